Background: an optimization exercise with open tools, aiming at small area. Do not read the settings as production practice. In this exercise RTL edits were held to simulation tests only and were not proved equivalent to the original. Runs are listed by start time; runs that overlapped did not see each other's results, and the first one shown may already differ from the original design. Not every run is shown, and edits may drop behaviour that the tests do not exercise. No driver is modelled on the clock port, so clocking that relies on it looks cheaper here than on a real chip. No activity file was given, so power comes from the tool's default toggle rates.

<file path="flow/config.mk">
export PLATFORM = sky130hd
export DESIGN_NAME = cpu
export DESIGN_NICKNAME = cpu
export VERILOG_FILES = /design/flow/design.v
export SDC_FILE = /design/flow/constraint.sdc
export NUM_CORES = 4
export LEC_CHECK = 0
export ABC_AREA = 1
export CAP_MARGIN = 20
export CORE_MARGIN = 2
export CORE_UTILIZATION = 40
export SLEW_MARGIN = 20
</file>
<file path="flow/constraint.sdc">
create_clock -name core_clock -period 8.0 [get_ports {clk}]
set_input_delay 1.6000 -clock core_clock [delete_from_list [all_inputs] [get_ports {clk}]]
set_output_delay 1.6000 -clock core_clock [all_outputs]
set_load 0.01 [all_outputs]
</file>
<file path="flow/design.v">
module cpu
	(output reg [7:0] address,
	 output wire [7:0] to_memory,
	 output wire write,
	 input wire [7:0] from_memory,
	 input wire clk, reset);
	reg [7:0] A, B, PC;
	reg [3:0] CCR;       
	reg [3:0] ph;        
	reg [2:0] cls;       
	reg       rsel;      
	localparam C_HALT = 3'd0, C_ALU = 3'd1, C_BRN = 3'd2, C_BRT = 3'd3,
	           C_IMM = 3'd4, C_DIR = 3'd5, C_ST = 3'd6;
	wire [7:0] m = from_memory;
	wire [3:0] n = m[3:0];
	wire p0 = (ph == 4'd0), p1 = (ph == 4'd1), p2 = (ph == 4'd2);
	wire p4 = (ph == 4'd4), p5 = (ph == 4'd5), p6 = (ph == 4'd6), p7 = (ph == 4'd7);
	wire p8 = (ph == 4'd8);
	wire pr = (ph == 4'd9);    
	wire hi4 = (m[7:4] == 4'h4);
	wire hi2 = (m[7:4] == 4'h2);
	wire is_alu = hi4 && (n >= 4'h2) && (n <= 4'hD);
	wire is_br  = hi2 && (n <= 4'h8);
	wire is_ld  = (m == 8'h86) || (m == 8'h87) || (m == 8'h88) || (m == 8'h89);
	wire is_st  = (m == 8'h96) || (m == 8'h97);
	reg  cond;
	always @(*) begin
		case (n)
			4'h0: cond = 1'b1;
			4'h1: cond = CCR[3];
			4'h2: cond = ~CCR[3];
			4'h3: cond = CCR[2];
			4'h4: cond = ~CCR[2];
			4'h5: cond = CCR[1];
			4'h6: cond = ~CCR[1];
			4'h7: cond = CCR[0];
			default: cond = ~CCR[0];
		endcase
	end
	reg [2:0] dcls;
	always @(*) begin
		if (is_alu) dcls = C_ALU;
		else if (is_br) dcls = cond ? C_BRT : C_BRN;
		else if (is_ld) dcls = m[0] ? C_DIR : C_IMM;
		else if (is_st) dcls = C_ST;
		else dcls = C_HALT;
	end
	wire drsel = m[4] ? m[0] : m[3];    
	reg       xA, xM, xP, yB, yM, inv, k, chain, cout_sel;
	always @(*) begin
		xA = 1'b0; xM = 1'b0; xP = 1'b0; yB = 1'b0; yM = 1'b0; inv = 1'b0;
		k = 1'b0; chain = 1'b1; cout_sel = 1'b0;
		if (pr) ;                                         
		else if (p0 | p4) xP = 1'b1;                      
		else if (p1 | p5) begin xM = 1'b1; k = 1'b1; end  
		else if (p7) begin xA = ~rsel; yB = rsel; end     
		else if (p6 | p8) yM = 1'b1;                      
		else begin                                        
			xA = 1'b1;
			case (n)
				4'h2, 4'hD: yB = 1'b1;                                    
				4'h3: begin yB = 1'b1; inv = 1'b1; k = 1'b1; end          
				4'h4: begin yB = 1'b1; chain = 1'b0; cout_sel = 1'b1; end  
				4'h5: begin yB = 1'b1; chain = 1'b0; k = 1'b1; cout_sel = 1'b1; end  
				4'h6, 4'h7: k = 1'b1;                                     
				4'h8, 4'h9: inv = 1'b1;                                   
				4'hA: begin yB = 1'b1; chain = 1'b0; end                  
				default: begin inv = 1'b1; chain = 1'b0; end              
			endcase
		end
	end
	wire [7:0] X = ({8{xA}} & A) | ({8{xM}} & address) | ({8{xP}} & PC);
	wire [7:0] Y = (({8{yB}} & B) | ({8{yM}} & m)) ^ {8{inv}};
	wire [8:0] c;        
	wire [7:0] ci;       
	wire [7:0] s;
	genvar i;
	generate for (i = 0; i < 8; i = i + 1) begin : rc
		if (i == 0) assign ci[i] = k;
		else assign ci[i] = chain ? c[i] : k;
		assign s[i] = X[i] ^ Y[i] ^ ci[i];
		assign c[i+1] = (X[i] & Y[i]) | (X[i] & ci[i]) | (Y[i] & ci[i]);
	end endgenerate
	wire [7:0] res = cout_sel ? c[8:1] : s;
	wire fN = res[7];
	wire fZ = ~|res;
	wire fV = chain & (c[8] ^ c[7]);
	wire fC = chain & (c[8] ^ inv);
	wire dst_b = (n == 4'h7) || (n == 4'h9) || (n == 4'hC) || (n == 4'hD);
	wire alu_go = p2 & is_alu;
	wire ld_go  = (p6 & (cls == C_IMM)) | p8;
	wire mar_en = p0 | pr | (p4 & (cls != C_ALU)) | (p6 & ((cls == C_DIR) | (cls == C_ST)));
	wire pc_en  = pr | p1 | p5 | (p6 & (cls == C_BRT));
	wire a_en   = pr | (alu_go & ~dst_b) | (ld_go & ~rsel);
	wire b_en   = pr | (alu_go & dst_b) | (ld_go & rsel);
	assign write = p7 & (cls == C_ST);
	assign to_memory = res;
	reg [3:0] nph;
	always @(*) begin
		case (ph)
			4'd0, 4'd9: nph = 4'd1;
			4'd1: nph = 4'd2;
			4'd2: nph = 4'd3;
			4'd3: nph = (cls == C_HALT) ? 4'd3 : 4'd4;
			4'd4: nph = (cls == C_ALU) ? 4'd0 : 4'd5;
			4'd5: nph = (cls == C_BRN) ? 4'd0 : 4'd6;
			4'd6: nph = ((cls == C_IMM) | (cls == C_BRT)) ? 4'd0 : 4'd7;
			4'd7: nph = (cls == C_ST) ? 4'd0 : 4'd8;
			default: nph = 4'd0;
		endcase
	end
	always @(posedge clk or negedge reset)
		if (!reset) ph <= 4'd9;
		else ph <= nph;
	always @(posedge clk)
		if (p2) begin
			cls  <= dcls;
			rsel <= drsel;
		end
	always @(posedge clk or negedge reset)
		if (!reset) begin
			address <= 8'h00; CCR <= 4'h0;
		end else begin
			if (mar_en) address <= res;
			if (alu_go) CCR <= {fN, fZ, fV, fC};
		end
	always @(posedge clk) begin
		if (pc_en) PC <= res;
		if (a_en) A <= res;
		if (b_en) B <= res;
	end
endmodule
</file>
<file path="flow/run.sh">
#!/bin/bash
# synth_recipe.tcl (not shown) runs the flow's synth.tcl, then flattens the netlist and writes it again
# the make line also repeats each setting of config.mk as NAME=value (left out here)
make -C /OpenROAD-flow-scripts/flow DESIGN_CONFIG=/design/flow/config.mk WORK_HOME=/design/flow/orfs CLKGATE_MAP_FILE= SYNTH_SCRIPT=/design/flow/synth_recipe.tcl finish
</file>
==> flow_metrics.tcl, run 1 <==
set metrics [dict create \
    yosysTopAreaCellShare_pct 29.3 \
    yosys.area.top_type "edfxtp_1" \
    period_share_pct 102 \
    crit_family "adder cells" \
    so_faults "negative setup slack" \
    final_nets 454 \
    track_usage_pct 21.9 \
    seq_area_frac_synth_pct 43.4 \
    clock_latency_ns 0.31 \
    area_growth_pct 32.3 \
    ant_nets 0 \
    grt_max_degree 17 \
    portBuffers 26 \
    cpMostUsedCell "fa_2" \
    critPathMaxFanout 4 \
    htreeDepth 2 \
    synth_area_leaders "edfxtp_1 29%, nand2_1 12%, dfrtp_1 12%, nand3_1 6.8%, inv_1 6.0%" \
    drv_slew 0 \
    clock.fmax_ghz 0.122 \
    synth-edff-count 28 \
    end_kind "output pin" \
    hpwl_microns 6050 \
    critical-path-max-stage-delay_ns 0.42 \
    yosysMostFrequentCell "nand2_1" \
    worst_pin_slew_ns 1.01 \
    n_antenna_cell 0 \
    clock_skew_ns 0.00469 \
    syn_nets 378 \
    drtIter0Drc 178 \
    async_flop_share_pct 36.4 \
    syn_inst 358 \
    ys_ff_latch 44 \
    dieArea_sq_um 7860 \
    min-delay-start "cls[1]" \
    clock-sinks 44 \
    cts_tree "done" \
    setup_violations 1 \
    fin_crit_ns 8.17 \
    critPathSlowestCell "fa_1" \
    design.core.area_sq_um 6870 \
    hold_path.class "register to register" \
    gr-total-overflow 0 \
    io_pins 27 \
    timing.critical_path.buf_inv 6 \
    grt_pass1_wl_microns 12900 \
    status "complete, but fails checks" \
    path_clk_slew_ns 0.09 \
    die_x_microns 88.7 \
    design_area_sq_um 3790 \
    root_buffer "clkbuf_8" \
    cts_max_path_buffers 2 \
    avgSynthCellArea_sq_um 8.01 \
    wire_per_inst_microns 14.8 \
    synth_top_flop_cell "edfxtp_1" \
    worstReg2RegStart "ph[0]" \
    synth_top_cells_by_count "95 x nand2_1, 46 x inv_1, 39 x nand3_1" \
    num_vias 2677 \
    die_y_microns 88.7 \
    slew-limit-headroom_pct 32.4 \
    numCtsBuffers 5 \
    cp-startpoint "from_memory[1]" \
    yosysWarningCount 1 \
    synth_cell_type_count 36 \
    hold_viol_final 0 \
    fillCellCount 643 \
    drive_above_1_share_pct 25.1 \
    vias_per_cell 5.04 \
    totalWireLength_microns 7850 \
    first_pass_iters 5 \
    place_area_sq_um 3560 \
    gp_congestion 0.908 \
    antenna_found_initial 0 \
    start_kind "input port" \
    drc 0 \
    rsz0062_at_grt "true" \
    drv_cap 0 \
    synth_area_sq_um 2870 \
    worstSetupPathType "input port to output pin" \
    timing.final.ws_setup_ns -0.172 \
    start_util_pct 41.7 \
    required_ns 6.40 \
    worstPathArrival_ns 6.57 \
    rows 30 \
    grt_pass1_vias 2653 \
]
## cell families (layout without fill, tap and decap cells)
family	count (synthesis)	count (layout)	share of synthesized area, %
AND/OR/NAND/NOR	180	180	27.8
AO/OA/AOI/OAI	63	63	13.2
buffers and inverters	59	136	8.47
flip-flops	44	44	43.4
adder cells (fa/ha/maj)	10	10	6.46
XOR/XNOR	2	2	0.611
## through the flow
stage                     worst slack [ns]  utilization [%]  TNS (ns)  cells  hold slack (ns)
after detailed placement             -1.23             51.8     -2.35    510            0.481
after floorplan                     -0.254                -    -0.254    358            0.451
final                               -0.172             55.2    -0.172    531            0.497
after global routing                -0.456             55.2    -0.505    531            0.515
after global placement               -1.11             51.8     -2.00    510            0.462
after CTS                           -0.249             55.3    -0.768    534            0.492
## per-layer routing
| metal | track usage (%) | up-vias | share of wire [%] |
|---|---|---|---|
| met5 | 0 | - | 0 |
| met4 | 5.23 | 0 | 1.0 |
| met3 | 3.73 | 9 | 4.7 |
| met2 | 36.3 | 70 | 48 |
| met1 | 29.9 | 1254 | 46 |
| li1 | - | 1344 | - |
## flip-flops by register name (all words and copies together), names as in the netlist
signal   flops
rsel         1
CCR          4
PC           8
B            8
A            8
ph           4
cls          3
address      8
## worst reg2reg max path: cells and delay by family (launching register included)
| family | cells | cell delay [ns] |
|---|---|---|
| fa+ha+maj | 8 | 2.76 |
| buf+inv | 15 | 1.54 |
| simple gates | 13 | 1.31 |
| flops | 1 | 0.60 |
| compound gates | 6 | 0.58 |
## path summary, 6_finish.rpt
kind / endpoint / slack, ns / depth (start not counted)
min reg2reg: ph[3] / 0.50 / 1
min in group asynchronous: ph[2] / 1.78 / 1
min: ph[3] / 0.50 / 1
max: to_memory[7] / -0.17 / 34
max reg2reg: B[7] / 0.99 / 42
max in group asynchronous: address[5] / 5.68 / 1
## timing repair
| action | 4_1_cts | 5_1_grt |
|---|---|---|
| setup endpoints to repair | 3 | 6 |
| setup buffers | 16 | 4 |
| hold buffers | 0 | 0 |
| pin swaps | 25 | 4 |
| gates resized for setup | 22 | 20 |
## cell usage in the layout (no fill, tap or decap), types with 3 or more instances in the layout
cell type / Yosys / routed
o21ai_1: 3 / 4
nor2_2: 3 / 4
o21ai_0: 23 / 18
o211ai_1: 15 / 15
nand3_1: 39 / 38
nand2_2: 2 / 7
nor3_1: 6 / 6
clkbuf_8: 0 / 5
fa_2: 0 / 7
buf_4: 1 / 49
nand2_1: 95 / 90
buf_6: 2 / 3
nor2_1: 27 / 26
inv_2: 5 / 8
dfrtp_1: 14 / 14
a21oi_1: 12 / 10
edfxtp_1: 28 / 28
inv_1: 46 / 42
clkdlybuf4s50_1: 0 / 20
o21ai_2: 3 / 6
## final cells by class
cell class                      instances  area (sq um)  share of cell area, %
Clock buffer                            5          68.8                   1.81
Clock inverter                          3          46.3                   1.22
Inverter                               52           210                   5.54
Multi-Input combinational cell        255          1470                   38.7
Sequential cell                        44          1240                   32.8
Tap cell                               96           120                   3.17
Timing Repair Buffer                   76           637                   16.8
Power of run 1 is not shown: default switching activity piles up to over one toggle a cycle in this logic, so the estimate is an artifact.
==> inputs of run 2 (changes only) <==
==> flow/design.v (replaced) <==
module ALUb
	(output wire [7:0] res,
	 output wire [3:0] NZVC,
	 input wire [7:0] X, Y,
	 input wire k, chain, cout_sel, sub);
	wire [8:0] c;        
	wire [7:0] ci;       
	wire [7:0] s;
	genvar i;
	generate for (i = 0; i < 8; i = i + 1) begin : rc
		if (i == 0) assign ci[i] = k;
		else assign ci[i] = chain ? c[i] : k;
		assign s[i] = X[i] ^ Y[i] ^ ci[i];
		assign c[i+1] = (X[i] & Y[i]) | (X[i] & ci[i]) | (Y[i] & ci[i]);
	end endgenerate
	assign res = cout_sel ? c[8:1] : s;
	assign NZVC = {res[7], ~|res, chain & (c[8] ^ c[7]), chain & (c[8] ^ sub)};
endmodule
module cpu
	(output reg [7:0] address,
	 output wire [7:0] to_memory,
	 output wire write,
	 input wire [7:0] from_memory,
	 input wire clk, reset);
	reg [7:0] A, B, PC;
	reg [3:0] CCR;       
	reg [3:0] ph;
	reg [2:0] cls;       
	reg       rsel;      
	localparam R  = 4'd0,    
	           F0 = 4'd1,    
	           F1 = 4'd2,    
	           F2 = 4'd3,    
	           DA = 4'd4,    
	           XA = 4'd5,    
	           DN = 4'd6,    
	           H  = 4'd7,    
	           S4 = 4'd8,    
	           S5 = 4'd9,    
	           S6 = 4'd10,   
	           S7 = 4'd11,   
	           S8 = 4'd12;   
	wire [7:0] m = from_memory;
	wire [3:0] n = m[3:0];
	wire pR = (ph == R), pF0 = (ph == F0), pF1 = (ph == F1), pF2 = (ph == F2);
	wire pS4 = (ph == S4), pS5 = (ph == S5), pS6 = (ph == S6), pS7 = (ph == S7);
	wire pS8 = (ph == S8);
	wire is_alu = (m[7:4] == 4'h4) && (n >= 4'h2) && (n <= 4'hD);
	wire is_br  = (m[7:4] == 4'h2) && (n <= 4'h8);
	wire is_ld  = (m[7:4] == 4'h8) && (n >= 4'h6) && (n <= 4'h9);
	wire is_st  = (m[7:1] == 7'b1001011);
	reg  taken;
	always @(*) begin
		case (n)
			4'h0: taken = 1'b1;
			4'h1: taken = CCR[3];
			4'h2: taken = ~CCR[3];
			4'h3: taken = CCR[2];
			4'h4: taken = ~CCR[2];
			4'h5: taken = CCR[1];
			4'h6: taken = ~CCR[1];
			4'h7: taken = CCR[0];
			default: taken = ~CCR[0];
		endcase
	end
	wire c_imm = cls[2] & ~cls[1] & ~cls[0];
	wire c_dir = cls[2] & ~cls[1] & cls[0];
	wire c_st  = cls[2] & cls[1];
	wire c_brt = ~cls[2] & cls[1];
	wire c_brn = ~cls[2] & ~cls[1];
	reg f_yB, f_inv, f_k, f_chain, f_cs, f_dstb;
	always @(*) begin
		f_yB = 1'b1; f_inv = 1'b0; f_k = 1'b0; f_chain = 1'b1; f_cs = 1'b0; f_dstb = 1'b0;
		case (n)
			4'h3: begin f_inv = 1'b1; f_k = 1'b1; end
			4'h4: begin f_chain = 1'b0; f_cs = 1'b1; end
			4'h5: begin f_chain = 1'b0; f_cs = 1'b1; f_k = 1'b1; end
			4'h6: begin f_yB = 1'b0; f_k = 1'b1; end
			4'h7: begin f_yB = 1'b0; f_k = 1'b1; f_dstb = 1'b1; end
			4'h8: begin f_yB = 1'b0; f_inv = 1'b1; end
			4'h9: begin f_yB = 1'b0; f_inv = 1'b1; f_dstb = 1'b1; end
			4'hA: f_chain = 1'b0;
			4'hB: begin f_yB = 1'b0; f_inv = 1'b1; f_chain = 1'b0; end
			4'hC: begin f_yB = 1'b0; f_inv = 1'b1; f_chain = 1'b0; f_dstb = 1'b1; end
			4'hD: f_dstb = 1'b1;
			default: ;
		endcase
	end
	wire xA = pF2 | (pS7 & ~rsel);
	wire xM = pF1 | pS5;
	wire xP = pF0 | pS4;
	wire yB = (pF2 & f_yB) | (pS7 & rsel);
	wire yM = pS6 | pS8;
	wire inv = pF2 & f_inv;
	wire k = xM | (pF2 & f_k);
	wire chain = ~pF2 | f_chain;
	wire cout_sel = pF2 & f_cs;
	wire [7:0] X = ({8{xA}} & A) | ({8{xM}} & address) | ({8{xP}} & PC);
	wire [7:0] Y = (({8{yB}} & B) | ({8{yM}} & m)) ^ {8{inv}};
	wire [7:0] res;
	wire [3:0] NZVC;
	ALUb alu (.res(res), .NZVC(NZVC), .X(X), .Y(Y), .k(k), .chain(chain), .cout_sel(cout_sel), .sub(inv));
	wire alu_go = pF2 & is_alu;
	wire ld_go  = (pS6 & c_imm) | pS8;
	wire mar_en = pR | pF0 | pS4 | (pS6 & cls[2] & (cls[1] | cls[0]));
	wire pc_en  = pR | xM | (pS6 & c_brt);
	wire a_en   = pR | (alu_go & ~f_dstb) | (ld_go & ~rsel);
	wire b_en   = pR | (alu_go & f_dstb) | (ld_go & rsel);
	assign write = pS7 & cls[1];
	assign to_memory = X | Y;    
	reg [3:0] nph;
	always @(*) begin
		case (ph)
			R, F0: nph = F1;
			F1: nph = F2;
			F2: nph = is_alu ? DA : (is_br | is_ld | is_st) ? DN : H;
			DA: nph = XA;
			DN: nph = S4;
			H:  nph = H;
			S4: nph = S5;
			S5: nph = c_brn ? F0 : S6;
			S6: nph = (c_imm | c_brt) ? F0 : S7;
			S7: nph = c_st ? F0 : S8;
			default: nph = F0;    
		endcase
	end
	always @(posedge clk or negedge reset)
		if (!reset) ph <= R;
		else ph <= nph;
	always @(posedge clk)
		if (pF2) begin
			cls  <= {m[7], m[7] ? m[4] : taken, m[0]};
			rsel <= m[3] | (m[4] & m[0]);
		end
	always @(posedge clk or negedge reset)
		if (!reset) begin
			address <= 8'h00; CCR <= 4'h0;
		end else begin
			if (mar_en) address <= res;
			if (alu_go) CCR <= NZVC;
		end
	always @(posedge clk) begin
		if (pc_en) PC <= res;
		if (a_en) A <= res;
		if (b_en) B <= res;
	end
endmodule
==> run 2 against run 1 <==
Effect of this change: the run now finishes clean; final cell count is 3.8% lower; largest cell class unchanged; critical path type is now input port to register; design area is 6.0% lower; first-iteration DRC count is 13% lower; critical endpoint is now address[7]; die area is 5.8% higher; sequential share of layout area is 2.0 points higher; maximum frequency is 11% higher.
==> flow_metrics.tcl, run 2 <==
set metrics [dict create \
    yosys.area.top_type "edfxtp_1" \
    drv_slew 0 \
    drtIter0Drc 155 \
    yosysWarningCount 1 \
    syn_inst 374 \
    worst_pin_slew_ns 1.01 \
    cpMostUsedCell "nand2_1" \
    synth-edff-count 28 \
    status "no timing/DRC/antenna violations" \
    timing.critical_path.buf_inv 3 \
    root_buffer "clkbuf_8" \
    synth_area_sq_um 3040 \
    synth_area_leaders "edfxtp_1 28%, nand2_1 14%, dfrtp_1 13%, inv_1 7.7%, fa_1 5.3%" \
    holdPathEnd "CCR[1]" \
    wire_per_inst_microns 14.8 \
    clock.fmax_ghz 0.135 \
    setup_violations 0 \
    portBuffers 26 \
    reg2reg_to "address[7]" \
    min-delay-start "CCR[1]" \
    final_cell_mix "113 x nand2_1, 62 x inv_1, 28 x edfxtp_1" \
    yosys.area_share.xor_xnor_pct 0.576 \
    required_ns 8.24 \
    worstSetupPathType "input port to register" \
    ys_ff_latch 44 \
    fillCellCount 740 \
    n_antenna_cell 0 \
    synth_top_cells_by_count "113 x nand2_1, 62 x inv_1, 28 x edfxtp_1" \
    first_pass_iters 5 \
    synth_top_family_by_area "simple AND/OR/NAND/NOR gates" \
    cts_tree "done" \
    gp_congestion 0.932 \
    slew-limit-headroom_pct 32.3 \
    num_vias 2545 \
    final_common_cell "nand2_1" \
    reg2reg_depth 25 \
    seq_area_frac_synth_pct 40.8 \
    rsz0062_at_grt "false" \
    area_growth_pct 17.2 \
    fin_setup_tns_ns 0 \
    hpwl_microns 5760 \
    synth_top_flop_cell "edfxtp_1" \
    final_nets 437 \
    yosysTopAreaCellShare_pct 27.6 \
    avgSynthCellArea_sq_um 8.13 \
    async_flop_share_pct 36.4 \
    cts_max_path_buffers 2 \
    io_pins 27 \
    clock-sinks 44 \
    numCtsBuffers 5 \
    design.core.area_sq_um 7290 \
    worstPathArrival_ns 7.62 \
    drv_cap 0 \
    antenna_found_initial 0 \
    die_y_microns 91.2 \
    cts_resized 0 \
    grt_pass1_wl_microns 12500 \
    die_x_microns 91.2 \
    cts_setup_buffers 0 \
    hold_viol_final 0 \
    track_usage_pct 19.4 \
    yosysMostFrequentCell "nand2_1" \
    gr-total-overflow 0 \
    muxShareOfSynthArea_pct 0.329 \
    end_kind "register" \
    syn_nets 400 \
    htreeDepth 2 \
    fin_crit_ns 7.39 \
    synthAdderAreaFrac_pct 8.56 \
    grt_max_degree 17 \
    critPathSlowestCell "clkdlybuf4s50_1" \
    hold_buffers 0 \
    period_share_pct 92.3 \
    drive_above_1_share_pct 10.7 \
    vias_per_cell 4.98 \
    min_path_cells 2 \
    totalWireLength_microns 7550 \
    start_kind "input port" \
    clock_latency_ns 0.31 \
    synth_cell_type_count 38 \
    synth_compound_area_share_pct 11.6 \
    grt_pass1_vias 2471 \
    hold_path.class "register to register" \
    dieArea_sq_um 8320 \
    drc 0 \
    yosys.area_share.simple_pct 27.9 \
    critPathMaxFanout 7 \
    rows 31 \
    ant_nets 0 \
    start_util_pct 41.7 \
    path_clk_slew_ns 0.08 \
    worstReg2RegStart "ph[1]" \
    crit_family "adder cells" \
    clock_skew_ns 0.00568 \
    rrSetupSlack_ns 1.47 \
    critical-path-max-stage-delay_ns 0.51 \
]
run 2: cell families (layout without fill, tap and decap cells):
group / Yosys count / count (layout)
DFF: 44 / 44
buffers and inverters: 73 / 111
xor gates and xnor gates: 2 / 2
adders and majority gates: 16 / 16
muxes: 1 / 1
AOI/OAI and AO/OA: 55 / 55
and+or+nand+nor: 183 / 183
run 2: worst min-delay path: cells and delay by family, from the launching register on:
| kind | cells | cell delay (ns) |
|---|---|---|
| compound gates | 1 | 0.06 |
| flops | 1 | 0.38 |
| simple gates | 1 | 0.06 |
run 2: area by class of cell:
type	instances	area (sq um)	area share, %
Clock buffer	6	82.6	2.32
Clock inverter	2	38.8	1.09
Inverter	68	260	7.30
Multi-Input combinational cell	257	1490	41.8
Sequential cell	44	1240	34.8
Tap cell	99	124	3.47
Timing Repair Buffer	35	328	9.20
run 2: worst max-delay path by stage:
stage	start	to	slack, ns	cells after the start
6_report	from_memory[1]	address[7]	0.61	31
3_3_place_gp	from_memory[3]	address[7]	0.44	26
5_1_grt	from_memory[1]	address[7]	0.19	31
3_5_place_dp	from_memory[1]	address[7]	0.31	31
4_1_cts	from_memory[1]	address[7]	0.59	31
2_1_floorplan	from_memory[0]	CCR[2]	0.89	32
run 2: metal layers:
layer / wire, microns / vias to the layer above / share of wire (%) / global-route usage [%]
met5: 0 / - / 0 / 0
met4: 133 / 0 / 1.8 / 5.93
met3: 303 / 11 / 4.0 / 2.82
met2: 3480 / 55 / 46 / 30.6
met1: 3630 / 1197 / 48 / 27.6
li1: - / 1282 / - / -
run 2: through the flow:
stage	instance area [sq um]	hold slack [ns]	setup WS [ns]	utilization, %	cells
finish	3560	0.530	0.614	48.9	511
global route	3560	0.548	0.185	48.9	511
CTS	3560	0.538	0.594	48.9	511
detailed placement	3440	0.511	0.307	47.2	503
global placement	3440	0.507	0.441	47.2	503
floorplan	3040	0.469	0.891	-	374
Power of run 2 is not shown: the default activity estimate is doubtful for this run.
==> inputs of run 3 (changes only) <==
==> flow/flow/run.sh (new file) <==
#!/bin/bash
# Own layout flow:
#  1. the standard synthesis (standard.sh), unchanged;
#  2. its combinational cells re-mapped by ABC with an area script; the
#     registers stay as the standard synthesis made them (same cells, names);
#  3. the standard layout of that netlist, with the smallest buffer on
#     the ports.
# Each tool's output goes to a log of its own in the work folder.
set -euo pipefail
W=$(pwd)
R=$W/orfs/results/$FLOW_PLATFORM/cpu/base
PDIR=$FLOW_HOME/platforms/$FLOW_PLATFORM
export RS_LIB=$PDIR/lib/sky130_fd_sc_hd__tt_025C_1v80.lib
export RS_DONT_USE=$(sed -n '/^export DONT_USE_CELLS/,/^$/p' $PDIR/config.mk | grep -o 'sky130_fd_sc_hd__[a-z0-9_]*' | tr '\n' ' ')
export RS_IN=$W/synth_standard.v
export RS_OUT=$W/synth_resynth.v
export RS_ABC=$W/flow/resynth.abc

bash standard.sh "$R/1_2_yosys.v" > log_synth_standard.log 2>&1
cp "$R/1_2_yosys.v" "$RS_IN"
yosys -c flow/resynth.tcl > log_resynth.log 2>&1
cp "$RS_OUT" "$R/1_2_yosys.v"
bash standard.sh BUFFER_PORTS_ARGS="-buffer_cell sky130_fd_sc_hd__buf_1" finish > log_layout.log 2>&1
==> flow/flow/resynth.abc (new file) <==
strash
&get -n
&deepsyn -T 20
&put
dch -f
map -a
==> flow/flow/resynth.tcl (new file) <==
# Re-map the combinational part of the standard synthesis netlist with ABC.
# Cells are read with their functions; the flip-flop cells are kept as black
# boxes, so the registers keep their cells and instance names.
yosys read_liberty -ignore_miss_func $::env(RS_LIB)
yosys read_verilog $::env(RS_IN)
yosys hierarchy -top cpu
yosys blackbox sky130_fd_sc_hd__df* sky130_fd_sc_hd__edf*
yosys flatten
yosys rename -hide w:*.*
yosys opt -purge
set du {}
foreach c $::env(RS_DONT_USE) { lappend du -dont_use $c }
yosys abc -liberty $::env(RS_LIB) {*}$du -script $::env(RS_ABC)
yosys opt_clean -purge
yosys splitnets
yosys opt_clean -purge
yosys hilomap -singleton -hicell sky130_fd_sc_hd__conb_1 HI -locell sky130_fd_sc_hd__conb_1 LO
yosys insbuf -buf sky130_fd_sc_hd__buf_4 A X
yosys stat -liberty $::env(RS_LIB)
yosys write_verilog -noattr -noexpr -nohex -nodec -selected $::env(RS_OUT)
==> flow/standard.sh (new file) <==
#!/bin/bash
# synth_recipe.tcl (not shown) runs the flow's synth.tcl, then flattens the netlist and writes it again
# the make line also repeats each setting of config.mk as NAME=value (left out here)
make -C /OpenROAD-flow-scripts/flow DESIGN_CONFIG=/design/flow/config.mk WORK_HOME=/design/flow/orfs CLKGATE_MAP_FILE= SYNTH_SCRIPT=/design/flow/synth_recipe.tcl "${@:-finish}"
removed: flow/run.sh
==> run 3 against run 2 <==
Effect of this change: register-to-register slack gained 0.38 ns; routed wire length shrank 6.6%; sequential share of layout area grew 8.6 points; non-clock buffer count shrank 6; count of clock-buffer cells in the layout is the same; final cell count shrank 16%; first-iteration DRC count shrank 14%; die area shrank 16%; flip-flop and latch count is the same; global-route usage grew 1.3 points; synthesized cell count shrank 15%; worst setup slack gained 1.1 ns; critical path type unchanged.
==> flow_metrics.tcl, run 3 <==
set metrics [dict create \
    syn_inst 317 \
    path_clk_slew_ns 0.08 \
    cts_setup_buffers 0 \
    totalWireLength_microns 7050 \
    period_share_pct 78.4 \
    critical-path-max-stage-delay_ns 0.37 \
    worst-path-stages 27 \
    grt_pass1_vias 2224 \
    rsz0062_at_grt "false" \
    num_vias 2393 \
    setup_violations 0 \
    timing.final.ws_setup_ns 1.73 \
    area_growth_pct 13.3 \
    avgSynthCellArea_sq_um 7.97 \
    numCtsBuffers 5 \
    fillCellCount 613 \
    clock_latency_ns 0.30 \
    final_cell_mix "53 x clkinv_1, 50 x nand2_1, 46 x nor2_1" \
    hold_buffers 0 \
    cts_tree "done" \
    grt_pass1_wl_microns 11400 \
    slew-limit-headroom_pct 28.5 \
    design.core.area_sq_um 6030 \
    hpwl_microns 5530 \
    wire_per_inst_microns 16.4 \
    die_x_microns 83.5 \
    worst_pin_slew_ns 1.06 \
    ant_nets 0 \
    grt_max_degree 17 \
    clock_skew_ns 0.00918 \
    status "no timing/DRC/antenna violations" \
    worstSetupPathType "input port to register" \
    clock.fmax_ghz 0.159 \
    first_pass_iters 5 \
    critPathMaxFanout 16 \
    drtIter0Drc 134 \
    hold_path.class "register to register" \
    portBuffers 26 \
    drc 0 \
    io_pins 27 \
    n_antenna_cell 0 \
    start_kind "input port" \
    gp_congestion 0.950 \
    die_y_microns 83.5 \
    critPathSlowestCell "o21ai_0" \
    gr-total-overflow 0 \
    worstPathArrival_ns 6.51 \
    fin_setup_tns_ns 0 \
    syn_nets 327 \
    min_path_cells 2 \
    crit_family "compound AO/OA/AOI/OAI gates" \
    final_common_cell "clkinv_1" \
    fin_crit_ns 6.27 \
    fin_util_pct 47.5 \
    drive_above_1_share_pct 3.95 \
    end_kind "register" \
    clock-sinks 44 \
    vias_per_cell 5.58 \
    final_nets 363 \
    drv_slew 0 \
    timing.critical_path.buf_inv 6 \
    antenna_found_initial 0 \
    root_buffer "clkbuf_8" \
    dp_slack_ns 1.58 \
    start_util_pct 41.9 \
    cts_max_path_buffers 2 \
    cts_resized 0 \
    hold_viol_final 0 \
    reg2reg_depth 28 \
    drv_cap 0 \
    track_usage_pct 20.7 \
    synth_area_sq_um 2520 \
    required_ns 8.24 \
    htreeDepth 2 \
    yosysWarningCount 1 \
    dieArea_sq_um 6960 \
    rows 28 \
]
run 3: per-stage QoR:
step | hold slack [ns] | instances | instance area [sq um]
floorplan | 0.486 | 317 | 2520
global placement | 0.540 | 421 | 2740
detailed placement | 0.540 | 421 | 2740
CTS | 0.562 | 429 | 2860
global route | 0.582 | 429 | 2860
finish | 0.559 | 429 | 2860
run 3: path summary, 6_finish.rpt:
kind                                 from         end  slack, ns
max                        from_memory[2]      CCR[2]       1.73
min                            address[5]  address[5]       0.56
max reg2reg                         ph[3]      CCR[2]       1.85
min reg2reg                    address[5]  address[5]       0.56
max in group asynchronous           reset  address[0]       5.95
min in group asynchronous           reset      CCR[2]       1.44
run 3: cell type report:
type	instances	area [sq um]	share of cell area [%]
multi-input cells	220	1080	37.9
well taps	75	93.8	3.28
flip-flops and latches	44	1240	43.4
repair buffers	29	120	4.20
clock buffers	6	82.6	2.89
clock inverters	2	38.8	1.36
inverters	53	199	6.96
run 3: per-layer routing:
layer | GRT usage [%] | vias up | share of wire, %
met5 | 0 | - | 0
li1 | - | 1182 | -
met2 | 30.9 | 104 | 42
met4 | 5.87 | 0 | 1.7
met1 | 31.2 | 1094 | 49
met3 | 3.46 | 13 | 6.4
run 3: worst register-to-register path, delay by kind of cell, from the launching register on:
kind,cells,cell delay [ns]
XOR/XNOR,1,0.27
AO/OA/AOI/OAI,15,3.15
buffers and inverters,4,0.80
AND/OR/NAND/NOR,8,1.41
flip-flops,1,0.46
Power of run 3 is not shown: the default activity estimate is doubtful for this run.
==> inputs of run 4 (changes only) <==
--- a/flow/flow/run.sh
+++ b/flow/flow/run.sh
@@ -22,2 +22,4 @@
 cp "$RS_OUT" "$R/1_2_yosys.v"
-bash standard.sh BUFFER_PORTS_ARGS="-buffer_cell sky130_fd_sc_hd__buf_1" finish > log_layout.log 2>&1
+bash standard.sh BUFFER_PORTS_ARGS="-buffer_cell sky130_fd_sc_hd__buf_1" \
+  CTS_ARGS="-sink_clustering_enable -repair_clock_nets -dont_use_dummy_load -buf_list sky130_fd_sc_hd__clkbuf_8 -sink_clustering_size 24" \
+  finish > log_layout.log 2>&1
==> run 4 against run 3 <==
Effect of this change: worst setup slack improved by 0.022 ns; routed wire length is 0.18% lower; highest routed layer unchanged; die area is the same; maximum frequency increased by 0.36%; design area fell by 1.8%; via count about the same; utilization fell by 0.87 points; flip-flop and latch count unchanged.
==> flow_metrics.tcl, run 4 <==
set metrics [dict create \
    min-delay-start "address[5]" \
    hpwl_microns 5530 \
    fin_crit_ns 6.25 \
    cts_setup_buffers 0 \
    htreeDepth 2 \
    avgSynthCellArea_sq_um 7.97 \
    clock_skew_ns 0.0181 \
    portBuffers 26 \
    worstReg2RegStart "ph[3]" \
    die_y_microns 83.5 \
    required_ns 8.24 \
    period_share_pct 78.1 \
    cts_tree "done" \
    hold_viol_final 0 \
    clock-sinks 44 \
    drc 0 \
    end_kind "register" \
    totalWireLength_microns 7040 \
    reg2reg_to "CCR[2]" \
    design.core.area_sq_um 6030 \
    synth_area_sq_um 2520 \
    critPathMaxFanout 16 \
    final_common_cell "clkinv_1" \
    holdPathEnd "address[5]" \
    numCtsBuffers 5 \
    hold_buffers 0 \
    ant_nets 0 \
    drive_above_1_share_pct 3.13 \
    slew-limit-headroom_pct 25.5 \
    root_buffer "clkbuf_8" \
    clock_latency_ns 0.29 \
    cts_max_path_buffers 2 \
    status "no timing/DRC/antenna violations" \
    io_pins 27 \
    fillCellCount 612 \
    rrSetupSlack_ns 1.89 \
    area_growth_pct 11.2 \
    min_path_cells 2 \
    n_antenna_cell 0 \
    cts_resized 0 \
    grt_max_degree 17 \
    syn_nets 327 \
    gp_congestion 0.950 \
    reg2reg_depth 28 \
    hold_path.class "register to register" \
    drv_slew 0 \
    setup_violations 0 \
    final_cell_mix "53 x clkinv_1, 50 x nand2_1, 46 x nor2_1" \
    worst_pin_slew_ns 1.11 \
    timing.final.ws_setup_ns 1.75 \
    syn_inst 317 \
    clock.fmax_ghz 0.160 \
    start_kind "input port" \
    antenna_found_initial 0 \
    dp_slack_ns 1.58 \
    worstSetupPathType "input port to register" \
    gr-total-overflow 0 \
    fin_setup_tns_ns 0 \
    grt_pass1_vias 2215 \
    rows 28 \
    grt_pass1_wl_microns 11400 \
    rsz0062_at_grt "false" \
    num_vias 2394 \
    dieArea_sq_um 6960 \
    track_usage_pct 20.6 \
    drtIter0Drc 141 \
    die_x_microns 83.5 \
    yosysWarningCount 1 \
    first_pass_iters 5 \
    worstPathArrival_ns 6.48 \
    vias_per_cell 5.62 \
    drv_cap 0 \
    wire_per_inst_microns 16.5 \
    path_clk_slew_ns 0.08 \
    start_util_pct 41.9 \
    final_nets 363 \
]
run 4: cell count changes in the layout (fill, tap and decap cells not counted):
cell	delta
clkbuf_8	-1
clkinv_4	-1
bufinv_16	-1
run 4: worst max path at each step:
stage,startpoint,to,slack [ns],cells after the start
2_1_floorplan,from_memory[2],CCR[2],1.85,25
3_3_place_gp,from_memory[2],CCR[2],1.73,27
3_5_place_dp,from_memory[2],CCR[2],1.58,27
4_1_cts,from_memory[2],CCR[2],1.85,27
5_1_grt,from_memory[2],CCR[2],1.03,27
6_report,from_memory[2],CCR[2],1.75,27
run 4: layout make-up:
cell class | instances | area, sq um | area share, %
Timing Repair Buffer | 29 | 120 | 4.28
Tap cell | 75 | 93.8 | 3.34
Multi-Input combinational cell | 220 | 1080 | 38.6
Clock buffer | 5 | 68.8 | 2.45
Sequential cell | 44 | 1240 | 44.2
Inverter | 53 | 199 | 7.09
run 4: critical path, stage by stage:
cell,delay (ns)
buf_1,0.17
clkinv_1,0.15
nor2_1,0.13
clkinv_1,0.11
nor3_1,0.17
buf_4,0.24
o221ai_1,0.33
a21oi_1,0.29
nor2_1,0.08
a21oi_1,0.19
clkinv_1,0.10
o21ai_0,0.22
a21oi_1,0.11
nor2_1,0.17
a311oi_1,0.10
o21ai_0,0.28
o21ai_0,0.19
nand2_1,0.11
o21ai_0,0.14
a22oi_1,0.20
a31oi_1,0.09
o21ai_0,0.36
nor2_1,0.10
xnor2_1,0.27
clkinv_1,0.20
nor2_1,0.18
a32o_1,0.17
run 4: metal layers:
metal  wire, microns  vias up  global-route usage, %
met1            3460     1098                   31.2
li1                -     1176                      -
met5               0        -                      0
met2            3000      108                   30.7
met4             114        0                   5.43
met3             461       12                   3.46
run 4: metrics by stage:
stage          hold WS, ns  utilization, %  instances  area, sq um
2_1_floorplan        0.486               -        317         2520
5_1_grt              0.582            46.6        426         2810
3_3_place_gp         0.540            45.5        421         2740
3_5_place_dp         0.540            45.5        421         2740
6_report             0.559            46.6        426         2810
4_1_cts              0.560            46.6        426         2810
Power of run 4 is not shown: the default activity estimate is doubtful for this run.
==> inputs of run 5 (changes only) <==
==> flow/flow/run.sh (replaced) <==
#!/bin/bash
# Own layout flow:
#  1. the standard synthesis (standard.sh), unchanged;
#  2. its combinational cells re-mapped by ABC with an area script
#     (deepsyn with a few seeds; the smallest result is kept); the registers
#     stay as the standard synthesis made them (same cells, same names);
#  3. the standard layout of that netlist, with the smallest buffer on
#     the ports and a clock tree of small buffers without dummy loads.
# Each tool's output goes to a log of its own in the work folder.
set -euo pipefail
W=$(pwd)
R=$W/orfs/results/$FLOW_PLATFORM/cpu/base
PDIR=$FLOW_HOME/platforms/$FLOW_PLATFORM
export RS_LIB=$PDIR/lib/sky130_fd_sc_hd__tt_025C_1v80.lib
export RS_DONT_USE=$(sed -n '/^export DONT_USE_CELLS/,/^$/p' $PDIR/config.mk | grep -o 'sky130_fd_sc_hd__[a-z0-9_]*' | tr '\n' ' ')
export RS_IN=$W/synth_standard.v
SEEDS="1 2 3 4 5 6 7 8"
source flow/settings.sh

bash standard.sh "$R/1_2_yosys.v" > log_synth_standard.log 2>&1
cp "$R/1_2_yosys.v" "$RS_IN"

run_seed() {
  local s=$1
  sed "s/@SEED@/$s/" flow/resynth.abc > $W/resynth_$s.abc
  RS_ABC=$W/resynth_$s.abc RS_OUT=$W/synth_resynth_$s.v yosys -c flow/resynth.tcl > log_resynth_$s.log 2>&1 || true
}
n=0
for s in $SEEDS; do
  run_seed $s &
  n=$((n + 1))
  if (( n % ${NUM_CORES:-4} == 0 )); then wait; fi
done
wait
best=""; best_area=""
for s in $SEEDS; do
  a=$(grep "Chip area for module" log_resynth_$s.log | tail -1 | awk '{print $NF}') || true
  [[ -n "$a" && -s synth_resynth_$s.v ]] || continue
  if [[ -z "$best" ]] || awk -v a=$a -v b=$best_area 'BEGIN{exit !(a<b)}'; then best=$s; best_area=$a; fi
done
echo "resynthesis: seed $best, area $best_area" > log_resynth_choice.log
cp "synth_resynth_$best.v" "$R/1_2_yosys.v"

bash standard.sh BUFFER_PORTS_ARGS="-buffer_cell sky130_fd_sc_hd__buf_1" \
  CTS_ARGS="$CTS_ARGS" finish > log_layout.log 2>&1
==> flow/flow/resynth.abc (replaced) <==
strash
&get -n
&deepsyn -S @SEED@ -T 20
&put
dch -f
map -a
==> flow/flow/settings.sh (new file) <==
CTS_ARGS="-sink_clustering_enable -repair_clock_nets -dont_use_dummy_load -buf_list sky130_fd_sc_hd__clkbuf_8 -sink_clustering_size 24"
--- a/flow/config.mk
+++ b/flow/config.mk
@@ -10,3 +10,3 @@
 export CORE_MARGIN = 2
-export CORE_UTILIZATION = 40
+export CORE_UTILIZATION = 70
 export SLEW_MARGIN = 20
==> run 5 against run 4 <==
Effect of this change: design area fell by 0.94%; worst hold slack got worse by 0.034 ns; still clean on timing, DRC and antenna; critical endpoint unchanged; critical path type unchanged; die area fell by 41%; maximum frequency fell by 7.9%; first-iteration DRC count rose to 2.8 times the previous value; sequential share of layout area rose by 0.42 points.
==> flow_metrics.tcl, run 5 <==
set metrics [dict create \
    clock_skew_ns 0.0223 \
    hold_path.class "register to register" \
    timing.critical_path.buf_inv 7 \
    portBuffers 26 \
    rows 21 \
    synth_area_sq_um 2530 \
    fin_hold_ws_ns 0.524 \
    drv_cap 0 \
    vias_per_cell 6.27 \
    cts_max_path_buffers 2 \
    clock.fmax_ghz 0.147 \
    hpwl_microns 5380 \
    gp_congestion 0.953 \
    final_cell_mix "58 x nand2_1, 54 x nor2_1, 49 x clkinv_1" \
    design_area_sq_um 2780 \
    yosysWarningCount 1 \
    design.core.area_sq_um 3420 \
    gr-total-overflow 0 \
    numCtsBuffers 5 \
    use_met3_pct 7.04 \
    required_ns 8.20 \
    cts_resized 0 \
    reg2reg_depth 30 \
    worstPathArrival_ns 6.99 \
    grt_busiest_layer "met2" \
    min_path_cells 2 \
    worst_pin_slew_ns 1.02 \
    clock-sinks 44 \
    die_y_microns 64.2 \
    critical-path-max-stage-delay_ns 0.62 \
    grt_pass1_vias 2398 \
    use_met2_pct 63.0 \
    crit_family "compound AO/OA/AOI/OAI gates" \
    fin_setup_tns_ns 0 \
    wire_per_inst_microns 17.6 \
    period_share_pct 84.8 \
    n_antenna_cell 0 \
    die_x_microns 64.2 \
    start_kind "input port" \
    path_clk_slew_ns 0.06 \
    grt_max_degree 17 \
    rsz0062_at_grt "false" \
    critPathMaxFanout 11 \
    cpMostUsedCell "clkinv_1" \
    hold_viol_final 0 \
    track_usage_pct 37.3 \
    final_nets 369 \
    fin_crit_ns 6.78 \
    io_pins 27 \
    ant_nets 0 \
    drv_slew 0 \
    area_growth_pct 9.72 \
    worstSetupPathType "input port to register" \
    hold_buffers 0 \
    totalWireLength_microns 7090 \
    setup_violations 0 \
    cts_setup_buffers 0 \
    status "no timing/DRC/antenna violations" \
    avgSynthCellArea_sq_um 7.85 \
    stdcell_count 403 \
    dpl.cell_count 398 \
    place_area_sq_um 2710 \
    grt_use_met1_pct 46.2 \
    critPathSlowestCell "a21oi_1" \
    cts_tree "done" \
    worst-path-stages 29 \
    first_pass_iters 6 \
    num_vias 2527 \
    grt_pass1_wl_microns 11300 \
    syn_nets 333 \
    drtIter0Drc 401 \
    slew-limit-headroom_pct 32.0 \
    drive_above_1_share_pct 4.48 \
    start_util_pct 74.2 \
    final_common_cell "nand2_1" \
    root_buffer "clkbuf_8" \
    dieArea_sq_um 4120 \
    drc 0 \
    syn_inst 323 \
    htreeDepth 2 \
    clock_latency_ns 0.30 \
    end_kind "register" \
    fillCellCount 234 \
    antenna_found_initial 0 \
]
## run 5: cell count changes in the layout (fill, tap and decap cells not counted), sizes merged, moves of 4 or more
cell,delta
a221oi,-5
a31oi,-5
nand2,+8
o21ai,-5
a21oi,+8
nor2,+8
clkinv,-4
## run 5: per-layer routing
metal / vias up / routed length (microns)
li1: 1179 / -
met3: 38 / 671
met5: - / 0
met4: 0 / 315
met2: 171 / 3410
met1: 1139 / 2690
## run 5: area by class of cell
cell class,instances,area (sq um),share of cell area [%]
Clock buffer,5,68.8,2.47
Sequential cell,44,1240,44.6
Inverter,49,184,6.61
Multi-Input combinational cell,230,1110,39.9
Timing Repair Buffer,29,120,4.32
Tap cell,46,57.6,2.07
## run 5: final timing paths
path / to / startpoint / slack (ns)
max: CCR[2] / from_memory[2] / 1.22
min: CCR[3] / CCR[3] / 0.52
min in group asynchronous: address[1] / reset / 1.45
min reg2reg: CCR[3] / CCR[3] / 0.52
max in group asynchronous: address[7] / reset / 5.91
max reg2reg: CCR[2] / ph[0] / 1.52
## run 5: worst reg2reg max path: cells and delay by family, from the launching register on
kind / cells / cell delay [ns]
AND/OR/NAND/NOR: 13 / 2.36
flip-flops: 1 / 0.45
buffers and inverters: 6 / 1.22
XOR/XNOR: 1 / 0.20
AO/OA/AOI/OAI: 10 / 2.17
## run 5: per-stage QoR
step           setup slack, ns  utilization (%)
5_1_grt                  0.557             81.4
3_3_place_gp              1.50             79.4
4_1_cts                   1.41             81.4
3_5_place_dp              1.20             79.4
2_1_floorplan             2.46                -
6_report                  1.22             81.4
Power of run 5 is not shown: the default activity estimate is doubtful for this run.
==> inputs of run 6 (changes only) <==
--- a/flow/design.v
+++ b/flow/design.v
@@ -135,9 +135,6 @@
 	always @(posedge clk or negedge reset)
-		if (!reset) begin
-			address <= 8'h00; CCR <= 4'h0;
-		end else begin
-			if (mar_en) address <= res;
-			if (alu_go) CCR <= NZVC;
-		end
+		if (!reset) address <= 8'h00;
+		else if (mar_en) address <= res;
 	always @(posedge clk) begin
+		if (alu_go | pR) CCR <= {NZVC[3], NZVC[2] & ~pR, NZVC[1:0]};
 		if (pc_en) PC <= res;
--- a/flow/flow/run.sh
+++ b/flow/flow/run.sh
@@ -16,3 +16,3 @@
 export RS_IN=$W/synth_standard.v
-SEEDS="1 2 3 4 5 6 7 8"
+SEEDS="0 1 2 3 4 5 6 7"
 source flow/settings.sh
@@ -24,3 +24,3 @@
   local s=$1
-  sed "s/@SEED@/$s/" flow/resynth.abc > $W/resynth_$s.abc
+  if [[ $s == 0 ]]; then sed "s/-S @SEED@ //" flow/resynth.abc; else sed "s/@SEED@/$s/" flow/resynth.abc; fi > $W/resynth_$s.abc
   RS_ABC=$W/resynth_$s.abc RS_OUT=$W/synth_resynth_$s.v yosys -c flow/resynth.tcl > log_resynth_$s.log 2>&1 || true
--- a/flow/config.mk
+++ b/flow/config.mk
@@ -10,3 +10,3 @@
 export CORE_MARGIN = 2
-export CORE_UTILIZATION = 70
+export CORE_UTILIZATION = 40
 export SLEW_MARGIN = 20
==> run 6 against run 5 <==
Effect of this change: critical path type unchanged; final cell count grew 0.99%; critical path depth shrank 2; first-iteration DRC count shrank 45%; still clean; utilization shrank 35 points; count of clock-buffer cells in the layout is the same; design area grew 0.54%; critical endpoint is now CCR[2]; synthesized area shrank 1.0%; die area grew 68%; maximum frequency grew 18%; routed wire length shrank 9.2%.
==> flow_metrics.tcl, run 6 <==
set metrics [dict create \
    status "no timing/DRC/antenna violations" \
    critPathSlowestCell "a32oi_1" \
    path_clk_slew_ns 0.09 \
    io_pins 27 \
    critPathMaxFanout 8 \
    worstReg2RegStart "ph[1]" \
    worstSetupPathType "input port to register" \
    reg2reg_depth 26 \
    clock-sinks 44 \
    min-delay-start "address[5]" \
    portBuffers 26 \
    crit_family "compound AO/OA/AOI/OAI gates" \
    numCtsBuffers 5 \
    cp-endpoint "CCR[2]" \
    worst-path-stages 27 \
    clock_latency_ns 0.30 \
    hpwl_microns 4990 \
    antenna_found_initial 0 \
    yosysWarningCount 1 \
    grt_pass1_vias 2086 \
    wire_per_inst_microns 15.8 \
    hold_buffers 0 \
    cts_tree "done" \
    fillCellCount 595 \
    die_y_microns 83.2 \
    grt_pass1_wl_microns 10400 \
    design.core.area_sq_um 5990 \
    required_ns 8.02 \
    setup_violations 0 \
    num_vias 2261 \
    gp_congestion 0.941 \
    dieArea_sq_um 6920 \
    reg2reg_to "CCR[2]" \
    fin_setup_tns_ns 0 \
    rows 28 \
    final_cell_mix "54 x nand2_1, 43 x clkinv_1, 37 x nor2_1" \
    critical-path-max-stage-delay_ns 0.41 \
    fin_crit_ns 5.76 \
    cts_setup_buffers 0 \
    root_buffer "clkbuf_8" \
    worst_pin_slew_ns 0.994 \
    cts_resized 0 \
    worstPathArrival_ns 5.78 \
    seq_area_sq_um 1260 \
    n_antenna_cell 0 \
    hold_path.class "register to register" \
    start_util_pct 41.9 \
    grt_max_degree 16 \
    track_usage_pct 19.1 \
    timing.critical_path.buf_inv 5 \
    die_x_microns 83.2 \
    drive_above_1_share_pct 6.02 \
    end_kind "register" \
    clock_skew_ns 0.0243 \
    synth_area_sq_um 2510 \
    ant_nets 0 \
    multi_input_area_sq_um 1100 \
    cpMostUsedCell "nand2_1" \
    gr-total-overflow 0 \
    final_common_cell "nand2_1" \
    slew-limit-headroom_pct 33.4 \
    drtIter0Drc 221 \
    syn_inst 299 \
    clock.fmax_ghz 0.174 \
    syn_nets 309 \
    htreeDepth 2 \
    vias_per_cell 5.56 \
    cp-startpoint "from_memory[2]" \
    rsz0062_at_grt "false" \
    first_pass_iters 4 \
    drc 0 \
    drv_cap 0 \
    area_growth_pct 11.5 \
    final_nets 344 \
    totalWireLength_microns 6430 \
    rrSetupSlack_ns 2.51 \
    drv_slew 0 \
    hold_viol_final 0 \
    start_kind "input port" \
    avgSynthCellArea_sq_um 8.39 \
    cts_max_path_buffers 2 \
    period_share_pct 72.0 \
]
## run 6: layout make-up
class / instances / share of cell area (%)
Sequential cell: 44 / 45.1
Multi-Input combinational cell: 212 / 39.3
Inverter: 43 / 5.77
Timing Repair Buffer: 28 / 4.03
Tap cell: 75 / 3.36
Clock buffer: 5 / 2.46
## run 6: worst register-to-register path: stages (launching register included)
cell and delay (ns):
dfrtp_1 0.46, clkinv_1 0.17, nor2_1 0.14, clkinv_1 0.10
nor2_1 0.50, clkinv_1 0.22, nor3_2 0.55, xor2_1 0.32
a21oi_1 0.21, clkinv_1 0.09, o211ai_1 0.14, nand4_1 0.22
a21oi_1 0.19, a21oi_1 0.08, o22ai_1 0.21, o21ai_0 0.11
o21ai_0 0.13, clkinv_1 0.13, nand2_1 0.07, nand2_1 0.05
or2_2 0.28, nand2_1 0.09, clkinv_1 0.10, nand2_1 0.09
nand2_1 0.07, a32oi_1 0.41, nor4_1 0.08
## run 6: stage by stage
stage	util (%)	cell area, sq um	std cells	setup slack [ns]	hold WS (ns)
floorplan	-	2510	299	2.62	0.572
CTS	46.6	2790	407	2.01	0.555
global placement	45.4	2720	402	2.01	0.531
detailed placement	45.4	2720	402	1.73	0.533
global route	46.7	2800	407	1.53	0.578
finish	46.7	2800	407	2.24	0.543
## run 6: worst min path at each step
stage / to / slack [ns] / cells after the start
floorplan: address[6] / 0.57 / 1
global placement: address[5] / 0.53 / 1
detailed placement: address[5] / 0.53 / 1
CTS: address[5] / 0.56 / 1
global route: address[6] / 0.58 / 1
finish: address[5] / 0.54 / 1
## run 6: metal layers
layer  vias to the layer above  routed length (microns)  share of wire [%]  track usage [%]
li1                       1129                        -                  -                -
met2                        66                     2800                 44             28.2
met1                      1058                     3180                 49             28.4
met3                         8                      383                6.0             2.88
met5                         -                        0                  0                0
met4                         0                       75                1.2             6.86
Power of run 6 is not shown: the default activity estimate is doubtful for this run.
==> inputs of run 7 (changes only) <==
--- a/flow/design.v
+++ b/flow/design.v
@@ -29,15 +29,15 @@
 	reg       rsel;      
-	localparam R  = 4'd0,    
-	           F0 = 4'd1,    
-	           F1 = 4'd2,    
-	           F2 = 4'd3,    
-	           DA = 4'd4,    
-	           XA = 4'd5,    
+	localparam R  = 4'd4,    
+	           F0 = 4'd0,    
+	           F1 = 4'd13,    
+	           F2 = 4'd11,    
+	           DA = 4'd8,    
+	           XA = 4'd10,    
 	           DN = 4'd6,    
-	           H  = 4'd7,    
-	           S4 = 4'd8,    
-	           S5 = 4'd9,    
-	           S6 = 4'd10,   
-	           S7 = 4'd11,   
-	           S8 = 4'd12;   
+	           H  = 4'd12,    
+	           S4 = 4'd2,    
+	           S5 = 4'd15,    
+	           S6 = 4'd9,   
+	           S7 = 4'd5,   
+	           S8 = 4'd14;   
 	wire [7:0] m = from_memory;
==> flow/flow/resynth.abc (replaced) <==
strash
&get -n
&deepsyn -S @SEED@ -T 60
&put
dch -f
map -a
==> run 7 against run 6 <==
Effect of this change: still clean; routed wire length is 8.7% higher; synthesized area is 1.3% lower; design area is 1.2% lower; worst hold slack worse by 0.020 ns; count of clock-buffer cells in the layout stayed put; utilization is 0.27 points lower; critical endpoint unchanged; largest cell class unchanged.
==> flow_metrics.tcl, run 7 <==
set metrics [dict create \
    min-delay-start "address[4]" \
    synth_area_sq_um 2470 \
    power.leakage_nw 0.977 \
    wire_per_inst_microns 17.2 \
    fin_setup_tns_ns 0 \
    grt_pass1_vias 2219 \
    ir_drop_mv 0.154 \
    worstPathArrival_ns 5.75 \
    design_area_sq_um 2760 \
    avgSynthCellArea_sq_um 8.33 \
    worstReg2RegStart "ph[3]" \
    worst_pin_slew_ns 0.940 \
    clock_latency_ns 0.30 \
    final_cell_mix "47 x clkinv_1, 46 x nor2_1, 44 x nand2_1" \
    final_nets 343 \
    ant_nets 0 \
    numCtsBuffers 5 \
    period_share_pct 70.7 \
    timing.critical_path.buf_inv 5 \
    die_y_microns 82.7 \
    drtIter0Drc 189 \
    area_growth_pct 11.7 \
    num_vias 2269 \
    dpl.cell_count 401 \
    vias_per_cell 5.59 \
    totalWireLength_microns 7000 \
    cts_tree "done" \
    required_ns 8.09 \
    track_usage_pct 23.0 \
    clock.fmax_ghz 0.177 \
    clock_skew_ns 0.0206 \
    rrSetupSlack_ns 2.73 \
    cp-startpoint "from_memory[0]" \
    fin_util_pct 46.4 \
    cts_max_path_buffers 2 \
    use_met3_pct 4.67 \
    grt_use_met1_pct 30.4 \
    multi_input_area_sq_um 1040 \
    cts_resized 0 \
    cp-endpoint "CCR[2]" \
    clock-sinks 44 \
    pwr_density_cell_nw_per_um2 390 \
    root_buffer "clkbuf_8" \
    dieArea_sq_um 6830 \
    worstSetupPathType "input port to register" \
    gp_congestion 0.949 \
    drive_above_1_share_pct 4.23 \
    hold_viol_final 0 \
    final_common_cell "clkinv_1" \
    timing.final.ws_setup_ns 2.34 \
    grt_busiest_layer "met2" \
    start_util_pct 41.6 \
    path_cells "buf_1, clkinv_1, a21oi_1, clkinv_1, nor3_1, clkinv_1, nor2_1, a21oi_1, a21oi_1, nor2_1, a21oi_1, nor2_1, a211oi_1, a221oi_1, o21ai_0, o211ai_1, o31ai_1, or2_2, nand2_1, nor2_1, clkinv_1, a21boi_0, nand3_1, nor4_1" \
    worst-path-stages 24 \
    path_clk_slew_ns 0.09 \
    critPathMaxFanout 8 \
    gr-total-overflow 0 \
    antenna_found_initial 0 \
    use_met2_pct 37.7 \
    hold_buffers 0 \
    drc 0 \
    min_path_cells 2 \
    place_area_sq_um 2690 \
    syn_nets 307 \
    hpwl_microns 5170 \
    yosysWarningCount 1 \
    portBuffers 26 \
    fin_crit_ns 5.66 \
    rows 28 \
    slew-limit-headroom_pct 37.1 \
    grt_max_degree 15 \
    status "no timing/DRC/antenna violations" \
    crit_family "compound AO/OA/AOI/OAI gates" \
    rsz0062_at_grt "false" \
    critPathSlowestCell "buf_1" \
    reg2reg_to "CCR[2]" \
    first_pass_iters 5 \
    critical-path-max-stage-delay_ns 0.32 \
    cts_setup_buffers 0 \
    dp_slack_ns 2.13 \
    reg2reg_depth 23 \
    die_x_microns 82.7 \
    stdcell_count 406 \
    seq_area_sq_um 1260 \
    hold_path.class "register to register" \
    end_kind "register" \
    drv_cap 0 \
    design.core.area_sq_um 5960 \
    fillCellCount 619 \
    grt_pass1_wl_microns 11300 \
    n_antenna_cell 0 \
    start_kind "input port" \
    htreeDepth 2 \
    syn_inst 297 \
    io_pins 27 \
    setup_violations 0 \
    drv_slew 0 \
]
run 7: worst min path at each step:
| stage | endpoint | slack (ns) |
|---|---|---|
| finish | address[4] | 0.52 |
| global route | address[4] | 0.55 |
| CTS | address[7] | 0.52 |
| detailed placement | address[7] | 0.50 |
| global placement | address[0] | 0.50 |
| floorplan | address[4] | 0.53 |
run 7: power by group:
group / switching [mW] / internal (mW)
Sequential: 0.0479 / 0.385
Combinational: 0.371 / 0.149
Clock: 0.0685 / 0.0563
Total: 0.488 / 0.590
run 7: metal layers:
layer	up-vias	share of wire [%]
met5	-	0
met4	0	1.9
met3	14	7.2
met2	94	47
met1	1047	44
li1	1114	-
run 7: worst min-delay path: stages (launching register included):
cell and delay, ns:
dfrtp_1 0.38, nand2_1 0.06, nand2_1 0.06
run 7: layout make-up:
class                           instances  area share, %
Clock buffer                            5           2.49
Inverter                               47           6.38
Timing Repair Buffer                   29           4.35
Sequential cell                        44           45.7
Tap cell                               75           3.40
Multi-Input combinational cell        206           37.7
run 7: per-stage QoR:
| stage | hold slack [ns] | power [mW] |
|---|---|---|
| 3_3_place_gp | 0.497 | 0.952 |
| 3_5_place_dp | 0.505 | 0.956 |
| 5_1_grt | 0.548 | 1.17 |
| 2_1_floorplan | 0.534 | 0.761 |
| 6_report | 0.523 | 1.08 |
| 4_1_cts | 0.521 | 1.08 |
==> inputs of run 8 (changes only) <==
--- a/flow/design.v
+++ b/flow/design.v
@@ -29,15 +29,15 @@
 	reg       rsel;      
-	localparam R  = 4'd4,    
+	localparam R  = 4'd10,    
 	           F0 = 4'd0,    
-	           F1 = 4'd13,    
-	           F2 = 4'd11,    
-	           DA = 4'd8,    
-	           XA = 4'd10,    
-	           DN = 4'd6,    
-	           H  = 4'd12,    
-	           S4 = 4'd2,    
-	           S5 = 4'd15,    
-	           S6 = 4'd9,   
-	           S7 = 4'd5,   
-	           S8 = 4'd14;   
+	           F1 = 4'd8,    
+	           F2 = 4'd1,    
+	           DA = 4'd6,    
+	           XA = 4'd9,    
+	           DN = 4'd5,    
+	           H  = 4'd14,    
+	           S4 = 4'd4,    
+	           S5 = 4'd12,    
+	           S6 = 4'd3,   
+	           S7 = 4'd2,   
+	           S8 = 4'd11;   
 	wire [7:0] m = from_memory;
==> run 8 against run 7 <==
Effect of this change: clock skew shrank 0.0066 ns; worst hold slack gained 0.032 ns; final cell count shrank 2.0%; combinational power grew 21%; design area shrank 1.5%; routed wire length shrank 4.2%; maximum frequency grew 8.0%; first-iteration DRC count grew 39%; global-route usage shrank 0.90 points.
==> flow_metrics.tcl, run 8 <==
set metrics [dict create \
    status "no timing/DRC/antenna violations" \
    final_nets 335 \
    final_cell_mix "46 x nor2_1, 44 x nand2_1, 42 x clkinv_1" \
    synth_area_sq_um 2430 \
    track_usage_pct 22.1 \
    worstPathArrival_ns 5.27 \
    clock-sinks 44 \
    syn_nets 299 \
    final_common_cell "nor2_1" \
    worst_pin_slew_ns 1.01 \
    cts_resized 0 \
    power.leakage_nw 0.952 \
    drv_slew 0 \
    drive_above_1_share_pct 4.02 \
    timing.final.ws_setup_ns 2.76 \
    clock.fmax_ghz 0.191 \
    ir_drop_mv 0.224 \
    pwr-share-comb_pct 52.6 \
    n_antenna_cell 0 \
    grt_pass1_vias 2112 \
    start_util_pct 41.4 \
    setup_violations 0 \
    clock_skew_ns 0.0140 \
    drv_cap 0 \
    first_pass_iters 4 \
    fin_setup_tns_ns 0 \
    required_ns 8.03 \
    htreeDepth 2 \
    portBuffers 26 \
    dp_slack_ns 2.46 \
    cts_max_path_buffers 2 \
    rsz0062_at_grt "false" \
    pwr_density_cell_nw_per_um2 441 \
    hold_path.class "register to register" \
    clock_latency_ns 0.29 \
    grt_use_met1_pct 29.8 \
    drc 0 \
    use_met2_pct 35.9 \
    avgSynthCellArea_sq_um 8.43 \
    numCtsBuffers 5 \
    place_area_sq_um 2650 \
    grt_max_degree 13 \
    intPower_mw 0.640 \
    power_frac_clock_pct 10.5 \
    fin_hold_ws_ns 0.554 \
    period_share_pct 65.5 \
    ant_nets 0 \
    hold_viol_final 0 \
    totalWireLength_microns 6700 \
    design_area_sq_um 2720 \
    vias_per_cell 5.53 \
    die_y_microns 82.0 \
    root_buffer "clkbuf_8" \
    grt_busiest_layer "met2" \
    use_met3_pct 4.18 \
    cts_tree "done" \
    die_x_microns 82.0 \
    dieArea_sq_um 6730 \
    syn_inst 289 \
    worstSetupPathType "input port to register" \
    antenna_found_initial 0 \
    io_pins 27 \
    switchingPower_mw 0.562 \
    grt_pass1_wl_microns 10800 \
    wire_per_inst_microns 16.8 \
    rows 28 \
    fin_crit_ns 5.24 \
    critPathMaxFanout 10 \
    cts_setup_buffers 0 \
    pwr-share-seq_pct 36.8 \
    area_growth_pct 11.8 \
    drtIter0Drc 262 \
    design.core.area_sq_um 5890 \
    slew-limit-headroom_pct 32.4 \
    gp_congestion 0.954 \
    path_clk_slew_ns 0.08 \
    gr-total-overflow 0 \
    yosysWarningCount 1 \
    hold_buffers 0 \
    start_kind "input port" \
    swShare_pct 46.7 \
    hpwl_microns 5100 \
    end_kind "register" \
    num_vias 2202 \
]
==> run 8: final timing paths <==
check / start / slack, ns / cells past startpoint / end
max: from_memory[0] / 2.76 / 21 / CCR[2]
min: address[5] / 0.55 / 2 / address[5]
max reg2reg: ph[0] / 3.20 / 23 / CCR[2]
min reg2reg: address[5] / 0.55 / 2 / address[5]
max in group asynchronous: reset / 6.17 / 1 / ph[0]
min in group asynchronous: reset / 1.34 / 1 / address[2]
==> run 8: layout make-up <==
type | instances | area, sq um
inverters | 42 | 158
fillers | 606 | 3160
well taps | 75 | 93.8
clock buffers | 5 | 68.8
repair buffers | 29 | 120
multi-input cells | 203 | 1020
flip-flops and latches | 44 | 1260
==> run 8: metrics by stage <==
step / power (mW) / std cells / util, %
global route: 1.30 / 398 / 46.3
finish: 1.20 / 398 / 46.3
CTS: 1.20 / 398 / 46.3
detailed placement: 1.08 / 393 / 45.1
floorplan: 0.855 / 289 / -
global placement: 1.08 / 393 / 45.1
==> run 8: worst max-delay path, stage by stage <==
cell and delay [ns]:
buf_1 0.31, nand2_1 0.19, nand3_1 0.42, nor2_1 0.07, a21oi_1 0.28, o211ai_1 0.25, o21a_1 0.20, nand2_1 0.07
o311ai_0 0.14, nor2_1 0.17, clkinv_1 0.10, nand4_1 0.07, nand2_1 0.06, or2_2 0.30, nand3_1 0.10, o21a_1 0.15
a31oi_1 0.05, nor2_1 0.20, nor2_1 0.08, xnor2_1 0.37, nor4_1 0.08
==> run 8: layer usage <==
layer / wire, microns / vias up / share of wire [%]
met5: 0 / - / 0
met4: 136 / 0 / 2.0
met3: 516 / 12 / 7.7
met2: 3220 / 79 / 48
met1: 2830 / 1011 / 42
li1: - / 1100 / -
==> run 8: power groups by stage <==
| stage | sequential, mW | combinational, mW | clock (mW) |
|---|---|---|---|
| after floorplan | 0.446 | 0.409 | 0 |
| after global placement | 0.447 | 0.632 | 0 |
| after detailed placement | 0.449 | 0.629 | 0 |
| after CTS | 0.443 | 0.631 | 0.129 |
| after global routing | 0.454 | 0.709 | 0.139 |
| final | 0.443 | 0.633 | 0.127 |
==> inputs of run 9 (changes only) <==
--- a/flow/flow/run.sh
+++ b/flow/flow/run.sh
@@ -4,3 +4,3 @@
 #  2. its combinational cells re-mapped by ABC with an area script
-#     (deepsyn with a few seeds; the smallest result is kept); the registers
+#     (deepsyn and amap, a few seeds; the smallest result is kept); the registers
 #     stay as the standard synthesis made them (same cells, same names);
@@ -17,2 +17,3 @@
 SEEDS="0 1 2 3 4 5 6 7"
+POSTS="a b"
 source flow/settings.sh
@@ -22,10 +23,14 @@
 
-run_seed() {
-  local s=$1
-  if [[ $s == 0 ]]; then sed "s/-S @SEED@ //" flow/resynth.abc; else sed "s/@SEED@/$s/" flow/resynth.abc; fi > $W/resynth_$s.abc
-  RS_ABC=$W/resynth_$s.abc RS_OUT=$W/synth_resynth_$s.v yosys -c flow/resynth.tcl > log_resynth_$s.log 2>&1 || true
+run_job() {
+  local s=$1 p=$2 seedarg="" post="amap"
+  [[ $s == 0 ]] || seedarg="-S $s"
+  [[ $p == b ]] && post="dch -f; amap"
+  sed -e "s/@SEEDARG@/$seedarg/" -e "s/@POST@/$post/" flow/resynth.abc | tr ';' '\n' > $W/resynth_$s$p.abc
+  RS_ABC=$W/resynth_$s$p.abc RS_OUT=$W/synth_resynth_$s$p.v yosys -c flow/resynth.tcl > log_resynth_$s$p.log 2>&1 || true
 }
+JOBS=""
+for s in $SEEDS; do for p in $POSTS; do JOBS="$JOBS $s$p"; done; done
 n=0
-for s in $SEEDS; do
-  run_seed $s &
+for j in $JOBS; do
+  run_job ${j%?} ${j: -1} &
   n=$((n + 1))
@@ -35,8 +40,8 @@
 best=""; best_area=""
-for s in $SEEDS; do
-  a=$(grep "Chip area for module" log_resynth_$s.log | tail -1 | awk '{print $NF}') || true
-  [[ -n "$a" && -s synth_resynth_$s.v ]] || continue
-  if [[ -z "$best" ]] || awk -v a=$a -v b=$best_area 'BEGIN{exit !(a<b)}'; then best=$s; best_area=$a; fi
+for j in $JOBS; do
+  a=$(grep "Chip area for module" log_resynth_$j.log | tail -1 | awk '{print $NF}') || true
+  [[ -n "$a" && -s synth_resynth_$j.v ]] || continue
+  if [[ -z "$best" ]] || awk -v a=$a -v b=$best_area 'BEGIN{exit !(a<b)}'; then best=$j; best_area=$a; fi
 done
-echo "resynthesis: seed $best, area $best_area" > log_resynth_choice.log
+echo "resynthesis: job $best, area $best_area" > log_resynth_choice.log
 cp "synth_resynth_$best.v" "$R/1_2_yosys.v"
==> flow/flow/resynth.abc (replaced) <==
strash
&get -n
&deepsyn @SEEDARG@ -T 60
&put
@POST@
==> run 9 against run 8 <==
Effect of this change: first-iteration DRC count is 39% lower; highest routed layer unchanged; synthesized cell count is 16% lower; largest cell class unchanged; clock skew is 0.0079 ns higher; global-route usage is 1.4 points lower; sequential share of layout area is 1.2 points higher; critical path type unchanged; critical endpoint unchanged; synthesized area is 3.0% lower; still clean; critical path depth is 2 lower; count of clock-buffer cells in the layout stayed put; design area is 2.5% lower.
==> flow_metrics.tcl, run 9 <==
set metrics [dict create \
    slew-limit-headroom_pct 28.0 \
    start_kind "input port" \
    rrSetupSlack_ns 1.98 \
    drv_cap 0 \
    first_pass_iters 7 \
    track_usage_pct 20.7 \
    dieArea_sq_um 6530 \
    drive_above_1_share_pct 4.32 \
    worstReg2RegStart "ph[0]" \
    fin_crit_ns 6.56 \
    die_y_microns 80.8 \
    min-delay-start "address[5]" \
    start_util_pct 42.1 \
    design.core.area_sq_um 5610 \
    die_x_microns 80.8 \
    path_clk_slew_ns 0.08 \
    clock-sinks 44 \
    totalWireLength_microns 6360 \
    status "no timing/DRC/antenna violations" \
    fillCellCount 548 \
    final_cell_mix "36 x clkinv_1, 32 x edfxtp_1, 28 x nor2_1" \
    cts_max_path_buffers 2 \
    drtIter0Drc 161 \
    clock_skew_ns 0.0219 \
    period_share_pct 82.0 \
    critPathMaxFanout 8 \
    ant_nets 0 \
    syn_nets 252 \
    grt_max_degree 15 \
    final_nets 290 \
    yosysWarningCount 1 \
    setup_violations 0 \
    synth_area_sq_um 2360 \
    worst_pin_slew_ns 1.08 \
    rows 27 \
    reg2reg_to "CCR[2]" \
    num_vias 2062 \
    wire_per_inst_microns 18.2 \
    portBuffers 26 \
    hold_buffers 0 \
    fin_util_pct 47.3 \
    fin_setup_tns_ns 0 \
    required_ns 8.00 \
    n_antenna_cell 0 \
    area_growth_pct 12.5 \
    worstPathArrival_ns 6.56 \
    htreeDepth 2 \
    clock.fmax_ghz 0.152 \
    syn_inst 242 \
    gr-total-overflow 0 \
    drv_slew 0 \
    drc 0 \
    end_kind "register" \
    min_path_cells 1 \
    hpwl_microns 4650 \
    holdPathEnd "address[5]" \
    gp_congestion 0.990 \
    hold_viol_final 0 \
    worstSetupPathType "input port to register" \
    clock_latency_ns 0.30 \
    rsz0062_at_grt "false" \
    root_buffer "clkbuf_8" \
    hold_path.class "register to register" \
    reg2reg_depth 21 \
    cts_resized 0 \
    final_common_cell "clkinv_1" \
    cts_setup_buffers 0 \
    numCtsBuffers 5 \
    antenna_found_initial 0 \
    io_pins 27 \
    avgSynthCellArea_sq_um 9.76 \
    cts_tree "done" \
    vias_per_cell 5.89 \
    grt_pass1_vias 1858 \
    grt_pass1_wl_microns 9910 \
]
run 9: cell types whose count changed in the layout (fill, tap and decap cells not counted), moves of 5 or more:
cell      before  now
nand2_1       44   15
or2_0          0    5
nand3_1       10    4
a222oi_1       0    7
a31oi_1        7    1
a22o_1         0    5
nor2_1        46   28
clkinv_1      42   36
o22ai_1        3   12
o221ai_1       0    8
a21oi_1       30    9
run 9: how the worst max path moves through the flow:
stage / startpoint / end / slack (ns) / cells after the start
global route: from_memory[2] / CCR[2] / 0.65 / 19
CTS: from_memory[2] / CCR[2] / 1.55 / 19
detailed placement: from_memory[2] / CCR[2] / 1.26 / 19
floorplan: from_memory[2] / CCR[2] / 2.59 / 18
finish: from_memory[2] / CCR[2] / 1.44 / 19
global placement: from_memory[2] / CCR[2] / 1.27 / 19
run 9: layer usage:
metal  up-vias  global-route usage, %  routed length (microns)
met5         -                      0                        0
met4         0                   6.78                      218
met3        23                   3.89                      416
met2        87                   33.3                     2960
met1       945                   28.3                     2770
li1       1007                      -                        -
run 9: metrics by stage:
| step | instance area, sq um | std cells | setup WS, ns | hold WS [ns] |
|---|---|---|---|---|
| finish | 2660 | 350 | 1.44 | 0.537 |
| floorplan | 2360 | 242 | 2.59 | 0.550 |
| global placement | 2590 | 345 | 1.27 | 0.518 |
| detailed placement | 2590 | 345 | 1.26 | 0.518 |
| global route | 2660 | 350 | 0.650 | 0.556 |
| CTS | 2660 | 350 | 1.55 | 0.541 |
run 9: critical path, cell delays in order:
cell      delay [ns]
buf_1           0.17
clkinv_1        0.23
nor4_1          0.91
clkinv_1        0.41
o221ai_1        0.37
o22ai_1         0.17
nand3b_1        0.19
o21ai_0         0.16
o21ai_0         0.26
clkinv_1        0.11
o21ai_0         0.29
a21oi_1         0.13
o21ai_0         0.30
a21oi_1         0.14
o21ai_0         0.23
a22o_1          0.21
nor2_1          0.06
o21ai_0         0.51
nor3_1          0.09
run 9: cell type report:
class / count / area [sq um] / area share, %
timing repair buffer: 31 / 135 / 5.09
inverter: 36 / 135 / 5.09
multi-input combinational: 162 / 962 / 36.2
sequential: 44 / 1260 / 47.6
clock buffer: 5 / 68.8 / 2.59
tap: 72 / 90.1 / 3.39
Power of run 9 is not shown: the default activity estimate is doubtful for this run.
==> inputs of run 10 (changes only) <==
--- a/flow/design.v
+++ b/flow/design.v
@@ -28,3 +28,2 @@
 	reg [2:0] cls;       
-	reg       rsel;      
 	localparam R  = 4'd10,    
@@ -65,7 +64,7 @@
 	end
-	wire c_imm = cls[2] & ~cls[1] & ~cls[0];
-	wire c_dir = cls[2] & ~cls[1] & cls[0];
+	wire c_brn = ~cls[2] & ~cls[1] & ~cls[0];
+	wire c_brt = ~cls[2] & ~cls[1] & cls[0];
+	wire c_imm = ~cls[2] & cls[1];
 	wire c_st  = cls[2] & cls[1];
-	wire c_brt = ~cls[2] & cls[1];
-	wire c_brn = ~cls[2] & ~cls[1];
+	wire rsel  = cls[0];
 	reg f_yB, f_inv, f_k, f_chain, f_cs, f_dstb;
@@ -104,3 +103,3 @@
 	wire ld_go  = (pS6 & c_imm) | pS8;
-	wire mar_en = pR | pF0 | pS4 | (pS6 & cls[2] & (cls[1] | cls[0]));
+	wire mar_en = pR | pF0 | pS4 | (pS6 & cls[2]);
 	wire pc_en  = pR | xM | (pS6 & c_brt);
@@ -131,4 +130,3 @@
 		if (pF2) begin
-			cls  <= {m[7], m[7] ? m[4] : taken, m[0]};
-			rsel <= m[3] | (m[4] & m[0]);
+			cls <= m[7] ? {m[4] | m[0], m[4] | ~m[0], m[4] ? m[0] : m[3]} : {2'b00, taken};
 		end
==> run 10 against run 9 <==
Effect of this change: first-iteration DRC count is 1.2% higher; critical path type unchanged; sequential share of layout area is 0.96 points lower; worst setup slack better by 0.57 ns.
==> flow_metrics.tcl, run 10 <==
set metrics [dict create \
    status "no timing/DRC/antenna violations" \
    worstPathArrival_ns 6.18 \
    clock_latency_ns 0.30 \
    cts_resized 0 \
    htreeDepth 2 \
    crit_family "simple AND/OR/NAND/NOR gates" \
    wire_per_inst_microns 17.7 \
    start_util_pct 42.0 \
    worst-path-stages 24 \
    period_share_pct 74.9 \
    antenna_found_initial 0 \
    design.core.area_sq_um 5570 \
    min_path_cells 1 \
    required_ns 8.19 \
    fin_setup_tns_ns 0 \
    cts_max_path_buffers 2 \
    track_usage_pct 21.0 \
    critical-path-max-stage-delay_ns 0.58 \
    io_pins 27 \
    vias_per_cell 5.91 \
    rows 27 \
    numCtsBuffers 5 \
    syn_inst 245 \
    synth_area_sq_um 2340 \
    n_antenna_cell 0 \
    num_vias 2093 \
    dieArea_sq_um 6490 \
    grt_pass1_wl_microns 10000 \
    path_clk_slew_ns 0.08 \
    drtIter0Drc 163 \
    area_growth_pct 12.9 \
    slew-limit-headroom_pct 33.2 \
    end_kind "register" \
    hold_viol_final 0 \
    setup_violations 0 \
    drc 0 \
    gr-total-overflow 0 \
    gp_congestion 0.895 \
    clock.fmax_ghz 0.167 \
    design_area_sq_um 2650 \
    place_area_sq_um 2580 \
    root_buffer "clkbuf_8" \
    timing.critical_path.buf_inv 3 \
    fin_hold_ws_ns 0.541 \
    worstSetupPathType "input port to register" \
    reg2reg_depth 23 \
    final_nets 294 \
    die_y_microns 80.5 \
    drive_above_1_share_pct 4.61 \
    yosysWarningCount 1 \
    fin_crit_ns 5.99 \
    start_kind "input port" \
    grt_max_degree 16 \
    final_cell_mix "38 x nor2_1, 37 x clkinv_1, 31 x edfxtp_1" \
    first_pass_iters 4 \
    fin_util_pct 47.5 \
    drv_slew 0 \
    cts_setup_buffers 0 \
    rsz0062_at_grt "false" \
    avgSynthCellArea_sq_um 9.57 \
    critPathSlowestCell "nor2_1" \
    ant_nets 0 \
    syn_nets 255 \
    worst_pin_slew_ns 0.992 \
    cts_tree "done" \
    clock-sinks 43 \
    clock_skew_ns 0.0277 \
    die_x_microns 80.5 \
    hold_buffers 0 \
    hpwl_microns 4690 \
    final_common_cell "nor2_1" \
    grt_pass1_vias 1984 \
    cpMostUsedCell "nor2_1" \
    path_cells "buf_1, clkinv_1, nor2_1, nor2_1, nor3_1, o21ai_0, nor2_1, clkinv_1, nor2_1, a21oi_1, o21ai_0, nor2_1, or2_0, o22ai_1, o211a_1, nand2_1, o21ai_0, a22o_1, nand2_1, o21ai_0, and2_0, nor2_1, o22a_1, o22a_1" \
    totalWireLength_microns 6250 \
    drv_cap 0 \
    critPathMaxFanout 9 \
    hold_path.class "register to register" \
    portBuffers 26 \
]
## run 10: worst paths after layout
check / slack (ns) / end / startpoint
worst max-delay path: 2.01 / address[7] / from_memory[3]
worst min-delay path: 0.54 / address[1] / address[1]
worst max register to register: 2.86 / CCR[2] / ph[1]
worst min register to register: 0.54 / address[1] / address[1]
max in group asynchronous: 6.24 / ph[2] / reset
min in group asynchronous: 1.31 / address[4] / reset
## run 10: area by class of cell
class | count | area (sq um)
clock buffers | 5 | 68.8
fillers | 559 | 2930
inverters | 37 | 139
multi-input cells | 165 | 971
flip-flops and latches | 43 | 1230
well taps | 72 | 90.1
repair buffers | 32 | 143
## run 10: layer usage
| metal | vias to the layer above | track usage, % | wire [microns] |
|---|---|---|---|
| li1 | 1014 | - | - |
| met1 | 1007 | 27.1 | 2730 |
| met2 | 63 | 34.2 | 3030 |
| met3 | 9 | 5.96 | 389 |
| met4 | 0 | 6.44 | 97 |
| met5 | - | 0 | 0 |
## run 10: through the flow
step / cells / setup slack, ns
floorplan: 245 / 2.84
global placement: 349 / 1.73
detailed placement: 349 / 1.80
CTS: 354 / 2.08
global route: 354 / 1.45
finish: 354 / 2.01
## run 10: worst register-to-register path, delay by kind of cell (launching register included)
kind	cells	cell delay [ns]
AO/OA/AOI/OAI	11	2.32
AND/OR/NAND/NOR	10	1.58
flip-flops	1	0.62
buffers and inverters	2	0.37
Power of run 10 is not shown: the default activity estimate is doubtful for this run.
==> inputs of run 11 (changes only) <==
--- a/flow/design.v
+++ b/flow/design.v
@@ -28,2 +28,3 @@
 	reg [2:0] cls;       
+	reg       rsel;      
 	localparam R  = 4'd10,    
@@ -64,7 +65,7 @@
 	end
-	wire c_brn = ~cls[2] & ~cls[1] & ~cls[0];
-	wire c_brt = ~cls[2] & ~cls[1] & cls[0];
-	wire c_imm = ~cls[2] & cls[1];
+	wire c_imm = cls[2] & ~cls[1] & ~cls[0];
+	wire c_dir = cls[2] & ~cls[1] & cls[0];
 	wire c_st  = cls[2] & cls[1];
-	wire rsel  = cls[0];
+	wire c_brt = ~cls[2] & cls[1];
+	wire c_brn = ~cls[2] & ~cls[1];
 	reg f_yB, f_inv, f_k, f_chain, f_cs, f_dstb;
@@ -103,3 +104,3 @@
 	wire ld_go  = (pS6 & c_imm) | pS8;
-	wire mar_en = pR | pF0 | pS4 | (pS6 & cls[2]);
+	wire mar_en = pR | pF0 | pS4 | (pS6 & cls[2] & (cls[1] | cls[0]));
 	wire pc_en  = pR | xM | (pS6 & c_brt);
@@ -130,3 +131,4 @@
 		if (pF2) begin
-			cls <= m[7] ? {m[4] | m[0], m[4] | ~m[0], m[4] ? m[0] : m[3]} : {2'b00, taken};
+			cls  <= {m[7], m[7] ? m[4] : taken, m[0]};
+			rsel <= m[3] | (m[4] & m[0]);
 		end
--- a/flow/flow/run.sh
+++ b/flow/flow/run.sh
@@ -16,4 +16,4 @@
 export RS_IN=$W/synth_standard.v
-SEEDS="0 1 2 3 4 5 6 7"
-POSTS="a b"
+SEEDS="0"
+POSTS="a"
 source flow/settings.sh
--- a/flow/config.mk
+++ b/flow/config.mk
@@ -8,5 +8,6 @@
 export ABC_AREA = 1
-export CAP_MARGIN = 20
+export CAP_MARGIN = 0
 export CORE_MARGIN = 2
 export CORE_UTILIZATION = 40
-export SLEW_MARGIN = 20
+export GPL_TIMING_DRIVEN = 0
+export SLEW_MARGIN = 0
==> run 11 against run 10 <==
Effect of this change: final cell count decreased by 2.5%; routed wire length rose by 2.7%; clock skew down 0.014 ns; synthesized area increased by 0.75%; worst setup slack lost 1.2 ns; register-to-register slack got worse by 2.1 ns; non-clock buffer count shrank 6.
==> flow_metrics.tcl, run 11 <==
set metrics [dict create \
    setup_violations 0 \
    hold_path.class "register to register" \
    drv_cap 0 \
    dieArea_sq_um 6530 \
    grt_pass1_wl_microns 9970 \
    vias_per_cell 6.01 \
    gr-total-overflow 0 \
    cts_tree "done" \
    rsz0062_at_grt "false" \
    cts_resized 0 \
    multi_input_area_sq_um 975 \
    fillCellCount 565 \
    dp_slack_ns 0.850 \
    cp-endpoint "CCR[2]" \
    worst_pin_slew_ns 1.37 \
    portBuffers 26 \
    fin_util_pct 46.9 \
    cp-startpoint "ph[0]" \
    timing.final.ws_setup_ns 0.808 \
    root_buffer "clkbuf_8" \
    track_usage_pct 21.0 \
    slew-limit-headroom_pct 7.87 \
    final_common_cell "clkinv_1" \
    seq_area_sq_um 1260 \
    final_cell_mix "36 x clkinv_1, 32 x edfxtp_1, 28 x nor2_1" \
    start_kind "register" \
    clock_latency_ns 0.31 \
    clock-sinks 44 \
    totalWireLength_microns 6420 \
    antenna_found_initial 0 \
    rrSetupSlack_ns 0.81 \
    cts_setup_buffers 0 \
    rows 27 \
    hold_buffers 0 \
    htreeDepth 2 \
    syn_inst 242 \
    path_clk_slew_ns 0.07 \
    cts_max_path_buffers 2 \
    area_growth_pct 11.4 \
    fin_setup_tns_ns 0 \
    clock.fmax_ghz 0.139 \
    first_pass_iters 5 \
    gp_congestion 0.932 \
    stdcell_count 345 \
    worstReg2RegStart "ph[0]" \
    design.core.area_sq_um 5610 \
    hpwl_microns 4600 \
    final_nets 285 \
    start_util_pct 42.1 \
    reg2reg_to "CCR[2]" \
    hold_viol_final 0 \
    status "no timing/DRC/antenna violations" \
    dpl.cell_count 340 \
    io_pins 27 \
    grt_max_degree 15 \
    numCtsBuffers 5 \
    period_share_pct 89.9 \
    ant_nets 0 \
    syn_nets 252 \
    grt_pass1_vias 1879 \
    avgSynthCellArea_sq_um 9.76 \
    required_ns 8.03 \
    die_x_microns 80.8 \
    drc 0 \
    synth_area_sq_um 2360 \
    drtIter0Drc 231 \
    num_vias 2074 \
    drv_slew 0 \
    drive_above_1_share_pct 3.30 \
    worstPathArrival_ns 7.22 \
    worstSetupPathType "register to register" \
    wire_per_inst_microns 18.6 \
    yosysWarningCount 1 \
    critPathMaxFanout 8 \
    clock_skew_ns 0.0135 \
    end_kind "register" \
    fin_crit_ns 7.19 \
    n_antenna_cell 0 \
    reg2reg_depth 20 \
    die_y_microns 80.8 \
]
-- run 11: stage by stage --
stage | area (sq um) | hold slack [ns]
2_1_floorplan | 2360 | 0.550
3_3_place_gp | 2550 | 0.522
3_5_place_dp | 2560 | 0.521
4_1_cts | 2630 | 0.546
5_1_grt | 2630 | 0.568
6_report | 2630 | 0.549
-- run 11: per-layer routing --
metal / track usage (%) / routed length (microns) / vias up
li1: - / - / 1002
met1: 27.1 / 2930 / 994
met2: 33.3 / 2920 / 63
met3: 5.00 / 407 / 15
met4: 9.66 / 160 / 0
met5: 0 / 0 / -
-- run 11: final cells by class --
type                       count  share of cell area [%]
multi-input combinational    162                    37.1
tap                           72                    3.43
timing repair buffer          26                    3.71
clock buffer                   5                    2.62
sequential                    44                    48.0
inverter                      36                    5.14
-- run 11: how the worst min path moves through the flow --
stage | depth (start not counted) | start | slack [ns] | end
2_1_floorplan | 1 | address[5] | 0.55 | address[5]
3_3_place_gp | 1 | address[5] | 0.52 | address[5]
6_report | 1 | address[1] | 0.55 | address[1]
3_5_place_dp | 1 | address[5] | 0.52 | address[5]
4_1_cts | 1 | address[5] | 0.55 | address[5]
5_1_grt | 1 | address[2] | 0.57 | address[2]
-- run 11: worst max-delay path, cell delays in order, from the launching register on --
cell and delay (ns):
dfrtp_1 0.42, clkinv_1 0.21, nor4_1 0.97, clkinv_1 0.52, nor4_1 0.95, clkinv_1 0.42
o221ai_1 0.42, o22ai_1 0.18, nand3b_1 0.17, o21ai_0 0.15, o21ai_0 0.28, clkinv_1 0.12
o21ai_0 0.30, a21oi_1 0.15, o21ai_0 0.29, a21oi_1 0.13, o21ai_0 0.26, a22o_1 0.23
nor2_1 0.07, o21ai_0 0.55, nor3_1 0.13
Power of run 11 is not shown: the default activity estimate is doubtful for this run.
==> inputs of run 12 (changes only) <==
--- a/flow/design.v
+++ b/flow/design.v
@@ -28,3 +28,2 @@
 	reg [2:0] cls;       
-	reg       rsel;      
 	localparam R  = 4'd10,    
@@ -65,7 +64,7 @@
 	end
-	wire c_imm = cls[2] & ~cls[1] & ~cls[0];
-	wire c_dir = cls[2] & ~cls[1] & cls[0];
+	wire c_brn = ~cls[2] & ~cls[1] & ~cls[0];
+	wire c_brt = ~cls[2] & ~cls[1] & cls[0];
+	wire c_imm = ~cls[2] & cls[1];
 	wire c_st  = cls[2] & cls[1];
-	wire c_brt = ~cls[2] & cls[1];
-	wire c_brn = ~cls[2] & ~cls[1];
+	wire rsel  = cls[0];
 	reg f_yB, f_inv, f_k, f_chain, f_cs, f_dstb;
@@ -104,3 +103,3 @@
 	wire ld_go  = (pS6 & c_imm) | pS8;
-	wire mar_en = pR | pF0 | pS4 | (pS6 & cls[2] & (cls[1] | cls[0]));
+	wire mar_en = pR | pF0 | pS4 | (pS6 & cls[2]);
 	wire pc_en  = pR | xM | (pS6 & c_brt);
@@ -131,4 +130,3 @@
 		if (pF2) begin
-			cls  <= {m[7], m[7] ? m[4] : taken, m[0]};
-			rsel <= m[3] | (m[4] & m[0]);
+			cls <= m[7] ? {m[4] | m[0], m[4] | ~m[0], m[4] ? m[0] : m[3]} : {2'b00, taken};
 		end
--- a/flow/flow/run.sh
+++ b/flow/flow/run.sh
@@ -16,4 +16,4 @@
 export RS_IN=$W/synth_standard.v
-SEEDS="0"
-POSTS="a"
+SEEDS="0 1 2 3 4 5 6 7"
+POSTS="a b"
 source flow/settings.sh
==> run 12 against run 11 <==
Effect of this change: flip-flop and latch count is 1 lower; via count is 0.29% higher; maximum frequency is 15% higher; critical path depth is 1 higher; sequential share of layout area is 0.74 points lower; critical endpoint unchanged; synthesized area is 0.74% lower; design area is 0.86% lower; final cell count is 1.2% higher; worst setup slack better by 0.96 ns; first-iteration DRC count is 15% higher.
==> flow_metrics.tcl, run 12 <==
set metrics [dict create \
    rrSetupSlack_ns 1.77 \
    vias_per_cell 5.96 \
    start_util_pct 42.0 \
    cts_setup_buffers 0 \
    final_common_cell "nor2_1" \
    fillCellCount 555 \
    rsz0062_at_grt "false" \
    fin_setup_tns_ns 0 \
    die_y_microns 80.5 \
    fin_crit_ns 6.23 \
    drv_slew 0 \
    critPathMaxFanout 10 \
    rows 27 \
    antenna_found_initial 0 \
    worstPathArrival_ns 6.34 \
    clock_latency_ns 0.29 \
    clock.fmax_ghz 0.161 \
    dieArea_sq_um 6490 \
    crit_family "simple AND/OR/NAND/NOR gates" \
    drc 0 \
    io_pins 27 \
    place_area_sq_um 2530 \
    avgSynthCellArea_sq_um 9.57 \
    drtIter0Drc 265 \
    hold_viol_final 0 \
    final_cell_mix "38 x nor2_1, 37 x clkinv_1, 31 x edfxtp_1" \
    synth_area_sq_um 2340 \
    gp_congestion 0.893 \
    cts_resized 0 \
    worstSetupPathType "register to register" \
    n_antenna_cell 0 \
    end_kind "register" \
    final_nets 289 \
    root_buffer "clkbuf_8" \
    path_cells "clkinv_1, nor3_1, nor4_1, clkinv_1, nor3_1, o22ai_1, or3_1, o21ai_0, nor2_1, or2_0, o22ai_1, o211a_1, nand2_1, o21ai_0, a22o_1, nand2_1, o21ai_0, and2_0, nor2_1, o22a_1, nor3_1" \
    htreeDepth 2 \
    numCtsBuffers 5 \
    design_area_sq_um 2610 \
    grt_pass1_vias 1873 \
    portBuffers 26 \
    syn_nets 255 \
    track_usage_pct 19.5 \
    gr-total-overflow 0 \
    yosysWarningCount 1 \
    timing.critical_path.buf_inv 2 \
    cts_max_path_buffers 2 \
    num_vias 2080 \
    period_share_pct 77.8 \
    ant_nets 0 \
    status "no timing/DRC/antenna violations" \
    die_x_microns 80.5 \
    cp-startpoint "ph[1]" \
    hpwl_microns 4500 \
    wire_per_inst_microns 17.4 \
    clock_skew_ns 0.0220 \
    reg2reg_to "CCR[2]" \
    start_kind "register" \
    holdPathEnd "address[1]" \
    drive_above_1_share_pct 2.89 \
    grt_max_degree 14 \
    setup_violations 0 \
    clock-sinks 43 \
    worst_pin_slew_ns 1.39 \
    critical-path-max-stage-delay_ns 1.08 \
    min-delay-start "address[1]" \
    required_ns 8.12 \
    slew-limit-headroom_pct 6.93 \
    cts_tree "done" \
    hold_buffers 0 \
    drv_cap 0 \
    first_pass_iters 5 \
    min_path_cells 1 \
    area_growth_pct 11.3 \
    totalWireLength_microns 6080 \
    design.core.area_sq_um 5570 \
    worstReg2RegStart "ph[1]" \
    worst-path-stages 21 \
    critPathSlowestCell "nor3_1" \
    path_clk_slew_ns 0.08 \
    grt_pass1_wl_microns 9550 \
    reg2reg_depth 21 \
    syn_inst 245 \
    hold_path.class "register to register" \
]
[run 12: cell types whose count changed in the layout (fill, tap and decap cells not counted), moves of 2 or more]
cell	change
nor2_1	+10
o21a_1	+4
or3_1	+3
nor3_1	+3
nand3_1	-2
o21ai_0	-6
a22o_1	-2
o22a_1	+3
o221ai_1	-5
a22oi_1	+2
nor2b_1	-2
o32a_1	-2
nand2_1	-4
[run 12: final cells by class]
class                           count  area (sq um)  share of cell area, %
Sequential cell                    43          1230                   47.3
Multi-Input combinational cell    165           971                   37.2
Inverter                           37           139                   5.33
Timing Repair Buffer               27           105                   4.03
Tap cell                           72          90.1                   3.45
Clock buffer                        5          68.8                   2.64
[run 12: worst max-delay path by stage]
stage	endpoint	slack (ns)
2_1_floorplan	address[7]	2.84
4_1_cts	CCR[2]	1.84
3_3_place_gp	address[7]	1.68
3_5_place_dp	CCR[2]	1.65
6_report	CCR[2]	1.77
5_1_grt	CCR[2]	1.14
[run 12: stage by stage]
stage          hold WS [ns]  worst slack, ns  instances  utilization (%)
5_1_grt               0.559             1.14        349             46.8
3_3_place_gp          0.516             1.68        343             45.4
6_report              0.540             1.77        349             46.8
4_1_cts               0.541             1.84        348             46.6
3_5_place_dp          0.522             1.65        343             45.4
2_1_floorplan         0.550             2.84        245                -
[run 12: per-layer routing]
metal  GRT usage (%)  wire, microns
met3            3.60            281
met4            6.44             91
met1            26.7           2800
met5               0              0
met2            31.3           2910
Power of run 12 is not shown: the default activity estimate is doubtful for this run.
==> inputs of run 13 (changes only) <==
--- a/flow/design.v
+++ b/flow/design.v
@@ -28,2 +28,3 @@
 	reg [2:0] cls;       
+	reg       rsel;      
 	localparam R  = 4'd10,    
@@ -64,7 +65,7 @@
 	end
-	wire c_brn = ~cls[2] & ~cls[1] & ~cls[0];
-	wire c_brt = ~cls[2] & ~cls[1] & cls[0];
-	wire c_imm = ~cls[2] & cls[1];
+	wire c_imm = cls[2] & ~cls[1] & ~cls[0];
+	wire c_dir = cls[2] & ~cls[1] & cls[0];
 	wire c_st  = cls[2] & cls[1];
-	wire rsel  = cls[0];
+	wire c_brt = ~cls[2] & cls[1];
+	wire c_brn = ~cls[2] & ~cls[1];
 	reg f_yB, f_inv, f_k, f_chain, f_cs, f_dstb;
@@ -103,3 +104,3 @@
 	wire ld_go  = (pS6 & c_imm) | pS8;
-	wire mar_en = pR | pF0 | pS4 | (pS6 & cls[2]);
+	wire mar_en = pR | pF0 | pS4 | (pS6 & cls[2] & (cls[1] | cls[0]));
 	wire pc_en  = pR | xM | (pS6 & c_brt);
@@ -130,3 +131,4 @@
 		if (pF2) begin
-			cls <= m[7] ? {m[4] | m[0], m[4] | ~m[0], m[4] ? m[0] : m[3]} : {2'b00, taken};
+			cls  <= {m[7], m[7] ? m[4] : taken, m[0]};
+			rsel <= m[3] | (m[4] & m[0]);
 		end
--- a/flow/flow/run.sh
+++ b/flow/flow/run.sh
@@ -16,4 +16,4 @@
 export RS_IN=$W/synth_standard.v
-SEEDS="0 1 2 3 4 5 6 7"
-POSTS="a b"
+SEEDS="0"
+POSTS="a"
 source flow/settings.sh
@@ -46,3 +46,4 @@
 echo "resynthesis: job $best, area $best_area" > log_resynth_choice.log
-cp "synth_resynth_$best.v" "$R/1_2_yosys.v"
+# one clock buffer drives every register's clock pin
+python3 flow/clkbuf.py "synth_resynth_$best.v" "$R/1_2_yosys.v" > log_clkbuf.log 2>&1
 
==> flow/flow/clkbuf.py (new file) <==
# Put one clock buffer between the clock port and the registers' clock pins.
import re, sys
src, dst = sys.argv[1], sys.argv[2]
v = open(src).read()
n = len(re.findall(r'\.CLK\(clk\)', v))
v = re.sub(r'\.CLK\(clk\)', '.CLK(clk_root)', v)
m = re.search(r'\n(\s*)wire ', v)
v = v[:m.start()] + '\n  wire clk_root;' + v[m.start():]
i = v.rindex('endmodule')
v = v[:i] + '  sky130_fd_sc_hd__clkbuf_16 clk_root_buf (\n    .A(clk),\n    .X(clk_root)\n  );\n' + v[i:]
open(dst, 'w').write(v)
print(f"clock pins moved to the buffer: {n}")
==> run 13 against run 12 <==
Effect of this change: first-iteration DRC count fell by 30%; design area rose by 2.9%; still clean; utilization fell by 0.93 points; worst setup slack got worse by 0.66 ns; routed wire length rose by 8.2%; maximum frequency fell by 9.6%; sequential share of layout area fell by 0.20 points; die area rose by 1.7%; register-to-register slack got worse by 0.66 ns.
==> flow_metrics.tcl, run 13 <==
set metrics [dict create \
    htreeDepth 2 \
    fin_setup_tns_ns 0 \
    fin_crit_ns 6.89 \
    clock_skew_ns 0.0199 \
    hold_path.class "register to register" \
    track_usage_pct 20.7 \
    slew-limit-headroom_pct 21.5 \
    syn_nets 253 \
    crit_family "compound AO/OA/AOI/OAI gates" \
    area_growth_pct 12.4 \
    dieArea_sq_um 6600 \
    hold_viol_final 0 \
    hpwl_microns 4730 \
    drv_slew 0 \
    path_clk_slew_ns 0.08 \
    final_nets 288 \
    period_share_pct 86.1 \
    start_kind "register" \
    final_common_cell "clkinv_1" \
    worstPathArrival_ns 7.03 \
    drtIter0Drc 185 \
    critPathSlowestCell "nor4_1" \
    vias_per_cell 6.06 \
    gp_congestion 0.858 \
    grt_pass1_wl_microns 10000 \
    fillCellCount 560 \
    n_antenna_cell 0 \
    drc 0 \
    yosysWarningCount 1 \
    wire_per_inst_microns 18.7 \
    die_x_microns 81.2 \
    final_cell_mix "36 x clkinv_1, 32 x edfxtp_1, 28 x nor2_1" \
    syn_inst 243 \
    rows 28 \
    worst_pin_slew_ns 1.17 \
    critical-path-max-stage-delay_ns 0.93 \
    end_kind "register" \
    first_pass_iters 5 \
    cts_tree "done" \
    root_buffer "clkbuf_8" \
    drv_cap 0 \
    path_cells "clkinv_1, nor4_1, clkinv_1, nor4_2, clkinv_1, o221ai_1, o22ai_1, nand3b_1, o21ai_0, o21ai_0, clkinv_1, o21ai_0, a21oi_1, o21ai_0, a21oi_1, o21ai_0, a22o_1, nor2_1, o21ai_0, nor3_1" \
    required_ns 8.14 \
    gr-total-overflow 0 \
    grt_pass1_vias 1851 \
    die_y_microns 81.2 \
    critPathMaxFanout 8 \
    rsz0062_at_grt "false" \
    setup_violations 0 \
    worstSetupPathType "register to register" \
    place_area_sq_um 2600 \
    design_area_sq_um 2680 \
    timing.critical_path.buf_inv 4 \
    avgSynthCellArea_sq_um 9.82 \
    synth_area_sq_um 2390 \
    hold_buffers 0 \
    cts_max_path_buffers 2 \
    grt_max_degree 15 \
    num_vias 2126 \
    design.core.area_sq_um 5850 \
    clock-sinks 44 \
    cpMostUsedCell "o21ai_0" \
    status "no timing/DRC/antenna violations" \
    io_pins 27 \
    drive_above_1_share_pct 5.07 \
    antenna_found_initial 0 \
    clock.fmax_ghz 0.145 \
    clock_latency_ns 0.41 \
    start_util_pct 40.8 \
    numCtsBuffers 5 \
    ant_nets 0 \
    portBuffers 26 \
    totalWireLength_microns 6580 \
]
==> run 13: per-layer routing <==
metal / share of wire (%) / GRT usage, % / wire (microns) / up-vias
li1: - / - / - / 1003
met1: 45 / 30.3 / 2960 / 1018
met2: 46 / 32.0 / 3050 / 94
met3: 7.1 / 3.44 / 469 / 11
met4: 1.5 / 5.59 / 98 / 0
met5: 0 / 0 / 0 / -
==> run 13: final cells by class <==
type / instances / area, sq um / area share (%)
flip-flops and latches: 44 / 1260 / 47.1
multi-input cells: 162 / 986 / 36.8
inverters: 36 / 135 / 5.04
repair buffers: 28 / 110 / 4.10
well taps: 75 / 93.8 / 3.50
clock buffers: 5 / 68.8 / 2.57
plain buffers: 1 / 25.0 / 0.933
==> run 13: timing repair <==
action	in CTS	in global routing
endpoints found under the setup margin	0	1
setup buffers	0	0
gates resized for setup	0	1
==> run 13: final timing paths <==
path / startpoint / end / slack (ns) / cells past startpoint
max in group asynchronous: reset / address[2] / 6.24 / 1
worst max-delay path: ph[0] / CCR[2] / 1.11 / 20
worst min register to register: address[7] / address[7] / 0.53 / 1
worst min-delay path: address[7] / address[7] / 0.53 / 1
worst max register to register: ph[0] / CCR[2] / 1.11 / 20
min in group asynchronous: reset / address[3] / 1.24 / 1
==> run 13: stage by stage <==
step                      util, %  instances  hold WS (ns)  setup WS [ns]
after floorplan                 -        243         0.550           2.59
after global placement       44.1        344         0.509          0.925
after detailed placement     44.4        345         0.512          0.839
after CTS                    45.6        350         0.530          0.845
after global routing         45.9        351         0.540          0.410
final                        45.9        351         0.532           1.11
Power of run 13 is not shown: the default activity estimate is doubtful for this run.
==> inputs of run 14 (changes only) <==
==> flow/flow/clkbuf.py (replaced) <==
# Clock distribution: the clock port drives three clkbuf_8 buffers, and each
# buffer drives the clock pins of one group of registers (A and B; PC and
# MAR; the control registers). Every register is one buffer from the port.
import re, sys
src, dst = sys.argv[1], sys.argv[2]
v = open(src).read()
groups = {'clk_g0': ('A[', 'B['), 'clk_g1': ('PC[', 'address[')}
count = {'clk_g0': 0, 'clk_g1': 0, 'clk_g2': 0}

def fix(m):
    body = m.group(0)
    if '.CLK(clk)' not in body:
        return body
    name = m.group(2).lstrip('\\')
    g = 'clk_g2'
    for net, prefixes in groups.items():
        if name.startswith(prefixes):
            g = net
    count[g] += 1
    return body.replace('.CLK(clk)', '.CLK(%s)' % g)

v = re.sub(r'(sky130_fd_sc_hd__\w+)\s+(\S+)\s*\((.*?)\);', fix, v, flags=re.S)
assert '.CLK(clk)' not in v
m = re.search(r'\n(\s*)wire ', v)
v = v[:m.start()] + '\n  wire clk_g0;\n  wire clk_g1;\n  wire clk_g2;' + v[m.start():]
i = v.rindex('endmodule')
bufs = ''.join('  sky130_fd_sc_hd__clkbuf_8 %s_buf (\n    .A(clk),\n    .X(%s)\n  );\n' % (g, g) for g in count)
v = v[:i] + bufs + v[i:]
open(dst, 'w').write(v)
print('registers per clock buffer:', count)
==> flow/flow/settings.sh (replaced) <==
CTS_ARGS="-clk_nets clk -dont_use_dummy_load -buf_list sky130_fd_sc_hd__clkbuf_8"
==> run 14 against run 13 <==
Effect of this change: maximum frequency up 0.17%; still clean; count of clock-buffer cells in the layout down 2; critical endpoint unchanged; worst hold slack better by 0.020 ns; critical path type unchanged.
==> flow_metrics.tcl, run 14 <==
set metrics [dict create \
    status "no timing/DRC/antenna violations" \
    vias_per_cell 5.90 \
    path_clk_slew_ns 0.11 \
    worst_pin_slew_ns 1.07 \
    numCtsBuffers 3 \
    design.core.area_sq_um 5850 \
    fin_hold_ws_ns 0.552 \
    period_share_pct 85.9 \
    die_y_microns 81.5 \
    seq_area_sq_um 1260 \
    portBuffers 26 \
    drc 0 \
    grt_max_degree 17 \
    required_ns 8.08 \
    gp_congestion 0.954 \
    holdPathEnd "address[6]" \
    drive_above_1_share_pct 3.64 \
    drv_slew 0 \
    area_growth_pct 10.2 \
    io_pins 27 \
    critPathMaxFanout 8 \
    start_util_pct 41.1 \
    grt_pass1_wl_microns 9830 \
    drv_cap 0 \
    slew-limit-headroom_pct 28.1 \
    cpMostUsedCell "o21ai_0" \
    syn_nets 255 \
    hold_buffers 0 \
    worstSetupPathType "register to register" \
    final_common_cell "clkinv_1" \
    multi_input_area_sq_um 968 \
    start_kind "register" \
    clock_skew_ns 0.0326 \
    antenna_found_initial 0 \
    end_kind "register" \
    clock.fmax_ghz 0.145 \
    worstReg2RegStart "ph[0]" \
    timing.final.ws_setup_ns 1.13 \
    avgSynthCellArea_sq_um 9.81 \
    num_vias 2065 \
    final_cell_mix "36 x clkinv_1, 32 x edfxtp_1, 28 x nor2_1" \
    ant_nets 0 \
    first_pass_iters 5 \
    reg2reg_depth 18 \
    path_cells "clkinv_1, nor4_1, clkinv_1, o41ai_1, o221ai_1, o22ai_1, o21ai_0, o21ai_0, clkinv_1, o21ai_0, a21oi_1, o21ai_0, a21oi_1, o21ai_0, a22o_1, nor2_1, o21ai_0, nor3_1" \
    gr-total-overflow 0 \
    hpwl_microns 4730 \
    dieArea_sq_um 6640 \
    track_usage_pct 19.5 \
    timing.critical_path.buf_inv 3 \
    fin_crit_ns 6.87 \
    cts_tree "done" \
    reg2reg_to "CCR[2]" \
    final_nets 287 \
    die_x_microns 81.5 \
    hold_viol_final 0 \
    syn_inst 245 \
    rsz0062_at_grt "false" \
    clock_latency_ns 0.40 \
    wire_per_inst_microns 17.5 \
    critical-path-max-stage-delay_ns 0.86 \
    rrSetupSlack_ns 1.13 \
    rows 28 \
    setup_violations 0 \
    synth_area_sq_um 2400 \
    drtIter0Drc 168 \
    min_path_cells 1 \
    worstPathArrival_ns 6.96 \
    hold_path.class "register to register" \
    totalWireLength_microns 6110 \
    fin_setup_tns_ns 0 \
    yosysWarningCount 1 \
    grt_pass1_vias 1908 \
    dp_slack_ns 0.717 \
    crit_family "compound AO/OA/AOI/OAI gates" \
    critPathSlowestCell "o41ai_1" \
    fillCellCount 566 \
    n_antenna_cell 0 \
    min-delay-start "address[6]" \
]
## run 14: through the flow
| step | area, sq um | cells | util [%] |
|---|---|---|---|
| 4_1_cts | 2640 | 350 | 45.1 |
| 6_report | 2650 | 350 | 45.2 |
| 3_3_place_gp | 2590 | 346 | 44.3 |
| 3_5_place_dp | 2600 | 347 | 44.4 |
| 5_1_grt | 2650 | 350 | 45.2 |
| 2_1_floorplan | 2400 | 245 | - |
## run 14: final cells by class
class	instances	area share (%)
plain buffers	3	1.56
clock buffers	3	1.56
well taps	75	3.55
flip-flops and latches	44	47.8
repair buffers	27	3.88
multi-input cells	162	36.6
inverters	36	5.11
## run 14: how the worst max path moves through the flow
| stage | from | endpoint | slack, ns | depth (start not counted) |
|---|---|---|---|---|
| CTS | ph[0] | CCR[2] | 0.76 | 20 |
| global route | ph[0] | CCR[2] | 0.34 | 20 |
| finish | ph[0] | CCR[2] | 1.13 | 18 |
| detailed placement | from_memory[2] | CCR[2] | 0.72 | 19 |
| global placement | from_memory[2] | CCR[2] | 0.81 | 19 |
| floorplan | from_memory[2] | CCR[2] | 2.59 | 18 |
## run 14: what timing repair did
item	in CTS	in global routing
hold endpoints to repair	0	0
setup buffers	0	0
endpoints found under the setup margin	0	2
gates resized for setup	0	1
## run 14: per-layer routing
| metal | GRT usage [%] | wire [microns] | vias to the layer above |
|---|---|---|---|
| li1 | - | - | 1004 |
| met1 | 27.8 | 2750 | 978 |
| met2 | 32.4 | 2940 | 79 |
| met3 | 2.53 | 357 | 4 |
| met4 | 3.05 | 71 | 0 |
| met5 | 0 | 0 | - |
## run 14: worst register-to-register path, stage by stage (launching register included)
cell,delay (ns)
dfrtp_1,0.44
clkinv_1,0.22
nor4_1,0.85
clkinv_1,0.46
o41ai_1,0.87
o221ai_1,0.53
o22ai_1,0.31
o21ai_0,0.18
o21ai_0,0.27
clkinv_1,0.12
o21ai_0,0.30
a21oi_1,0.15
o21ai_0,0.36
a21oi_1,0.14
o21ai_0,0.26
a22o_1,0.23
nor2_1,0.07
o21ai_0,0.70
nor3_1,0.14
Power of run 14 is not shown: the default activity estimate is doubtful for this run.
==> inputs of run 15 (changes only) <==
--- a/flow/flow/clkbuf.py
+++ b/flow/flow/clkbuf.py
@@ -1,4 +1,5 @@
-# Clock distribution: the clock port drives three clkbuf_8 buffers, and each
-# buffer drives the clock pins of one group of registers (A and B; PC and
-# MAR; the control registers). Every register is one buffer from the port.
+# Clock distribution: the clock port drives one root buffer, which drives
+# three clkbuf_8 buffers; each of these drives the clock pins of one group of
+# registers (A and B; PC and MAR; the control registers). Every register is
+# two buffers from the port.
 import re, sys
@@ -24,5 +25,6 @@
 m = re.search(r'\n(\s*)wire ', v)
-v = v[:m.start()] + '\n  wire clk_g0;\n  wire clk_g1;\n  wire clk_g2;' + v[m.start():]
+v = v[:m.start()] + '\n  wire clk_root;\n  wire clk_g0;\n  wire clk_g1;\n  wire clk_g2;' + v[m.start():]
 i = v.rindex('endmodule')
-bufs = ''.join('  sky130_fd_sc_hd__clkbuf_8 %s_buf (\n    .A(clk),\n    .X(%s)\n  );\n' % (g, g) for g in count)
+bufs = '  sky130_fd_sc_hd__clkbuf_2 clk_root_buf (\n    .A(clk),\n    .X(clk_root)\n  );\n'
+bufs += ''.join('  sky130_fd_sc_hd__clkbuf_8 %s_buf (\n    .A(clk_root),\n    .X(%s)\n  );\n' % (g, g) for g in count)
 v = v[:i] + bufs + v[i:]
==> run 15 against run 14 <==
Effect of this change: die area rose by 0.20%; synthesized cell count rose by 0.41%; global-route usage fell by 0.35 points; register-to-register slack improved by 0.04 ns; critical path type unchanged; largest cell class unchanged.
==> flow_metrics.tcl, run 15 <==
set metrics [dict create \
    worstPathArrival_ns 6.84 \
    multi_input_area_sq_um 968 \
    syn_inst 246 \
    grt_pass1_vias 1856 \
    critical-path-max-stage-delay_ns 0.82 \
    final_nets 285 \
    area_growth_pct 8.42 \
    fin_setup_tns_ns 0 \
    critPathSlowestCell "nor4_1" \
    antenna_found_initial 0 \
    n_antenna_cell 0 \
    avgSynthCellArea_sq_um 9.79 \
    drtIter0Drc 163 \
    timing.final.ws_setup_ns 1.17 \
    die_y_microns 81.6 \
    fin_util_pct 44.6 \
    clock.fmax_ghz 0.146 \
    path_cells "clkinv_1, nor4_1, clkinv_1, nor4_2, clkinv_1, o221ai_1, o22ai_1, nand3b_1, o21ai_0, o21ai_0, clkinv_1, o21ai_0, a21oi_1, o21ai_0, a21oi_1, o21ai_0, a22o_1, nor2_1, o21ai_0, nor3_1" \
    portBuffers 26 \
    start_util_pct 41.1 \
    period_share_pct 85.4 \
    grt_max_degree 17 \
    synth_area_sq_um 2410 \
    dieArea_sq_um 6650 \
    gr-total-overflow 0 \
    worstSetupPathType "register to register" \
    hpwl_microns 4710 \
    yosysWarningCount 1 \
    dp_slack_ns 0.730 \
    seq_area_sq_um 1260 \
    hold_buffers 0 \
    path_clk_slew_ns 0.10 \
    drv_slew 0 \
    critPathMaxFanout 8 \
    cts_resized 0 \
    drc 0 \
    design.core.area_sq_um 5850 \
    final_cell_mix "36 x clkinv_1, 32 x edfxtp_1, 28 x nor2_1" \
    track_usage_pct 19.1 \
    setup_violations 0 \
    fin_crit_ns 6.83 \
    hold_path.class "register to register" \
    io_pins 27 \
    final_common_cell "clkinv_1" \
    ant_nets 0 \
    worst_pin_slew_ns 1.07 \
    die_x_microns 81.6 \
    gp_congestion 0.946 \
    hold_viol_final 0 \
    vias_per_cell 5.85 \
    drive_above_1_share_pct 2.93 \
    start_kind "register" \
    totalWireLength_microns 6050 \
    drv_cap 0 \
    slew-limit-headroom_pct 28.3 \
    cts_setup_buffers 0 \
    clock_latency_ns 0.32 \
    required_ns 8.01 \
    first_pass_iters 5 \
    wire_per_inst_microns 17.4 \
    clock_skew_ns 0.0267 \
    cpMostUsedCell "o21ai_0" \
    status "no timing/DRC/antenna violations" \
    rows 28 \
    grt_pass1_wl_microns 9770 \
    fillCellCount 572 \
    syn_nets 256 \
    end_kind "register" \
    rsz0062_at_grt "false" \
    num_vias 2037 \
]
[run 15: cell count changes in the layout (fill, tap and decap cells not counted)]
cell	before	now
clkbuf_8	6	3
clkbuf_2	0	1
[run 15: routing by layer]
| metal | GRT usage [%] | routed length, microns | up-vias |
|---|---|---|---|
| met5 | 0 | 0 | - |
| met4 | 2.00 | 65 | 0 |
| met3 | 0.220 | 241 | 4 |
| met2 | 33.0 | 2930 | 66 |
| met1 | 28.1 | 2810 | 967 |
| li1 | - | - | 1000 |
[run 15: layout make-up]
type | count | share of cell area (%)
buffer | 4 | 1.77
inverter | 36 | 5.18
multi-input combinational | 162 | 37.1
sequential | 44 | 48.4
tap | 75 | 3.60
timing repair buffer | 27 | 3.93
[run 15: worst paths after layout]
check	end	slack, ns	from	cells past startpoint
setup / recovery	CCR[2]	1.17	ph[0]	20
hold / removal	address[6]	0.54	address[6]	1
setup reg to reg	CCR[2]	1.17	ph[0]	20
hold reg to reg	address[6]	0.54	address[6]	1
max in group asynchronous	ph[0]	6.28	reset	1
min in group asynchronous	address[5]	1.27	reset	1
[run 15: critical path, delay by kind of cell (launching register included)]
family / cells / cell delay [ns]
simple gates: 5 / 1.82
flops: 1 / 0.44
compound gates: 11 / 3.09
buf+inv: 4 / 1.19
[run 15: metrics by stage]
| step | instance area, sq um | hold WS (ns) | cells |
|---|---|---|---|
| final | 2610 | 0.540 | 348 |
| after CTS | 2600 | 0.513 | 348 |
| after global routing | 2610 | 0.567 | 348 |
| after floorplan | 2410 | 0.550 | 246 |
| after global placement | 2600 | 0.522 | 347 |
| after detailed placement | 2600 | 0.512 | 348 |
Power of run 15 is not shown: the default activity estimate is doubtful for this run.
==> inputs of run 16 (changes only) <==
--- a/flow/design.v
+++ b/flow/design.v
@@ -28,3 +28,2 @@
 	reg [2:0] cls;       
-	reg       rsel;      
 	localparam R  = 4'd10,    
@@ -65,7 +64,7 @@
 	end
-	wire c_imm = cls[2] & ~cls[1] & ~cls[0];
-	wire c_dir = cls[2] & ~cls[1] & cls[0];
+	wire c_brn = ~cls[2] & ~cls[1] & ~cls[0];
+	wire c_brt = ~cls[2] & ~cls[1] & cls[0];
+	wire c_imm = ~cls[2] & cls[1];
 	wire c_st  = cls[2] & cls[1];
-	wire c_brt = ~cls[2] & cls[1];
-	wire c_brn = ~cls[2] & ~cls[1];
+	wire rsel  = cls[0];
 	reg f_yB, f_inv, f_k, f_chain, f_cs, f_dstb;
@@ -104,3 +103,3 @@
 	wire ld_go  = (pS6 & c_imm) | pS8;
-	wire mar_en = pR | pF0 | pS4 | (pS6 & cls[2] & (cls[1] | cls[0]));
+	wire mar_en = pR | pF0 | pS4 | (pS6 & cls[2]);
 	wire pc_en  = pR | xM | (pS6 & c_brt);
@@ -131,4 +130,3 @@
 		if (pF2) begin
-			cls  <= {m[7], m[7] ? m[4] : taken, m[0]};
-			rsel <= m[3] | (m[4] & m[0]);
+			cls <= m[7] ? {m[4] | m[0], m[4] | ~m[0], m[4] ? m[0] : m[3]} : {2'b00, taken};
 		end
--- a/flow/flow/run.sh
+++ b/flow/flow/run.sh
@@ -6,4 +6,5 @@
 #     stay as the standard synthesis made them (same cells, same names);
-#  3. the standard layout of that netlist, with the smallest buffer on
-#     the ports and a clock tree of small buffers without dummy loads.
+#  3. a clock tree of four buffers added to that netlist (flow/clkbuf.py);
+#  4. the standard layout of that netlist, with the smallest buffer on
+#     the ports.
 # Each tool's output goes to a log of its own in the work folder.
@@ -16,4 +17,4 @@
 export RS_IN=$W/synth_standard.v
-SEEDS="0"
-POSTS="a"
+SEEDS="0 1 2 3 4 5 6 7"
+POSTS="a b"
 source flow/settings.sh
@@ -46,3 +47,4 @@
 echo "resynthesis: job $best, area $best_area" > log_resynth_choice.log
-# one clock buffer drives every register's clock pin
+# the clock reaches the registers through a small tree of buffers made here
+# (flow/clkbuf.py); the clock tree step then finds nothing left to do
 python3 flow/clkbuf.py "synth_resynth_$best.v" "$R/1_2_yosys.v" > log_clkbuf.log 2>&1
==> flow/flow/settings.sh (replaced) <==
# clock tree step: only the clock port's net, which drives one buffer, so it adds nothing
CTS_ARGS="-clk_nets clk -dont_use_dummy_load -buf_list sky130_fd_sc_hd__clkbuf_8"
==> run 16 against run 15 <==
Effect of this change: die area shrank 0.69%; design area shrank 1.1%; sequential share of layout area shrank 0.62 points; first-iteration DRC count grew 13%; utilization shrank 0.49 points; critical path depth grew 4; worst setup slack gained 0.64 ns; via count shrank 1.1%; routed wire length shrank 5.6%.
==> flow_metrics.tcl, run 16 <==
set metrics [dict create \
    clock_skew_ns 0.0137 \
    syn_nets 259 \
    drc 0 \
    stdcell_count 350 \
    worstPathArrival_ns 6.31 \
    grt_pass1_vias 1739 \
    holdPathEnd "address[1]" \
    setup_violations 0 \
    worstReg2RegStart "ph[0]" \
    ant_nets 0 \
    final_common_cell "nor2_1" \
    critPathMaxFanout 9 \
    hold_buffers 0 \
    place_area_sq_um 2580 \
    rrSetupSlack_ns 1.86 \
    path_clk_slew_ns 0.09 \
    reg2reg_depth 20 \
    drive_above_1_share_pct 2.18 \
    track_usage_pct 17.5 \
    gr-total-overflow 0 \
    grt_max_degree 17 \
    final_cell_mix "38 x nor2_1, 37 x clkinv_1, 31 x edfxtp_1" \
    yosysWarningCount 1 \
    vias_per_cell 5.75 \
    clock_latency_ns 0.30 \
    hold_path.class "register to register" \
    gp_congestion 0.899 \
    final_nets 287 \
    syn_inst 249 \
    dieArea_sq_um 6610 \
    n_antenna_cell 0 \
    die_x_microns 81.3 \
    area_growth_pct 8.01 \
    status "no timing/DRC/antenna violations" \
    slew-limit-headroom_pct 12.2 \
    start_util_pct 40.8 \
    grt_pass1_wl_microns 9070 \
    fin_crit_ns 6.19 \
    drv_slew 0 \
    antenna_found_initial 0 \
    period_share_pct 77.4 \
    drtIter0Drc 184 \
    clock.fmax_ghz 0.162 \
    dpl.cell_count 350 \
    hold_viol_final 0 \
    worstSetupPathType "input port to register" \
    die_y_microns 81.3 \
    hpwl_microns 4630 \
    num_vias 2014 \
    min_path_cells 1 \
    cts_resized 0 \
    required_ns 8.12 \
    reg2reg_to "CCR[2]" \
    worst_pin_slew_ns 1.31 \
    start_kind "input port" \
    first_pass_iters 5 \
    fin_util_pct 44.1 \
    wire_per_inst_microns 16.3 \
    min-delay-start "address[1]" \
    rsz0062_at_grt "false" \
    io_pins 27 \
    rows 28 \
    cts_setup_buffers 0 \
    synth_area_sq_um 2390 \
    portBuffers 26 \
    totalWireLength_microns 5710 \
    end_kind "register" \
    fin_setup_tns_ns 0 \
    design.core.area_sq_um 5850 \
    drv_cap 0 \
    design_area_sq_um 2580 \
    avgSynthCellArea_sq_um 9.60 \
]
-- run 16: cell type report --
class	count	area (sq um)
inverters	37	139
well taps	75	93.8
multi-input cells	165	971
plain buffers	4	46.3
repair buffers	26	97.6
fillers	553	3270
flip-flops and latches	43	1230
-- run 16: metrics by stage --
| step | hold slack [ns] | worst slack (ns) |
|---|---|---|
| floorplan | 0.550 | 2.84 |
| global placement | 0.522 | 1.62 |
| finish | 0.541 | 1.81 |
| global route | 0.574 | 1.28 |
| CTS | 0.525 | 1.52 |
| detailed placement | 0.523 | 1.54 |
-- run 16: worst max path at each step --
stage | from | to | slack [ns] | depth (start not counted)
floorplan | from_memory[3] | address[7] | 2.84 | 23
global placement | from_memory[3] | CCR[2] | 1.62 | 24
detailed placement | from_memory[3] | CCR[2] | 1.54 | 24
CTS | from_memory[3] | CCR[2] | 1.52 | 24
global route | ph[0] | CCR[2] | 1.28 | 21
finish | from_memory[3] | CCR[2] | 1.81 | 24
-- run 16: layer usage --
| metal | part of all wire (%) | vias to the layer above | GRT usage [%] |
|---|---|---|---|
| met4 | 1.9 | 0 | 3.05 |
| met1 | 47 | 923 | 26.3 |
| met2 | 46 | 87 | 28.2 |
| met3 | 5.3 | 6 | 0.889 |
| li1 | - | 998 | - |
| met5 | 0 | - | 0 |
-- run 16: critical path: stages --
cell and delay [ns]:
buf_1 0.12, clkinv_1 0.19, nor2_1 0.20, nor2_1 0.08, nor3_1 0.19, o21ai_0 0.16, nor2_1 0.60, clkinv_1 0.27
nor2_1 0.45, a21oi_1 0.12, o21ai_0 0.14, nor2_1 0.09, or2_0 0.24, o22ai_1 0.20, o211a_1 0.19, nand2_1 0.07
o21ai_0 0.15, a22o_1 0.22, nand2_1 0.07, o21ai_0 0.14, and2_0 0.25, nor2_1 0.06, o22a_1 0.29, nor3_1 0.21
Power of run 16 is not shown: the default activity estimate is doubtful for this run.
==> inputs of run 17 (changes only) <==
--- a/flow/design.v
+++ b/flow/design.v
@@ -103,4 +103,4 @@
 	wire ld_go  = (pS6 & c_imm) | pS8;
-	wire mar_en = pR | pF0 | pS4 | (pS6 & cls[2]);
-	wire pc_en  = pR | xM | (pS6 & c_brt);
+	wire mar_en = pF0 | pS4 | (pS6 & cls[2]);
+	wire pc_en  = xM | (pS6 & c_brt);
 	wire a_en   = pR | (alu_go & ~f_dstb) | (ld_go & ~rsel);
==> run 17 against run 16 <==
Effect of this change: still clean on timing, DRC and antenna; largest cell class unchanged; global-route usage increased by 1.5 points; first-iteration DRC count increased by 14%; critical endpoint is now address[7]; highest routed layer unchanged; maximum frequency decreased by 3.2%; sequential share of layout area decreased by 0.37 points.
==> flow_metrics.tcl, run 17 <==
set metrics [dict create \
    fillCellCount 587 \
    ant_nets 0 \
    top_layer "met4" \
    totalWireLength_microns 6150 \
    hpwl_microns 4790 \
    clock.fmax_ghz 0.156 \
    slew-limit-headroom_pct 30.2 \
    grt_max_degree 17 \
    gr-total-overflow 0 \
    reg2reg_depth 21 \
    syn_nets 271 \
    holdPathEnd "address[7]" \
    start_kind "input port" \
    multi_input_area_sq_um 971 \
    drv_cap 0 \
    worstSetupPathType "input port to register" \
    drive_above_1_share_pct 2.78 \
    hold_path.class "register to register" \
    die_x_microns 81.5 \
    period_share_pct 79.9 \
    io_pins 27 \
    syn_inst 261 \
    first_pass_iters 5 \
    area_growth_pct 8.39 \
    wl_met1_microns 2910 \
    rows 28 \
    rrSetupSlack_ns 1.87 \
    drc 0 \
    fin_crit_ns 6.39 \
    cts_resized 0 \
    yosysWarningCount 1 \
    n_antenna_cell 0 \
    start_util_pct 41.0 \
    gp_congestion 0.860 \
    vias_per_cell 5.83 \
    antenna_found_initial 0 \
    cts_setup_buffers 0 \
    wire_per_inst_microns 16.9 \
    avgSynthCellArea_sq_um 9.19 \
    setup_violations 0 \
    final_common_cell "nor2_1" \
    path_clk_slew_ns 0.10 \
    status "no timing/DRC/antenna violations" \
    grt_pass1_vias 1935 \
    grt_pass1_wl_microns 9780 \
    dieArea_sq_um 6630 \
    final_nets 300 \
    min-delay-start "address[7]" \
    seq_area_sq_um 1230 \
    hold_buffers 0 \
    worstPathArrival_ns 6.59 \
    hold_viol_final 0 \
    clock_skew_ns 0.0270 \
    worstReg2RegStart "ph[0]" \
    design.core.area_sq_um 5850 \
    required_ns 8.20 \
    fin_setup_tns_ns 0 \
    synth_area_sq_um 2400 \
    dr_wl_met2_microns 2810 \
    rsz0062_at_grt "false" \
    portBuffers 26 \
    min_path_cells 1 \
    worst_pin_slew_ns 1.04 \
    num_vias 2115 \
    final_cell_mix "46 x nor2_1, 41 x clkinv_1, 31 x edfxtp_1" \
    clock_latency_ns 0.31 \
    drtIter0Drc 209 \
    die_y_microns 81.5 \
    reg2reg_to "CCR[2]" \
    track_usage_pct 19.0 \
    wl_met3_microns 289 \
    critPathMaxFanout 8 \
    drv_slew 0 \
    end_kind "register" \
]
run 17: worst max path at each step:
stage | to | startpoint | depth (start not counted)
6_report | address[7] | from_memory[3] | 23
3_5_place_dp | CCR[2] | from_memory[2] | 22
5_1_grt | CCR[2] | from_memory[2] | 22
3_3_place_gp | CCR[2] | from_memory[2] | 22
2_1_floorplan | CCR[2] | from_memory[2] | 21
4_1_cts | CCR[2] | from_memory[2] | 22
run 17: cell type report:
class	instances	area share, %
Multi-Input combinational cell	173	37.3
Inverter	41	5.92
Tap cell	75	3.61
Buffer	4	1.78
Timing Repair Buffer	27	3.94
Sequential cell	43	47.4
run 17: metrics by stage:
stage	utilization, %	hold slack [ns]	cell area, sq um	setup slack, ns	cells
2_1_floorplan	-	0.515	2400	2.22	261
3_3_place_gp	44.3	0.519	2590	0.622	362
3_5_place_dp	44.4	0.532	2600	1.31	362
4_1_cts	44.4	0.534	2600	1.30	362
5_1_grt	44.5	0.580	2600	0.907	363
6_report	44.5	0.555	2600	1.61	363
run 17: worst max-delay path, stage by stage:
cell      delay, ns
buf_1          0.22
clkinv_1       0.33
a31oi_1        0.29
clkinv_1       0.12
a21oi_1        0.58
o22ai_1        0.18
o211ai_1       0.20
clkinv_1       0.14
nor2_1         0.17
o311ai_0       0.19
a21oi_1        0.23
and3_1         0.20
nand2_1        0.08
o211ai_1       0.12
nor2_1         0.08
nor3_1         0.23
nor2_1         0.12
nor3_1         0.27
o21ai_0        0.24
nor4_1         0.39
nor2_1         0.07
o22a_1         0.28
a22o_1         0.26
run 17: routing by layer:
metal,up-vias,track usage [%]
li1,1028,-
met1,1008,28.6
met2,71,30.5
met3,8,0.549
met4,0,4.41
met5,-,0
Power of run 17 is not shown: the default activity estimate is doubtful for this run.

[separate check: timing with driven ports]
The results above use ideal ports. As a check the final layouts listed here were re-extracted and re-timed, cells and wires unchanged.
Step 1, drivers: a clkbuf_16 drives clk and a buf_2 each remaining input, both assumed.
Step 2 adds t to the input delays and takes it off the output delays; t is the mean of the earliest and latest rising clock arrival at the registers after step 1. Input paths then give back, and output paths get back, about the clock's delay inside the block.
a / b / c = ideal / step 1 / step 2; a / b = the first two.
run | shift t [ns] | slack for setup (ns) | worst setup path after step 2 | worst data-port slew with drivers (ns)
run 1 | 0.332 | -0.172 / -0.233 / -0.233 | input to output | 0.06
run 2 | 0.340 | 0.614 / 0.621 / 0.281 | input to register | 0.03
run 3 | 0.325 | 1.730 / 1.735 / 1.410 | input to register | 0.03
run 4 | 0.312 | 1.753 / 1.757 / 1.444 | input to register | 0.03
run 5 | 0.317 | 1.215 / 1.223 / 0.906 | input to register | 0.04
run 6 | 0.317 | 2.239 / 2.243 / 1.926 | input to register | 0.03
run 7 | 0.320 | 2.342 / 2.348 / 2.028 | input to register | 0.03
run 8 | 0.312 | 2.763 / 2.768 / 2.456 | input to register | 0.03
run 9 | 0.314 | 1.439 / 1.441 / 1.127 | input to register | 0.03
run 10 | 0.314 | 2.005 / 2.009 / 1.696 | input to register | 0.03
run 11 | 0.328 | 0.808 / 0.808 / 0.808 | register to register | 0.03
run 12 | 0.309 | 1.772 / 1.772 / 1.582 | input to register | 0.03
run 13 | 0.426 | 1.115 / 1.115 / 0.999 | input to register | 0.03
run 14 | 0.399 | 1.126 / 1.126 / 0.792 | input to register | 0.03
run 15 | 0.320 | 1.170 / 1.160 / 0.841 | input to register | 0.03
run 16 | 0.309 | 1.810 / 1.794 / 1.485 | input to register | 0.03
run 17 | 0.312 | 1.606 / 1.597 / 1.285 | input to register | 0.03
For run 14, which loses most, drivers alone change the setup slack by 0.000 ns; drivers and shift together by -0.334 ns.
